Background: an optimization exercise with open tools, aiming at small area and a short achievable clock period. Do not read the settings as production practice. Only simulation tests tie the RTL to the original design; equivalence was not proved. Runs are listed by start time; runs that overlapped did not see each other's results, and the first one shown may already differ from the original design. The series may have gaps, and a smaller design here may also do less where the tests do not look.

==> flow/design.v <==
module pe_8e #(
	parameter ELE_BITS = 8 ,	 
	parameter OUT_BITS = 32,
	parameter BIAS_BITS = 32
)(
	clk 		
	,	reset 		
	,	act_0 		
	,	act_1 		
	,	act_2 		
	,	act_3 		
	,	act_4 		
	,	act_5 		
	,	act_6 		
	,	act_7 		
	,	valid_in 		
	,	final_in 		
	,	ker_0		
	,	ker_1		
	,	ker_2		
	,	ker_3		
	,	ker_4		
	,	ker_5		
	,	ker_6		
	,	ker_7		
	,	bias_in	
	,	pass_ker				
	,	pass_bias				
	,	valid_out				
	,	outmacb_sum 			
	,	outact_sum			
);
	input clk 	;
	input reset 	;
	input [ELE_BITS-1 : 0 ] act_0 	;
	input [ELE_BITS-1 : 0 ] act_1 	;
	input [ELE_BITS-1 : 0 ] act_2 	;
	input [ELE_BITS-1 : 0 ] act_3 	;
	input [ELE_BITS-1 : 0 ] act_4 	;
	input [ELE_BITS-1 : 0 ] act_5 	;
	input [ELE_BITS-1 : 0 ] act_6 	;
	input [ELE_BITS-1 : 0 ] act_7 	;
	input valid_in 	;
	input final_in 	;
	input [ELE_BITS-1 : 0 ] ker_0 ;
	input [ELE_BITS-1 : 0 ] ker_1 ;
	input [ELE_BITS-1 : 0 ] ker_2 ;
	input [ELE_BITS-1 : 0 ] ker_3 ;
	input [ELE_BITS-1 : 0 ] ker_4 ;
	input [ELE_BITS-1 : 0 ] ker_5 ;
	input [ELE_BITS-1 : 0 ] ker_6 ;
	input [ELE_BITS-1 : 0 ] ker_7 ;
	input wire signed [BIAS_BITS-1 : 0 ] bias_in ;
	output wire			[ELE_BITS*8-1 : 0 ] 	pass_ker 	;
	output wire signed	[BIAS_BITS-1 : 0 ] 		pass_bias 	;
	output reg valid_out ;
	output reg signed  [OUT_BITS-1 : 0 ] outmacb_sum ;
	output reg signed  [OUT_BITS-1 : 0 ] outact_sum ;
reg valid_in_dly0 , valid_in_dly1 , valid_in_dly2 , valid_in_dly3 , valid_in_dly4 , valid_in_dly5 , valid_in_dly6 , valid_in_dly7 ;
reg final_in_dly0 , final_in_dly1 , final_in_dly2 , final_in_dly3 , final_in_dly4 , final_in_dly5 , final_in_dly6 , final_in_dly7	;
reg signed [BIAS_BITS-1 : 0] stage0_bias_in ;
reg signed [BIAS_BITS-1 : 0] stage1_bias_in ;
reg signed [BIAS_BITS-1 : 0] stage2_bias_in ;
reg signed [BIAS_BITS-1 : 0] stage3_bias_in ;
reg signed [BIAS_BITS-1 : 0] stage4_bias_in ;
reg signed [BIAS_BITS-1 : 0] stage5_bias_in ;
reg signed [BIAS_BITS-1 : 0] stage6_bias_in ;
reg signed [BIAS_BITS-1 : 0] stage7_bias_in ;
reg signed [BIAS_BITS-1 : 0] bias_in_dly0 , bias_in_dly1 , bias_in_dly2 , bias_in_dly3 , bias_in_dly4 , bias_in_dly5 , bias_in_dly6 , bias_in_dly7 ;
reg		[ELE_BITS-1 : 0 ] stage0_act_0 ;
reg		[ELE_BITS-1 : 0 ] stage0_act_1 ;
reg		[ELE_BITS-1 : 0 ] stage0_act_2 ;
reg		[ELE_BITS-1 : 0 ] stage0_act_3 ;
reg		[ELE_BITS-1 : 0 ] stage0_act_4 ;
reg		[ELE_BITS-1 : 0 ] stage0_act_5 ;
reg		[ELE_BITS-1 : 0 ] stage0_act_6 ;
reg		[ELE_BITS-1 : 0 ] stage0_act_7 ;
reg		[ELE_BITS-1 : 0 ] stage0_ker_0 ;
reg		[ELE_BITS-1 : 0 ] stage0_ker_1 ;
reg		[ELE_BITS-1 : 0 ] stage0_ker_2 ;
reg		[ELE_BITS-1 : 0 ] stage0_ker_3 ;
reg		[ELE_BITS-1 : 0 ] stage0_ker_4 ;
reg		[ELE_BITS-1 : 0 ] stage0_ker_5 ;
reg		[ELE_BITS-1 : 0 ] stage0_ker_6 ;
reg		[ELE_BITS-1 : 0 ] stage0_ker_7 ;
reg		stage0_final_in	;
reg		stage1_final_in	;
reg		stage2_final_in	;
reg		stage3_final_in	;
reg		stage4_final_in	;
reg		stage5_final_in	;
reg		stage6_final_in	;
reg		stage7_final_in	;
reg		stage0_align_final	;
reg		stage1_align_final	;
reg		stage2_align_final	;
reg		stage3_align_final	;
reg		stage4_align_final	;
reg		stage5_align_final	;
reg		stage6_align_final	;
reg		stage7_align_final	;
reg 	stage0_valid_in	;
reg 	stage1_valid_in	;
reg 	stage2_valid_in	;
reg 	stage3_valid_in	;
reg 	stage4_valid_in	;
reg 	stage5_valid_in	;
reg 	stage6_valid_in	;
reg 	stage7_valid_in	;
reg signed [ 2*ELE_BITS+1  : 0] stage1_multsigned_pd_0 ;
reg signed [ 2*ELE_BITS+1  : 0] stage1_multsigned_pd_1 ;
reg signed [ 2*ELE_BITS+1  : 0] stage1_multsigned_pd_2 ;
reg signed [ 2*ELE_BITS+1  : 0] stage1_multsigned_pd_3 ;
reg signed [ 2*ELE_BITS+1  : 0] stage1_multsigned_pd_4 ;
reg signed [ 2*ELE_BITS+1  : 0] stage1_multsigned_pd_5 ;
reg signed [ 2*ELE_BITS+1  : 0] stage1_multsigned_pd_6 ;
reg signed [ 2*ELE_BITS+1  : 0] stage1_multsigned_pd_7 ;
reg signed [ 2*ELE_BITS+1  : 0] stage2_addmult_0 ;
reg signed [ 2*ELE_BITS+1  : 0] stage2_addmult_1 ;
reg signed [ 2*ELE_BITS+1  : 0] stage2_addmult_2 ;
reg signed [ 2*ELE_BITS+1  : 0] stage2_addmult_3 ;
reg signed [ 2*ELE_BITS+2  : 0] stage3_add2_0 ;
reg signed [ 2*ELE_BITS+2  : 0] stage3_add2_1 ;
reg signed [ OUT_BITS-1  : 0] stage4_addend_0 ;
reg signed [ OUT_BITS-1  : 0] stage5_acc_0 ;
reg signed [ OUT_BITS-1  : 0] stage5_accout ;
reg signed [ OUT_BITS-1  : 0] stage6_ab_0 ;
reg  [ ELE_BITS : 0] stage1_addact_ru_0	;
reg  [ ELE_BITS : 0] stage1_addact_ru_1	;
reg  [ ELE_BITS : 0] stage1_addact_ru_2	;
reg  [ ELE_BITS : 0] stage1_addact_ru_3	;
reg  [ ELE_BITS+1 : 0] stage2_addact_ru_0	;
reg  [ ELE_BITS+1 : 0] stage2_addact_ru_1	;
reg  [ ELE_BITS+2 : 0] stage3_addact_ru_0	;
reg  [ 17 : 0] stage4_addact_acc_0 ;
reg  [ 17 : 0] stage4_asum_out_0 ;
reg  [ 17 : 0] stage5_asum_out_0 ;
reg  [ 17 : 0] stage6_actsum ;
assign pass_ker =	{
	stage0_ker_0 , stage0_ker_1 , stage0_ker_2 , stage0_ker_3
	,	stage0_ker_4 , stage0_ker_5 , stage0_ker_6 , stage0_ker_7	};
assign pass_bias 	=	stage0_bias_in	;
always@( posedge clk )begin
	if ( stage0_valid_in )begin
		stage0_act_0 <= act_0	;
		stage0_act_1 <= act_1	;
		stage0_act_2 <= act_2	;
		stage0_act_3 <= act_3	;
		stage0_act_4 <= act_4	;
		stage0_act_5 <= act_5	;
		stage0_act_6 <= act_6	;
		stage0_act_7 <= act_7	;
	end
	else begin
		stage0_act_0 <= 'd0	;
		stage0_act_1 <= 'd0	;
		stage0_act_2 <= 'd0	;
		stage0_act_3 <= 'd0	;
		stage0_act_4 <= 'd0	;
		stage0_act_5 <= 'd0	;
		stage0_act_6 <= 'd0	;
		stage0_act_7 <= 'd0	;
	end
end
always@( posedge clk )begin
	if ( stage0_valid_in )begin
		stage0_ker_0 <= ker_0	;
		stage0_ker_1 <= ker_1	;
		stage0_ker_2 <= ker_2	;
		stage0_ker_3 <= ker_3	;
		stage0_ker_4 <= ker_4	;
		stage0_ker_5 <= ker_5	;
		stage0_ker_6 <= ker_6	;
		stage0_ker_7 <= ker_7	;
	end
	else begin
		stage0_ker_0 <= 'd0	;
		stage0_ker_1 <= 'd0	;
		stage0_ker_2 <= 'd0	;
		stage0_ker_3 <= 'd0	;
		stage0_ker_4 <= 'd0	;
		stage0_ker_5 <= 'd0	;
		stage0_ker_6 <= 'd0	;
		stage0_ker_7 <= 'd0	;
	end
end
always@( posedge clk )begin
	if( reset )begin
		stage1_multsigned_pd_0 <= 'd0 ;
		stage1_multsigned_pd_1 <= 'd0 ;
		stage1_multsigned_pd_2 <= 'd0 ;
		stage1_multsigned_pd_3 <= 'd0 ;
		stage1_multsigned_pd_4 <= 'd0 ;
		stage1_multsigned_pd_5 <= 'd0 ;
		stage1_multsigned_pd_6 <= 'd0 ;
		stage1_multsigned_pd_7 <= 'd0 ;
	end
	else begin
		stage1_multsigned_pd_0 <= $signed( {1'd0 , stage0_act_0} ) * $signed( {1'd0 , stage0_ker_0} )	;
		stage1_multsigned_pd_1 <= $signed( {1'd0 , stage0_act_1} ) * $signed( {1'd0 , stage0_ker_1} )	;
		stage1_multsigned_pd_2 <= $signed( {1'd0 , stage0_act_2} ) * $signed( {1'd0 , stage0_ker_2} )	;
		stage1_multsigned_pd_3 <= $signed( {1'd0 , stage0_act_3} ) * $signed( {1'd0 , stage0_ker_3} )	;
		stage1_multsigned_pd_4 <= $signed( {1'd0 , stage0_act_4} ) * $signed( {1'd0 , stage0_ker_4} )	;
		stage1_multsigned_pd_5 <= $signed( {1'd0 , stage0_act_5} ) * $signed( {1'd0 , stage0_ker_5} )	;
		stage1_multsigned_pd_6 <= $signed( {1'd0 , stage0_act_6} ) * $signed( {1'd0 , stage0_ker_6} )	;
		stage1_multsigned_pd_7 <= $signed( {1'd0 , stage0_act_7} ) * $signed( {1'd0 , stage0_ker_7} )	;
	end
end
always@(posedge clk )begin
	if(reset)begin
		stage1_addact_ru_0 <= 'd0 ;
		stage1_addact_ru_1 <= 'd0 ;
		stage1_addact_ru_2 <= 'd0 ;
		stage1_addact_ru_3 <= 'd0 ;
	end
	else begin
		stage1_addact_ru_0 <= stage0_act_0 + stage0_act_1	;
		stage1_addact_ru_1 <= stage0_act_2 + stage0_act_3	;
		stage1_addact_ru_2 <= stage0_act_4 + stage0_act_5	;
		stage1_addact_ru_3 <= stage0_act_6 + stage0_act_7	;
	end
end
always@( posedge clk )begin
	if( reset )begin
		stage2_addmult_0 <= 'd0 ;
		stage2_addmult_1 <= 'd0 ;
		stage2_addmult_2 <= 'd0 ;
		stage2_addmult_3 <= 'd0 ;
	end
	else begin
		stage2_addmult_0 <= $signed( stage1_multsigned_pd_0 ) + $signed( stage1_multsigned_pd_1 )	;
		stage2_addmult_1 <= $signed( stage1_multsigned_pd_2 ) + $signed( stage1_multsigned_pd_3 )	;
		stage2_addmult_2 <= $signed( stage1_multsigned_pd_4 ) + $signed( stage1_multsigned_pd_5 )	;
		stage2_addmult_3 <= $signed( stage1_multsigned_pd_6 ) + $signed( stage1_multsigned_pd_7 )	;
	end
end
always@(posedge clk )begin
	if( reset )begin
		stage2_addact_ru_0 <= 'd0 ;
		stage2_addact_ru_1 <= 'd0 ;
	end
	else begin
		stage2_addact_ru_0 <= stage1_addact_ru_0 + stage1_addact_ru_1 ;
		stage2_addact_ru_1 <= stage1_addact_ru_2 + stage1_addact_ru_3 ;
	end
end
always@( posedge clk )begin
	if( reset )begin
		stage3_add2_0 <= 'd0 ;
		stage3_add2_1 <= 'd0 ;
	end
	else begin
		stage3_add2_0	<= $signed( stage2_addmult_0 ) + $signed( stage2_addmult_1 )	;
		stage3_add2_1	<= $signed( stage2_addmult_2 ) + $signed( stage2_addmult_3 )	;
	end
end
always@(posedge clk )begin
	if( reset )begin
		stage3_addact_ru_0 <= 'd0 ;
	end
	else begin
		stage3_addact_ru_0 <= stage2_addact_ru_0 + stage2_addact_ru_1 ;
	end
end
always@( posedge clk )begin
	if( reset )begin
		stage4_addend_0 <= 'd0 ;
	end
	else begin
		stage4_addend_0 <= $signed( stage3_add2_0 ) + $signed( stage3_add2_1 )	;
	end
end
always@(posedge clk )begin
	if( reset )begin
		stage4_addact_acc_0 <= 'd0 ;
	end
	else begin
		if( stage4_valid_in)begin
			if( !stage4_final_in )begin
				stage4_addact_acc_0 <=  stage4_addact_acc_0 +  stage3_addact_ru_0  ;
			end
			else begin
				stage4_addact_acc_0 <=  0  ;
			end
		end
		else begin
			stage4_addact_acc_0 <= stage4_addact_acc_0 ;
		end
	end
end
always @(posedge clk ) begin
	if(reset)begin
		stage4_asum_out_0 <= 0 ;
	end
	else begin
		if(stage4_final_in)begin
			stage4_asum_out_0 <=  stage4_addact_acc_0 +  stage3_addact_ru_0  ;
		end
		else begin
			stage4_asum_out_0 <=  0 ;
		end
	end
end
always @(posedge clk ) begin
	if(reset)begin
		stage5_accout <= 'd0 ;
	end
	else begin
		if(stage5_final_in)begin
			stage5_accout <= $signed( stage5_acc_0 ) + $signed( stage4_addend_0 )	;
		end
		else begin
			stage5_accout <= 'd0 ;
		end
	end
end
always@( posedge clk )begin
	if( reset )begin
		stage5_acc_0 <= 'd0 ;
	end
	else begin
		if( stage5_valid_in )begin
			if( !stage5_final_in)begin
				stage5_acc_0 <= $signed( stage5_acc_0 ) + $signed( stage4_addend_0 )	;
			end
			else begin
				stage5_acc_0 <= 'd0 	;
			end
		end
		else begin
			stage5_acc_0 <= stage5_acc_0	;
		end
	end
end
always@(posedge clk )begin
	if(reset) begin
		stage5_asum_out_0 <= 'd0 ;
	end
	else begin
		stage5_asum_out_0 <= stage4_asum_out_0 ;
	end
end
always@(posedge clk )begin
	if(reset)begin
		stage6_ab_0 <= 32'd0	;
	end
	else begin
		if( stage6_final_in )begin
			stage6_ab_0 <= stage5_accout + stage6_bias_in;
		end
		else begin
			stage6_ab_0 <= 32'd0 ;
		end
	end
end
always@(posedge clk )begin
	if(reset) begin
		stage6_actsum <= 'd0 ;
	end
	else begin
		stage6_actsum <= stage5_asum_out_0 ;
	end
end
always@( posedge clk )begin
	if(reset )begin
		outmacb_sum <= 32'd0 ;
		outact_sum <= 32'd0 ;
		valid_out <= 0 ;
	end
	else begin
		if( stage7_valid_in )begin
			if( stage7_final_in)begin
				outmacb_sum <= stage6_ab_0		 ;
				outact_sum <=  stage6_actsum	 ;
				valid_out <= 1 ;
			end
			else begin
				outmacb_sum <= outmacb_sum;
				outact_sum <= outact_sum;
				valid_out <= 0 ;
			end
		end
		else begin
			outmacb_sum <= 32'd0	;
			outact_sum <= 32'd0	;
			valid_out <= 0 ;
		end
	end
end
always@( * )begin
	stage0_align_final	= final_in_dly0;
	stage1_align_final	= final_in_dly1 ;
	stage2_align_final	= final_in_dly2 ;
	stage3_align_final	= final_in_dly3 ;
	stage4_align_final	= final_in_dly4 ;
	stage5_align_final	= final_in_dly5 ;
	stage6_align_final	= final_in_dly6 ;
	stage7_align_final	= final_in_dly7 ;
end
always@( * )begin
	stage0_final_in	= final_in_dly0;
	stage1_final_in	= final_in_dly1 ;
	stage2_final_in	= final_in_dly2 ;
	stage3_final_in	= final_in_dly3 ;
	stage4_final_in	= stage3_align_final ;
	stage5_final_in	= stage4_align_final ;
	stage6_final_in	= stage5_align_final ;
	stage7_final_in	= stage6_align_final ;
end
always@( * )begin
	stage0_valid_in	= valid_in ;
	stage1_valid_in	= valid_in_dly0 ;
	stage2_valid_in	= valid_in_dly1 ;
	stage3_valid_in	= valid_in_dly2 ;
	stage4_valid_in	= valid_in_dly3 ;
	stage5_valid_in	= valid_in_dly4 ;
	stage6_valid_in	= valid_in_dly5 ;
	stage7_valid_in	= valid_in_dly6 ;
end
always @(posedge clk ) begin
	valid_in_dly0 <= valid_in ;
	valid_in_dly1 <= valid_in_dly0 ;
	valid_in_dly2 <= valid_in_dly1 ;
	valid_in_dly3 <= valid_in_dly2 ;
	valid_in_dly4 <= valid_in_dly3 ;
	valid_in_dly5 <= valid_in_dly4 ;
	valid_in_dly6 <= valid_in_dly5 ;
	valid_in_dly7 <= valid_in_dly6 ;
end
always @(posedge clk ) begin
	final_in_dly0 <= final_in ;
	final_in_dly1 <= final_in_dly0 ;
	final_in_dly2 <= final_in_dly1 ;
	final_in_dly3 <= final_in_dly2 ;
	final_in_dly4 <= final_in_dly3 ;
	final_in_dly5 <= final_in_dly4 ;
	final_in_dly6 <= final_in_dly5 ;
	final_in_dly7 <= final_in_dly6 ;
end
always @(posedge clk ) begin
	bias_in_dly0 <= bias_in ;
	bias_in_dly1 <= bias_in_dly0 ;
	bias_in_dly2 <= bias_in_dly1 ;
	bias_in_dly3 <= bias_in_dly2 ;
	bias_in_dly4 <= bias_in_dly3 ;
	bias_in_dly5 <= bias_in_dly4 ;
	bias_in_dly6 <= bias_in_dly5 ;
	bias_in_dly7 <= bias_in_dly6 ;
end
always @(*) begin
		stage0_bias_in	= bias_in_dly0	;
		stage1_bias_in	= bias_in_dly0	;
		stage2_bias_in	= bias_in_dly0	;
		stage3_bias_in	= bias_in_dly1	;
		stage4_bias_in	= bias_in_dly2	;
		stage5_bias_in	= bias_in_dly3	;
		stage6_bias_in	= bias_in_dly4	;	 
		stage7_bias_in	= bias_in_dly5	;
end
endmodule
module getpe_result #(
	parameter INV_BITS = 1 ,		 
	parameter OUTQ_BITS = 32		 
) (
	clk			
	,	reset				
	,	pe0_result 			
	,	pe1_result 			
	,	pe2_result 			
	,	pe3_result 			
	,	pe4_result 			
	,	pe5_result 			
	,	pe6_result 			
	,	pe7_result 			
	,	pe0_actsum 			
	,	pe1_actsum 			
	,	pe2_actsum 			
	,	pe3_actsum 			
	,	pe4_actsum 			
	,	pe5_actsum 			
	,	pe6_actsum 			
	,	pe7_actsum 			
	,	valid_out 			
	,	serial_result 		
	,	serial_actresult 	
);
input wire			clk 		;
input wire			reset 		;
input wire	[ OUTQ_BITS + INV_BITS - 1 : 0 ]		pe0_result 		;
input wire	[ OUTQ_BITS + INV_BITS - 1 : 0 ]		pe1_result 		;
input wire	[ OUTQ_BITS + INV_BITS - 1 : 0 ]		pe2_result 		;
input wire	[ OUTQ_BITS + INV_BITS - 1 : 0 ]		pe3_result 		;
input wire	[ OUTQ_BITS + INV_BITS - 1 : 0 ]		pe4_result 		;
input wire	[ OUTQ_BITS + INV_BITS - 1 : 0 ]		pe5_result 		;
input wire	[ OUTQ_BITS + INV_BITS - 1 : 0 ]		pe6_result 		;
input wire	[ OUTQ_BITS + INV_BITS - 1 : 0 ]		pe7_result 		;
input wire	[ OUTQ_BITS - 1 : 0 ]		pe0_actsum 		;
input wire	[ OUTQ_BITS - 1 : 0 ]		pe1_actsum 		;
input wire	[ OUTQ_BITS - 1 : 0 ]		pe2_actsum 		;
input wire	[ OUTQ_BITS - 1 : 0 ]		pe3_actsum 		;
input wire	[ OUTQ_BITS - 1 : 0 ]		pe4_actsum 		;
input wire	[ OUTQ_BITS - 1 : 0 ]		pe5_actsum 		;
input wire	[ OUTQ_BITS - 1 : 0 ]		pe6_actsum 		;
input wire	[ OUTQ_BITS - 1 : 0 ]		pe7_actsum 		;
output reg						valid_out 		;
output reg	[ OUTQ_BITS - 1: 0 ]			serial_result		;
output reg	[ OUTQ_BITS - 1: 0 ]			serial_actresult		;
wire [ 7:0 ] valid_in ;
reg signed [ 31 : 0 ] data_choose ;
reg signed [ 31 : 0 ] actsum_choose ;
assign valid_in = { 
	pe0_result[ OUTQ_BITS + INV_BITS-1  -: 1 ],
	pe1_result[ OUTQ_BITS + INV_BITS-1  -: 1 ],
	pe2_result[ OUTQ_BITS + INV_BITS-1  -: 1 ],
	pe3_result[ OUTQ_BITS + INV_BITS-1  -: 1 ],
	pe4_result[ OUTQ_BITS + INV_BITS-1  -: 1 ],
	pe5_result[ OUTQ_BITS + INV_BITS-1  -: 1 ],
	pe6_result[ OUTQ_BITS + INV_BITS-1  -: 1 ],
	pe7_result[ OUTQ_BITS + INV_BITS-1  -: 1 ]
	}	;
always@(*)begin
	case (valid_in)
		8'b1000_0000: data_choose = { pe0_result[ OUTQ_BITS -1  -: 32 ]};
		8'b0100_0000: data_choose = { pe1_result[ OUTQ_BITS -1  -: 32 ]};
		8'b0010_0000: data_choose = { pe2_result[ OUTQ_BITS -1  -: 32 ]};
		8'b0001_0000: data_choose = { pe3_result[ OUTQ_BITS -1  -: 32 ]};
		8'b0000_1000: data_choose = { pe4_result[ OUTQ_BITS -1  -: 32 ]};
		8'b0000_0100: data_choose = { pe5_result[ OUTQ_BITS -1  -: 32 ]};
		8'b0000_0010: data_choose = { pe6_result[ OUTQ_BITS -1  -: 32 ]};
		8'b0000_0001: data_choose = { pe7_result[ OUTQ_BITS -1  -: 32 ]};
		default: data_choose = 32'd0 ;
	endcase
end
always@(*)begin
	case (valid_in)
		8'b1000_0000: actsum_choose = pe0_actsum;
		8'b0100_0000: actsum_choose = pe1_actsum;
		8'b0010_0000: actsum_choose = pe2_actsum;
		8'b0001_0000: actsum_choose = pe3_actsum;
		8'b0000_1000: actsum_choose = pe4_actsum;
		8'b0000_0100: actsum_choose = pe5_actsum;
		8'b0000_0010: actsum_choose = pe6_actsum;
		8'b0000_0001: actsum_choose = pe7_actsum;
		default: actsum_choose = 32'd0 ;
	endcase
end
always@( posedge clk )begin
	if(reset)begin
		serial_result <= 32'd0 ;
		serial_actresult <= 32'd0 ;
		valid_out <= 0;
	end
	else begin
		if(  valid_in != 8'd0 )begin
			serial_result <= data_choose ;
			serial_actresult <= actsum_choose ;
			valid_out <= 1;
		end
		else begin
			serial_result <= 32'd0;
			serial_actresult <= 32'd0;
			valid_out <= 0;
		end
	end
end
endmodule
module quan2uint8(
	clk				
	,	reset			
	,	m0_scale		
	,	index			
	,	z_of_weight		
	,	z3				
	,	valid_in		
	,	serial32_in		
	,	act_sum_in		
	,	q_out			
	,	valid_out		
);
input wire    		clk;
input wire     		reset;
input wire    		valid_in;
input wire   [31:0] serial32_in;  
input wire   [31:0] act_sum_in;   
input wire   [31:0] m0_scale;     
input wire   [7 :0] index;
input wire 	 [15:0] z_of_weight;  
input wire	 [7 :0] z3; 		  
output reg   [7 :0] q_out;
output reg  		valid_out;
wire  signed [31:0] neg_result;
wire   		 [31:0] maskiflessthan;
wire   		 [31:0] threshold;
wire   		 [31:0] remainder;
wire  signed [31:0] maskifgreaterthan;
wire  signed [31:0] m_move_rounding;
reg   signed [31:0] act_zofw_reg ;
reg   signed [31:0] serial32_reg ;
reg   signed [63:0] saturatingrounding ;
reg   signed [31:0] bfm0_reg ;
reg   signed [63:0] after_m0_reg ;
reg   signed [31:0] m0_scale_reg ;
reg   signed [31:0] mask_index ;
reg   signed [31:0] add_z3;
reg   signed [7 :0] index_reg;
reg   signed [7 :0] z3_reg;
reg                	stage0_valid_in;
reg                	stage1_valid_in;
reg                	stage2_valid_in;
reg                	stage3_valid_in;
reg                	stage4_valid_in;
assign neg_result        = (after_m0_reg >= 0) ? (1<<30) : (1-(1<<30));  
assign maskiflessthan    = (saturatingrounding<0) ? 1 : 0;               
assign remainder         = saturatingrounding&mask_index;
assign threshold         = (mask_index>>1) + (maskiflessthan & 1);       
assign maskifgreaterthan = (remainder>threshold)?1:0;
assign m_move_rounding   = (saturatingrounding>>>index_reg)+(maskifgreaterthan&1);
always@( posedge clk )begin
	if( reset )begin
  		act_zofw_reg <= 'd0;
		m0_scale_reg <= 'd0;
		serial32_reg <= 'd0;
		index_reg <= 'd0;
		z3_reg <= 'd0;
	end
	else if(valid_in) begin
		act_zofw_reg <= act_sum_in * z_of_weight;	 
		serial32_reg <= serial32_in;
		m0_scale_reg <= m0_scale;
		index_reg <= index;
		z3_reg <= z3;
	end
	else begin
		act_zofw_reg <= 'd0;
		serial32_reg <= 'd0;
		m0_scale_reg <= m0_scale_reg;
		index_reg <= index_reg;
		z3_reg <= z3_reg;
	end
end
always@( posedge clk )begin
	if( reset )begin
		bfm0_reg <= 'd0;
	end
	else begin
		bfm0_reg <= serial32_reg - act_zofw_reg;
	end
end
always@( posedge clk )begin
	if( reset )begin
		after_m0_reg <= 'd0;
	end
	else begin
		after_m0_reg <= m0_scale_reg * bfm0_reg;
	end
end
always@( posedge clk ) begin
    if(reset) saturatingrounding <= 0;
    else      saturatingrounding <= (after_m0_reg + neg_result) >>> 31;
end
always@( posedge clk )begin
	if(reset)  mask_index <= 0;
	else   	mask_index <= (1<<index_reg)-1;
end
always@(posedge clk) begin
    if(reset) add_z3 <= 0;
    else      add_z3 <= m_move_rounding+z3_reg;
end
always@(*)
begin
    if(add_z3>255)     q_out = 255;
    else if (add_z3<0) q_out = 0;
    else               q_out = add_z3[7:0];
end
always@( posedge clk )begin
	stage0_valid_in <= valid_in;
	stage1_valid_in <= stage0_valid_in;
	stage2_valid_in <= stage1_valid_in;
	stage3_valid_in <= stage2_valid_in;
	stage4_valid_in <= stage3_valid_in;
end
always @(*) begin
	valid_out = stage4_valid_in ;
end
endmodule
module pe_blk64 
#(
	parameter TBITS = 64 
	,	TBYTE = 8
	,	BIAS_BITS = 32 
)(
	clk			
	,	reset	
	,	cfg_m0_scale 	
	,	cfg_index 		
	,	cfg_z_of_weight	
	,	cfg_z3			
	,	valid_din		
	,	final_din		
	,	act_din			
	,	ker_din_0		
	,	ker_din_1		
	,	ker_din_2		
	,	ker_din_3		
	,	ker_din_4		
	,	ker_din_5		
	,	ker_din_6		
	,	ker_din_7		
	,	bias_din_0		
	,	bias_din_1		
	,	bias_din_2		
	,	bias_din_3		
	,	bias_din_4		
	,	bias_din_5		
	,	bias_din_6		
	,	bias_din_7		
	,	pass_ker_dout_0			
	,	pass_ker_dout_1			
	,	pass_ker_dout_2			
	,	pass_ker_dout_3			
	,	pass_ker_dout_4			
	,	pass_ker_dout_5			
	,	pass_ker_dout_6			
	,	pass_ker_dout_7			
	,	pass_bias_dout_0		
	,	pass_bias_dout_1		
	,	pass_bias_dout_2		
	,	pass_bias_dout_3		
	,	pass_bias_dout_4		
	,	pass_bias_dout_5		
	,	pass_bias_dout_6		
	,	pass_bias_dout_7		
	,	q_result_dout			
	,	valid_dout				
);
	input wire clk	;
	input wire reset	;
input wire	[ 32	-1 :0	]	cfg_m0_scale 		;
input wire	[ 8		-1 :0	]	cfg_index 			;
input wire	[ 16	-1 :0	]	cfg_z_of_weight		;
input wire	[ 8		-1 :0	]	cfg_z3				;
input wire									valid_din			;
input wire									final_din			;
input wire			[TBITS-1:0]				act_din 			;
input wire			[TBITS-1:0]			ker_din_0 , ker_din_1 , ker_din_2 , ker_din_3 , ker_din_4 , ker_din_5 , ker_din_6 , ker_din_7			;
input wire			[BIAS_BITS	-1:0]	bias_din_0 , bias_din_1 , bias_din_2 , bias_din_3 , bias_din_4 , bias_din_5 , bias_din_6 , bias_din_7	;	
output wire			[TBITS-1 : 0 ] 		pass_ker_dout_0 , pass_ker_dout_1 , pass_ker_dout_2 , pass_ker_dout_3 , pass_ker_dout_4 , pass_ker_dout_5 , pass_ker_dout_6 , pass_ker_dout_7		;
output wire signed	[BIAS_BITS-1 : 0 ] 	pass_bias_dout_0 , pass_bias_dout_1 , pass_bias_dout_2 , pass_bias_dout_3 , pass_bias_dout_4 , pass_bias_dout_5 , pass_bias_dout_6 , pass_bias_dout_7	;
output wire [8-1	:0	]	q_result_dout	;
output wire 				valid_dout		;
reg	[TBITS-1:0]		act_shf		[0:7] 	;
reg 				valid_pe	[0:7] 	;
reg 				final_pe	[0:7] 	;
wire q_valid[0:7]	;
wire [32-1:0]	mac_result	[0:7]	;
wire [32-1:0]	act_sum		[0:7]	;
wire 			serial_valid		;
wire [32-1:0]	serial_conv		;
wire [32-1:0]	serial_actsum	;
integer i0 ;
always @(*) begin
	act_shf[0] 		= act_din ;
	valid_pe[0] 	= valid_din ;
	final_pe[0] 	= final_din ;
end
always @(posedge clk ) begin
	if(reset)begin
		for (i0 =1 ;i0<8 ;i0=i0+1 ) begin
			act_shf[i0]		<= 0 ;
			valid_pe[i0]	<= 0 ;
			final_pe[i0]	<= 0 ;
		end
	end
	else begin
		for (i0 =1 ;i0<8 ;i0=i0+1 ) begin
			act_shf[i0]		<= act_shf[i0-1]	;
			valid_pe[i0]	<= valid_pe[i0-1]	;
			final_pe[i0]	<= final_pe[i0-1]	;
		end
	end
end
quan2uint8	q0(
	.clk ( clk )  
	,	.reset 	( reset ) 		
	,	.m0_scale		(	cfg_m0_scale 		)
	,	.index			(	cfg_index 			)
	,	.z_of_weight	(	cfg_z_of_weight		)
	,	.z3				(	cfg_z3				)
	,	.valid_in		(	serial_valid	)
	,	.serial32_in	(	serial_conv		)
	,	.act_sum_in		(	serial_actsum	)
	,	.q_out			(	q_result_dout	)
	,	.valid_out		(	valid_dout		)
);
getpe_result #(
	.INV_BITS(	1 	) 		 
	,	.OUTQ_BITS(	32 	) 	 
) gr00(
	.clk ( clk )  
	,	.reset ( reset ) 			
	,	.pe0_result 		(	{	q_valid[0]	,mac_result[0]	}	)
	,	.pe1_result 		(	{	q_valid[1]	,mac_result[1]	}	)
	,	.pe2_result 		(	{	q_valid[2]	,mac_result[2]	}	)
	,	.pe3_result 		(	{	q_valid[3]	,mac_result[3]	}	)
	,	.pe4_result 		(	{	q_valid[4]	,mac_result[4]	}	)
	,	.pe5_result 		(	{	q_valid[5]	,mac_result[5]	}	)
	,	.pe6_result 		(	{	q_valid[6]	,mac_result[6]	}	)
	,	.pe7_result 		(	{	q_valid[7]	,mac_result[7]	}	)
	,	.pe0_actsum 		(	act_sum[0]	)
	,	.pe1_actsum 		(	act_sum[1]	)
	,	.pe2_actsum 		(	act_sum[2]	)
	,	.pe3_actsum 		(	act_sum[3]	)
	,	.pe4_actsum 		(	act_sum[4]	)
	,	.pe5_actsum 		(	act_sum[5]	)
	,	.pe6_actsum 		(	act_sum[6]	)
	,	.pe7_actsum 		(	act_sum[7]	)
	,	.valid_out 			(	serial_valid			)
	,	.serial_result 		(	serial_conv			)
	,	.serial_actresult 	(	serial_actsum		)
);
pe_8e  #(    .ELE_BITS(	8 	)     ,   .OUT_BITS(	32	)     ,   .BIAS_BITS(	32	) 
    )pe_r0_col_0(.clk ( clk )  ,    .reset ( reset ) 
    , .act_0( act_shf[0][63-:8] )
    , .act_1( act_shf[0][55-:8] )
    , .act_2( act_shf[0][47-:8] )
    , .act_3( act_shf[0][39-:8] )
    , .act_4( act_shf[0][31-:8] )
    , .act_5( act_shf[0][23-:8] )
    , .act_6( act_shf[0][15-:8] )
    , .act_7( act_shf[0][ 7-:8] )
    ,  .valid_in( valid_pe[0] )
    ,  .final_in( final_pe[0] )
    ,  .ker_0( ker_din_0[63-:8] )
    ,  .ker_1( ker_din_0[55-:8] )
    ,  .ker_2( ker_din_0[47-:8] )
    ,  .ker_3( ker_din_0[39-:8] )
    ,  .ker_4( ker_din_0[31-:8] )
    ,  .ker_5( ker_din_0[23-:8] )
    ,  .ker_6( ker_din_0[15-:8] )
    ,  .ker_7( ker_din_0[ 7-:8] )
    ,  .bias_in	( bias_din_0 )	
    ,  .pass_ker ( pass_ker_dout_0 )	
    ,  .pass_bias ( pass_bias_dout_0 )	
    ,  .valid_out ( q_valid[0] )	
    ,  .outmacb_sum ( mac_result[0] )	
    ,  .outact_sum ( act_sum[0] )	
    );
pe_8e  #(    .ELE_BITS(	8 	)     ,   .OUT_BITS(	32	)     ,   .BIAS_BITS(	32	) 
    )pe_r0_col_1(.clk ( clk )  ,    .reset ( reset ) 
    , .act_0( act_shf[1][63-:8] )
    , .act_1( act_shf[1][55-:8] )
    , .act_2( act_shf[1][47-:8] )
    , .act_3( act_shf[1][39-:8] )
    , .act_4( act_shf[1][31-:8] )
    , .act_5( act_shf[1][23-:8] )
    , .act_6( act_shf[1][15-:8] )
    , .act_7( act_shf[1][ 7-:8] )
    ,  .valid_in( valid_pe[1] )
    ,  .final_in( final_pe[1] )
    ,  .ker_0( ker_din_1[63-:8] )
    ,  .ker_1( ker_din_1[55-:8] )
    ,  .ker_2( ker_din_1[47-:8] )
    ,  .ker_3( ker_din_1[39-:8] )
    ,  .ker_4( ker_din_1[31-:8] )
    ,  .ker_5( ker_din_1[23-:8] )
    ,  .ker_6( ker_din_1[15-:8] )
    ,  .ker_7( ker_din_1[ 7-:8] )
    ,  .bias_in	( bias_din_1 )	
    ,  .pass_ker ( pass_ker_dout_1 )	
    ,  .pass_bias ( pass_bias_dout_1 )	
    ,  .valid_out ( q_valid[1] )	
    ,  .outmacb_sum ( mac_result[1] )	
    ,  .outact_sum ( act_sum[1] )	
    );
pe_8e  #(    .ELE_BITS(	8 	)     ,   .OUT_BITS(	32	)     ,   .BIAS_BITS(	32	) 
    )pe_r0_col_2(.clk ( clk )  ,    .reset ( reset ) 
    , .act_0( act_shf[2][63-:8] )
    , .act_1( act_shf[2][55-:8] )
    , .act_2( act_shf[2][47-:8] )
    , .act_3( act_shf[2][39-:8] )
    , .act_4( act_shf[2][31-:8] )
    , .act_5( act_shf[2][23-:8] )
    , .act_6( act_shf[2][15-:8] )
    , .act_7( act_shf[2][ 7-:8] )
    ,  .valid_in( valid_pe[2] )
    ,  .final_in( final_pe[2] )
    ,  .ker_0( ker_din_2[63-:8] )
    ,  .ker_1( ker_din_2[55-:8] )
    ,  .ker_2( ker_din_2[47-:8] )
    ,  .ker_3( ker_din_2[39-:8] )
    ,  .ker_4( ker_din_2[31-:8] )
    ,  .ker_5( ker_din_2[23-:8] )
    ,  .ker_6( ker_din_2[15-:8] )
    ,  .ker_7( ker_din_2[ 7-:8] )
    ,  .bias_in	( bias_din_2 )	
    ,  .pass_ker ( pass_ker_dout_2 )	
    ,  .pass_bias ( pass_bias_dout_2 )	
    ,  .valid_out ( q_valid[2] )	
    ,  .outmacb_sum ( mac_result[2] )	
    ,  .outact_sum ( act_sum[2] )	
    );
pe_8e  #(    .ELE_BITS(	8 	)     ,   .OUT_BITS(	32	)     ,   .BIAS_BITS(	32	) 
    )pe_r0_col_3(.clk ( clk )  ,    .reset ( reset ) 
    , .act_0( act_shf[3][63-:8] )
    , .act_1( act_shf[3][55-:8] )
    , .act_2( act_shf[3][47-:8] )
    , .act_3( act_shf[3][39-:8] )
    , .act_4( act_shf[3][31-:8] )
    , .act_5( act_shf[3][23-:8] )
    , .act_6( act_shf[3][15-:8] )
    , .act_7( act_shf[3][ 7-:8] )
    ,  .valid_in( valid_pe[3] )
    ,  .final_in( final_pe[3] )
    ,  .ker_0( ker_din_3[63-:8] )
    ,  .ker_1( ker_din_3[55-:8] )
    ,  .ker_2( ker_din_3[47-:8] )
    ,  .ker_3( ker_din_3[39-:8] )
    ,  .ker_4( ker_din_3[31-:8] )
    ,  .ker_5( ker_din_3[23-:8] )
    ,  .ker_6( ker_din_3[15-:8] )
    ,  .ker_7( ker_din_3[ 7-:8] )
    ,  .bias_in	( bias_din_3 )	
    ,  .pass_ker ( pass_ker_dout_3 )	
    ,  .pass_bias ( pass_bias_dout_3 )	
    ,  .valid_out ( q_valid[3] )	
    ,  .outmacb_sum ( mac_result[3] )	
    ,  .outact_sum ( act_sum[3] )	
    );
pe_8e  #(    .ELE_BITS(	8 	)     ,   .OUT_BITS(	32	)     ,   .BIAS_BITS(	32	) 
    )pe_r0_col_4(.clk ( clk )  ,    .reset ( reset ) 
    , .act_0( act_shf[4][63-:8] )
    , .act_1( act_shf[4][55-:8] )
    , .act_2( act_shf[4][47-:8] )
    , .act_3( act_shf[4][39-:8] )
    , .act_4( act_shf[4][31-:8] )
    , .act_5( act_shf[4][23-:8] )
    , .act_6( act_shf[4][15-:8] )
    , .act_7( act_shf[4][ 7-:8] )
    ,  .valid_in( valid_pe[4] )
    ,  .final_in( final_pe[4] )
    ,  .ker_0( ker_din_4[63-:8] )
    ,  .ker_1( ker_din_4[55-:8] )
    ,  .ker_2( ker_din_4[47-:8] )
    ,  .ker_3( ker_din_4[39-:8] )
    ,  .ker_4( ker_din_4[31-:8] )
    ,  .ker_5( ker_din_4[23-:8] )
    ,  .ker_6( ker_din_4[15-:8] )
    ,  .ker_7( ker_din_4[ 7-:8] )
    ,  .bias_in	( bias_din_4 )	
    ,  .pass_ker ( pass_ker_dout_4 )	
    ,  .pass_bias ( pass_bias_dout_4 )	
    ,  .valid_out ( q_valid[4] )	
    ,  .outmacb_sum ( mac_result[4] )	
    ,  .outact_sum ( act_sum[4] )	
    );
pe_8e  #(    .ELE_BITS(	8 	)     ,   .OUT_BITS(	32	)     ,   .BIAS_BITS(	32	) 
    )pe_r0_col_5(.clk ( clk )  ,    .reset ( reset ) 
    , .act_0( act_shf[5][63-:8] )
    , .act_1( act_shf[5][55-:8] )
    , .act_2( act_shf[5][47-:8] )
    , .act_3( act_shf[5][39-:8] )
    , .act_4( act_shf[5][31-:8] )
    , .act_5( act_shf[5][23-:8] )
    , .act_6( act_shf[5][15-:8] )
    , .act_7( act_shf[5][ 7-:8] )
    ,  .valid_in( valid_pe[5] )
    ,  .final_in( final_pe[5] )
    ,  .ker_0( ker_din_5[63-:8] )
    ,  .ker_1( ker_din_5[55-:8] )
    ,  .ker_2( ker_din_5[47-:8] )
    ,  .ker_3( ker_din_5[39-:8] )
    ,  .ker_4( ker_din_5[31-:8] )
    ,  .ker_5( ker_din_5[23-:8] )
    ,  .ker_6( ker_din_5[15-:8] )
    ,  .ker_7( ker_din_5[ 7-:8] )
    ,  .bias_in	( bias_din_5 )	
    ,  .pass_ker ( pass_ker_dout_5 )	
    ,  .pass_bias ( pass_bias_dout_5 )	
    ,  .valid_out ( q_valid[5] )	
    ,  .outmacb_sum ( mac_result[5] )	
    ,  .outact_sum ( act_sum[5] )	
    );
pe_8e  #(    .ELE_BITS(	8 	)     ,   .OUT_BITS(	32	)     ,   .BIAS_BITS(	32	) 
    )pe_r0_col_6(.clk ( clk )  ,    .reset ( reset ) 
    , .act_0( act_shf[6][63-:8] )
    , .act_1( act_shf[6][55-:8] )
    , .act_2( act_shf[6][47-:8] )
    , .act_3( act_shf[6][39-:8] )
    , .act_4( act_shf[6][31-:8] )
    , .act_5( act_shf[6][23-:8] )
    , .act_6( act_shf[6][15-:8] )
    , .act_7( act_shf[6][ 7-:8] )
    ,  .valid_in( valid_pe[6] )
    ,  .final_in( final_pe[6] )
    ,  .ker_0( ker_din_6[63-:8] )
    ,  .ker_1( ker_din_6[55-:8] )
    ,  .ker_2( ker_din_6[47-:8] )
    ,  .ker_3( ker_din_6[39-:8] )
    ,  .ker_4( ker_din_6[31-:8] )
    ,  .ker_5( ker_din_6[23-:8] )
    ,  .ker_6( ker_din_6[15-:8] )
    ,  .ker_7( ker_din_6[ 7-:8] )
    ,  .bias_in	( bias_din_6 )	
    ,  .pass_ker ( pass_ker_dout_6 )	
    ,  .pass_bias ( pass_bias_dout_6 )	
    ,  .valid_out ( q_valid[6] )	
    ,  .outmacb_sum ( mac_result[6] )	
    ,  .outact_sum ( act_sum[6] )	
    );
pe_8e  #(    .ELE_BITS(	8 	)     ,   .OUT_BITS(	32	)     ,   .BIAS_BITS(	32	) 
    )pe_r0_col_7(.clk ( clk )  ,    .reset ( reset ) 
    , .act_0( act_shf[7][63-:8] )
    , .act_1( act_shf[7][55-:8] )
    , .act_2( act_shf[7][47-:8] )
    , .act_3( act_shf[7][39-:8] )
    , .act_4( act_shf[7][31-:8] )
    , .act_5( act_shf[7][23-:8] )
    , .act_6( act_shf[7][15-:8] )
    , .act_7( act_shf[7][ 7-:8] )
    ,  .valid_in( valid_pe[7] )
    ,  .final_in( final_pe[7] )
    ,  .ker_0( ker_din_7[63-:8] )
    ,  .ker_1( ker_din_7[55-:8] )
    ,  .ker_2( ker_din_7[47-:8] )
    ,  .ker_3( ker_din_7[39-:8] )
    ,  .ker_4( ker_din_7[31-:8] )
    ,  .ker_5( ker_din_7[23-:8] )
    ,  .ker_6( ker_din_7[15-:8] )
    ,  .ker_7( ker_din_7[ 7-:8] )
    ,  .bias_in	( bias_din_7 )	
    ,  .pass_ker ( pass_ker_dout_7 )	
    ,  .pass_bias ( pass_bias_dout_7 )	
    ,  .valid_out ( q_valid[7] )	
    ,  .outmacb_sum ( mac_result[7] )	
    ,  .outact_sum ( act_sum[7] )	
    );
endmodule
==> flow/run.sh <==
#!/bin/bash
# synth_recipe.tcl (not shown) runs the flow's synth.tcl, then flattens the netlist and writes it again
# the make line also repeats each setting of config.mk as NAME=value (left out here)
make -C /OpenROAD-flow-scripts/flow DESIGN_CONFIG=/design/flow/config.mk WORK_HOME=/design/flow/orfs CLKGATE_MAP_FILE= SYNTH_SCRIPT=/design/flow/synth_recipe.tcl finish
==> flow/config.mk <==
export PLATFORM = sky130hd
export DESIGN_NAME = pe_blk64
export DESIGN_NICKNAME = pe_blk64
export VERILOG_FILES = /design/flow/design.v
export SDC_FILE = /design/flow/constraint.sdc
export NUM_CORES = 4
export LEC_CHECK = 0
export CAP_MARGIN = 20
export CORE_MARGIN = 2
export CORE_UTILIZATION = 45
export PLACE_DENSITY = 0.6
export SLEW_MARGIN = 20
==> flow/constraint.sdc <==
create_clock -name core_clock -period 10.0 [get_ports {clk}]
set_input_delay 2.0000 -clock core_clock [delete_from_list [all_inputs] [get_ports {clk}]]
set_output_delay 2.0000 -clock core_clock [all_outputs]
set_load 0.01 [all_outputs]
==> run_results.csv, run 1 <==
group,metric,value,unit
timing,finalCritPeriodShare,89.7,%
global_route,grt_max_degree,189,
clocking,cts_tree,"yes",
synth,yosys_most_used_dff,"dfxtp_1",
global_route,grt_pass1_vias,336000,
critical_path,critical_path.slowest_cell,"dfxtp_1",
detailed_routing,vias,332000,
synth,ys_ff_latch,7535,
detailed_routing,drt_first_pass_iters,6,
critical_path,cp-start-kind,"register",
timing,tns,0,ns
placement,io_buffer_count,1676,
global_route,globalRouteOverflowTotal,0,
cells_and_area,nNetsFinal,58100,
clocking,h-tree-depth,6,
detailed_routing,wire_per_inst,22.1,µm
die,start_util,45.2,%
synth,yosys.cell_types.count,91,
critical_path,crit_start,"q0.m0_scale_reg[6]",
critical_path,cp_max_fo,18,
die,fp-row-count,367,
critical_path,cpPeakStageDelay,1.01,ns
synth,yosys-top-cells-area,"dfxtp_1 (33%), fa_1 (17%), ha_1 (13%)",
synth,yosysSeqAreaShare,33.4,%
placement,gp_congestion,0.939,
die,io_pins,1677,
synth,ys_warn_count,10,
critical_path,cp-end-kind,"register",
cells_and_area,fillCellCount,91300,
critical_path,crit_required,11.07,ns
clocking,clk_latency,1.23,ns
clocking,cts_buffer_depth,5,
synth,synthCells,47300,
global_route,antenna_found_initial,248,
timing,worst-slew-pin-transition,1.37,ns
clocking,cts_setup_buffers,0,
clocking,cts.clk_slew.worst_paths,0.07,ns
status,status,"complete, no violations",
timing,grt_setup_unrepaired,"no",
synth,yosys.area.top_type,"dfxtp_1",
cells_and_area,area_delta_synth_final,13.9,%
placement,hpwl,1120000,µm
critical_path,cp_top_family,"adder cells",
clocking,holdBufCountCts,0,
critical_path,crit_path_frequent_cell,"fa_1",
global_route,grt_pass1_wl,2080000,µm
timing,setup_violations,0,
die,die_x,1010,µm
synth,yosysMostFrequentCell,"dfxtp_1",
synth,synth.avg_cell_area,9.54,µm²
clocking,cts.sinks,7535,
detailed_routing,drcViolationCount,0,
synth,synth-edff-count,0,
clocking,numCtsBuffers,832,
synth,synth_top_area_share,33.4,%
synth,ys_async_sr_fraction,0,%
timing,fmax,112,MHz
timing,timing.final.hold_violations,0,
die,die_height,1010,µm
critical_path,arrival,10.04,ns
detailed_routing,drt-total-wl,1400000,µm
critical_path,criticalPathCategory,"reg -> reg",
cells_and_area,largest_reg_flops,448,
detailed_routing,viasPerCell,5.24,
critical_path,cp_num_buf_inv,4,
synth,synth_commonest_cells,"dfxtp_1 (7535), inv_1 (5630), ha_1 (4607), and2_1 (4049), fa_1 (3746)",
critical_path,crit-reg2reg-launch,"q0.m0_scale_reg[6]",
timing,fin_skew,0.105,ns
detailed_routing,drt_iter0_markers,22100,
cells_and_area,drive_gt1_share,4.22,%
global_route,grt.total_usage,27.1,%
worst_hold_path,min_from,"pe_r0_col_3.bias_in_dly2[7]",
clocking,cts_resized,0,
critical_path,cp_cell_sequence,"buf_4 > nand2_1 > fa_1 > fa_1 > fa_1 > inv_1 > fa_1 > ha_1 > ha_1 > inv_1 > fa_1 > inv_1 > fa_1 > ha_1 > a2111oi_0 > o21ai_0 > a21boi_0 > o32ai_1 > o2111ai_1 > a21oi_1 > o21ai_0 > o21ai_0 > o21ai_0 > mux2_2",
die,dieArea,1010000,µm²
detailed_routing,antenna_left,0,
clocking,clockRootBuffer,"clkbuf_16",
synth,mappedNetlistArea,451000,µm²
die,core_area,999000,µm²
timing,fin_crit,8.97,ns
timing,slew_headroom,8.54,%
worst_hold_path,min_path_type,"reg -> reg",
timing,maxSlewViolCount,0,
flow_run,cap_violations,0,
per-layer routing:
layer	track usage, %	part of all wire [%]	vias to the layer above
met5	0	0.024	-
met4	12.6	5.5	52
met3	3.91	5.9	2183
met2	42.2	44	9214
met1	37.2	45	163000
li1	-	-	157000
layout make-up:
type	count	area [µm²]	share of cell area [%]
clock inverter	450	6510	1.27
antenna	412	1030	0.201
sequential	7535	151000	29.4
timing repair buffer	1977	19300	3.76
inverter	5634	21200	4.12
tap	13300	16600	3.23
clock buffer	1093	23500	4.58
multi-input combinational	32900	275000	53.5
per-stage QoR:
step | hold WS, ns | area, µm² | cells | utilization [%] | setup slack (ns)
2_1_floorplan | 0.310 | 451000 | 47300 | - | 1.94
3_3_place_gp | 0.310 | 483000 | 61300 | 48.3 | 0.841
3_5_place_dp | 0.312 | 483000 | 61300 | 48.3 | 0.966
4_1_cts | 0.267 | 513000 | 62900 | 51.3 | 1.20
5_1_grt | 0.277 | 514000 | 63200 | 51.4 | 0.493
6_report | 0.272 | 514000 | 63300 | 51.4 | 1.03
layout by cell type, fill, tap and decap left out, types with 127 or more instances in the layout:
cell	netlist	layout
mux2i_1	517	517
diode_2	0	412
a21boi_0	325	325
buf_4	1	277
fa_1	3746	3746
a211oi_1	177	174
and2_1	4049	4049
nor2_1	3710	3710
and3_1	508	508
xnor2_1	1073	1071
mux2_2	127	127
nand2b_1	249	248
a21o_1	591	591
inv_1	5630	5627
nand3_1	391	391
clkdlybuf4s50_1	0	1674
o21bai_1	326	326
dfxtp_1	7535	7507
o21ai_0	1449	1449
nor3b_1	155	145
a22oi_1	209	209
clkbuf_16	0	842
ha_1	4607	4607
a21oi_1	1728	1727
or3_1	240	240
a31oi_1	265	264
nand2_1	3439	3428
xor2_1	705	704
nor2b_1	1626	1611
clkbuf_8	0	153
nor3_1	1238	1230
kinds of logic after synthesis:
| kind of cell | after synthesis | synth area share [%] |
|---|---|---|
| XOR/XNOR | 1778 | 3.45 |
| flip-flops | 7535 | 33.4 |
| AO/OA/AOI/OAI | 6178 | 8.74 |
| adder cells (fa/ha/maj) | 8353 | 29.4 |
| buffers and inverters | 6877 | 5.72 |
| multiplexers | 646 | 1.47 |
| AND/OR/NAND/NOR | 15900 | 17.8 |
path summary, 6_finish.rpt:
kind	cells past startpoint	slack (ns)	end
worst max-delay path	24	1.03	q0.after_m0_reg[61]
worst min-delay path	0	0.27	pe_r0_col_3.bias_in_dly3[7]
worst max register to register	24	1.03	q0.after_m0_reg[61]
worst min register to register	0	0.27	pe_r0_col_3.bias_in_dly3[7]
Power of run 1 is not shown: the default activity estimate is doubtful for this run.
==> run 2: too many edits to list; what changed since run 1 <==
flow/design.v: 1037 -> 4668 lines; modules unchanged: 0
  pe_mac: new, 1227 lines, not shown
  fa: new, 4 lines
  ha: new, 4 lines
  gpc: new, 3 lines
  bpc: new, 4 lines
  result_sel: new, 15 lines
  asum_zw: new, 777 lines, not shown
  quant: new, 2497 lines, shown in part
  pe_blk64: edited, 352 -> 137 lines
  removed: pe_8e, getpe_result, quan2uint8
==> module fa as of run 2 <==
module fa (input wire a, input wire b, input wire c, output wire s, output wire co);
assign s = a ^ b ^ c;
assign co = (a & b) | (a & c) | (b & c);
endmodule
==> module ha as of run 2 <==
module ha (input wire a, input wire b, output wire s, output wire co);
assign s = a ^ b;
assign co = a & b;
endmodule
==> module gpc as of run 2 <==
module gpc (input wire g1, input wire p1, input wire g0, output wire g);
assign g = g1 | (p1 & g0);
endmodule
==> module bpc as of run 2 <==
module bpc (input wire g1, input wire p1, input wire g0, input wire p0, output wire g, output wire p);
assign g = g1 | (p1 & g0);
assign p = p1 & p0;
endmodule
==> module result_sel as of run 2 <==
module result_sel (
	input  wire [7:0]  fb,
	input  wire [7:0]  fsn,
	input  wire [7:0]  fc,
	input  wire [31:0] b0, b1, b2, b3, b4, b5, b6, b7,
	input  wire [31:0] s0, s1, s2, s3, s4, s5, s6, s7,
	input  wire [31:0] c0, c1, c2, c3, c4, c5, c6, c7,
	output wire [31:0] bsel,
	output wire [31:0] ssel,
	output wire [31:0] csel
);
assign bsel = ({32{fb[0]}} & b0) | ({32{fb[1]}} & b1) | ({32{fb[2]}} & b2) | ({32{fb[3]}} & b3) | ({32{fb[4]}} & b4) | ({32{fb[5]}} & b5) | ({32{fb[6]}} & b6) | ({32{fb[7]}} & b7);
assign ssel = ({32{~fsn[0]}} & s0) | ({32{~fsn[1]}} & s1) | ({32{~fsn[2]}} & s2) | ({32{~fsn[3]}} & s3) | ({32{~fsn[4]}} & s4) | ({32{~fsn[5]}} & s5) | ({32{~fsn[6]}} & s6) | ({32{~fsn[7]}} & s7);
assign csel = ({32{fc[0]}} & c0) | ({32{fc[1]}} & c1) | ({32{fc[2]}} & c2) | ({32{fc[3]}} & c3) | ({32{fc[4]}} & c4) | ({32{fc[5]}} & c5) | ({32{fc[6]}} & c6) | ({32{fc[7]}} & c7);
endmodule
==> module quant as of run 2, first 62 of 2497 lines <==
module quant (
	input  wire        clk,
	input  wire [31:0] ss,
	input  wire [31:0] sc,
	input  wire [31:0] bsel,
	input  wire [31:0] azs,
	input  wire [31:0] azc,
	input  wire [31:0] cfg_m0,
	input  wire [4:0]  cfg_e,
	input  wire [7:0]  cfg_z3,
	output reg  [7:0]  q
);
reg [15:0] bone, btwo, bneg, bonen, btwon, bnegn;
reg m0nz;
reg m0s;
reg [4:0] e;
reg [31:0] eoh;
reg ef;
reg [7:0] z3;
genvar g;
wire [32:0] m0x = {cfg_m0, 1'b0};
reg [32:0] mz, m1;
wire [32:0] mz_n, m1_n;
generate for (g = 0; g < 33; g = g + 1) begin : mk
	assign mz_n[g] = (g >= ((e + 6'd8) > 6'd32 ? 6'd32 : e + 6'd8)) && (g <= ((e + 6'd30) > 6'd32 ? 6'd32 : e + 6'd30));
	assign m1_n[g] = (g >= ((e + 6'd9) > 6'd32 ? 6'd32 : e + 6'd9)) && (g <= ((e + 6'd30) > 6'd32 ? 6'd32 : e + 6'd30));
end endgenerate
wire [15:0] d_one, d_two, d_neg;
generate for (g = 0; g < 16; g = g + 1) begin : bd
	assign d_one[g] = m0x[2*g+1] ^ m0x[2*g];
	assign d_two[g] = (m0x[2*g+2] & ~m0x[2*g+1] & ~m0x[2*g]) | (~m0x[2*g+2] & m0x[2*g+1] & m0x[2*g]);
	assign d_neg[g] = m0x[2*g+2];
end endgenerate
always @(posedge clk) begin
	bone <= d_one;
	btwo <= d_two;
	bneg <= d_neg;
	bonen <= ~d_one;
	btwon <= ~d_two;
	bnegn <= ~d_neg;
	m0nz <= |cfg_m0;
	m0s <= cfg_m0[31];
	e <= cfg_e;
	eoh <= 32'd1 << cfg_e;
	ef <= |cfg_e;
	z3 <= cfg_z3;
	mz <= mz_n;
	m1 <= m1_n;
end
wire xx_1 = ~(bsel[0] ^ azs[0]);
wire xo_2 = bsel[0] | azs[0];
wire xs3, xc3;
ha uxs3 (.a(~ss[0]), .b(~sc[0]), .s(xs3), .co(xc3));
wire xx_4 = ~(bsel[1] ^ azs[1]);
wire xo_5 = bsel[1] | azs[1];
wire xs6, xc6;
fa uxs6 (.a(azc[1]), .b(xo_2), .c(~ss[1]), .s(xs6), .co(xc6));
wire xs7, xc7;
fa uxs7 (.a(~sc[1]), .b(xx_4), .c(xc3), .s(xs7), .co(xc7));
wire xs8, xc8;
fa uxs8 (.a(bsel[2]), .b(azs[2]), .c(azc[2]), .s(xs8), .co(xc8));
wire xs9, xc9;
==> module pe_blk64 as of run 2 <==
module pe_blk64 (
	input  wire        clk,
	input  wire        reset,
	input  wire [31:0] cfg_m0_scale,
	input  wire [7:0]  cfg_index,
	input  wire [15:0] cfg_z_of_weight,
	input  wire [7:0]  cfg_z3,
	input  wire        valid_din,
	input  wire        final_din,
	input  wire [63:0] act_din,
	input  wire [63:0] ker_din_0, ker_din_1, ker_din_2, ker_din_3,
	input  wire [63:0] ker_din_4, ker_din_5, ker_din_6, ker_din_7,
	input  wire [31:0] bias_din_0, bias_din_1, bias_din_2, bias_din_3,
	input  wire [31:0] bias_din_4, bias_din_5, bias_din_6, bias_din_7,
	output wire [63:0] pass_ker_dout_0, pass_ker_dout_1, pass_ker_dout_2, pass_ker_dout_3,
	output wire [63:0] pass_ker_dout_4, pass_ker_dout_5, pass_ker_dout_6, pass_ker_dout_7,
	output wire signed [31:0] pass_bias_dout_0, pass_bias_dout_1, pass_bias_dout_2, pass_bias_dout_3,
	output wire signed [31:0] pass_bias_dout_4, pass_bias_dout_5, pass_bias_dout_6, pass_bias_dout_7,
	output wire [7:0]  q_result_dout,
	output wire        valid_dout
);
wire [63:0] ker_din [0:7];
wire [31:0] bias_din [0:7];
assign ker_din[0] = ker_din_0; assign ker_din[1] = ker_din_1;
assign ker_din[2] = ker_din_2; assign ker_din[3] = ker_din_3;
assign ker_din[4] = ker_din_4; assign ker_din[5] = ker_din_5;
assign ker_din[6] = ker_din_6; assign ker_din[7] = ker_din_7;
assign bias_din[0] = bias_din_0; assign bias_din[1] = bias_din_1;
assign bias_din[2] = bias_din_2; assign bias_din[3] = bias_din_3;
assign bias_din[4] = bias_din_4; assign bias_din[5] = bias_din_5;
assign bias_din[6] = bias_din_6; assign bias_din[7] = bias_din_7;
reg rst_r;
always @(posedge clk) rst_r <= reset;
reg [7:1]  vch;
reg [10:1] fch;
wire [7:0]  vd = {vch, valid_din};
always @(posedge clk) begin
	vch <= {vch[6:1], valid_din};
	fch <= {fch[9:1], final_din};
end
reg [63:0] act_d [1:8];
integer i;
always @(posedge clk) begin
	act_d[1] <= valid_din ? act_din : 64'd0;
	for (i = 2; i <= 8; i = i + 1) act_d[i] <= act_d[i-1];
end
reg [63:0] ker_r [0:7];
reg [31:0] bias_r [0:7];
always @(posedge clk) begin
	for (i = 0; i < 8; i = i + 1) begin
		ker_r[i] <= vd[i] ? ker_din[i] : 64'd0;
		bias_r[i] <= bias_din[i];
	end
end
assign pass_ker_dout_0 = ker_r[0]; assign pass_ker_dout_1 = ker_r[1];
assign pass_ker_dout_2 = ker_r[2]; assign pass_ker_dout_3 = ker_r[3];
assign pass_ker_dout_4 = ker_r[4]; assign pass_ker_dout_5 = ker_r[5];
assign pass_ker_dout_6 = ker_r[6]; assign pass_ker_dout_7 = ker_r[7];
assign pass_bias_dout_0 = bias_r[0]; assign pass_bias_dout_1 = bias_r[1];
assign pass_bias_dout_2 = bias_r[2]; assign pass_bias_dout_3 = bias_r[3];
assign pass_bias_dout_4 = bias_r[4]; assign pass_bias_dout_5 = bias_r[5];
assign pass_bias_dout_6 = bias_r[6]; assign pass_bias_dout_7 = bias_r[7];
wire [31:0] accs [0:7];
wire [31:0] accc [0:7];
reg [1:0] clrp [0:7];
always @(posedge clk)
	for (i = 0; i < 8; i = i + 1) clrp[i] <= {~(fch[i+2] | reset), fch[i+2] | reset};
genvar k;
generate for (k = 0; k < 8; k = k + 1) begin : pe
	pe_mac u (
		.clk(clk),
		.clr(clrp[k]),
		.act(act_d[k+1]),
		.ker(ker_r[k]),
		.accs(accs[k]),
		.accc(accc[k])
	);
end endgenerate
wire [31:0] azs, azc;
reg [15:0] zw_r;
always @(posedge clk) zw_r <= cfg_z_of_weight;
reg clra, lda, ldan;
always @(posedge clk) begin
	clra <= fch[1] | reset;
	lda <= fch[1];
	ldan <= ~fch[1];
end
asum_zw uz (
	.clk(clk),
	.clr(clra),
	.load(lda),
	.loadn(ldan),
	.act(act_d[1]),
	.zw(zw_r),
	.azs(azs),
	.azc(azc)
);
wire [31:0] ss, sc;
wire [31:0] bs;
reg [7:0] selb, selsn, selc;
always @(posedge clk) begin
	selb <= fch[8:1];
	selsn <= ~fch[9:2];
	selc <= fch[9:2];
end
result_sel us (
	.fb(selb),
	.fsn(selsn),
	.fc(selc),
	.b0(bias_r[0]), .b1(bias_r[1]), .b2(bias_r[2]), .b3(bias_r[3]),
	.b4(bias_r[4]), .b5(bias_r[5]), .b6(bias_r[6]), .b7(bias_r[7]),
	.s0(accs[0]), .s1(accs[1]), .s2(accs[2]), .s3(accs[3]),
	.s4(accs[4]), .s5(accs[5]), .s6(accs[6]), .s7(accs[7]),
	.c0(accc[0]), .c1(accc[1]), .c2(accc[2]), .c3(accc[3]),
	.c4(accc[4]), .c5(accc[5]), .c6(accc[6]), .c7(accc[7]),
	.bsel(bs), .ssel(ss), .csel(sc)
);
reg [31:0] bsel;
always @(posedge clk) bsel <= bs;
wire [7:0] q;
quant uq (
	.clk(clk),
	.ss(ss), .sc(sc), .bsel(bsel), .azs(azs), .azc(azc),
	.cfg_m0(cfg_m0_scale), .cfg_e(cfg_index[4:0]), .cfg_z3(cfg_z3),
	.q(q)
);
reg [7:0] qd [8:14];
reg [14:4] vq;
always @(posedge clk) begin
	qd[8] <= q;
	for (i = 9; i <= 14; i = i + 1) qd[i] <= qd[i-1];
	if (rst_r) vq <= 11'd0;
	else vq <= {vq[13:4], |fch[10:3]};
end
assign q_result_dout = qd[14];
assign valid_dout = vq[14];
endmodule
--- a/flow/config.mk
+++ b/flow/config.mk
@@ -7,6 +7,9 @@
 export LEC_CHECK = 0
 export CAP_MARGIN = 20
 export CORE_MARGIN = 2
-export CORE_UTILIZATION = 45
-export PLACE_DENSITY = 0.6
+export CORE_UTILIZATION = 50
+export PLACE_DENSITY = 0.62
+export SETUP_SLACK_MARGIN = 5
 export SLEW_MARGIN = 20
+export SYNTH_HIERARCHICAL = 1
+export SYNTH_MINIMUM_KEEP_SIZE = 0
==> run_results.csv, run 2 <==
group,metric,value,unit
clocking,cts_tree,"yes",
clocking,holdBufCountCts,0,
critical_path,critical_path.slowest_cell,"dfxtp_1",
cells_and_area,multi_input_comb_area,147000,µm²
die,io_pins,1677,
detailed_routing,drt_iter0_markers,19700,
placement,dpl_cell_area,238000,µm²
worst_hold_path,min_path_type,"reg -> reg",
cells_and_area,area_delta_synth_final,13.6,%
synth,synthCells,19300,
cells_and_area,nNetsFinal,26000,
timing,slew_headroom,10.3,%
die,core_area,438000,µm²
placement,io_buffer_count,1673,
placement,hpwl,740000,µm
detailed_routing,viasPerCell,6.06,
status,status,"complete, no violations",
clocking,h-tree-depth,5,
critical_path,cp-start-kind,"register",
cells_and_area,utilization,57.0,%
critical_path,crit_required,8.00,ns
critical_path,cp_max_fo,9,
die,dieArea,444000,µm²
clocking,clockRootBuffer,"clkbuf_16",
cells_and_area,fillCellCount,37200,
die,fp-row-count,243,
timing,fin_skew,0.0648,ns
synth,ys_warn_count,20,
critical_path,cp.depth,1,
cells_and_area,ff_latch_area,62000,µm²
cells_and_area,layout_common_cells,"fa_1 (4918), nand2_1 (4470), dfxtp_1 (2979)",
detailed_routing,drt-total-wl,925000,µm
global_route,grt_pass1_vias,165000,
critical_path,criticalPathCategory,"reg -> out",
timing,tns,0,ns
timing,timing.final.hold_violations,0,
critical_path,cp_cell_sequence,"clkdlybuf4s50_1",
worst_hold_path,hold_depth,0,
global_route,globalRouteOverflowTotal,0,
timing,fmax,204,MHz
die,start_util,50.1,%
timing,finalCritPeriodShare,49.0,%
timing,worst-slew-pin-transition,1.34,ns
critical_path,arrival,2.90,ns
die,die_x,666,µm
timing,grt_setup_unrepaired,"no",
clocking,cts.sinks,3064,
synth,mappedNetlistArea,219000,µm²
global_route,antenna_found_initial,102,
die,die_height,666,µm
synth,synth.avg_cell_area,11.3,µm²
detailed_routing,antenna_left,0,
critical_path,cp_num_buf_inv,1,
clocking,cts.clk_slew.worst_paths,0.06,ns
critical_path,rrSetupSlack,5.12,ns
critical_path,cp_top_family,"flip-flops",
timing,setup_violations,0,
critical_path,cp-end-kind,"output pin",
timing,fin_crit,4.90,ns
detailed_routing,drt_first_pass_iters,9,
detailed_routing,wire_per_inst,35.7,µm
global_route,grt_max_degree,117,
critical_path,cpPeakStageDelay,1.02,ns
detailed_routing,vias,157000,
placement,gp_congestion,1.07,
clocking,cts_buffer_depth,4,
cells_and_area,layout_commonest_cell,"fa_1",
cells_and_area,final_area,249000,µm²
clocking,clk_latency,1.00,ns
clocking,numCtsBuffers,336,
timing,maxSlewViolCount,0,
global_route,grt_pass1_wl,1280000,µm
flow_run,cap_violations,0,
critical_path,reg2regPathDepth,14,
detailed_routing,drcViolationCount,0,
global_route,grt.total_usage,41.4,%
cells_and_area,drive_gt1_share,5.76,%
[run 2: per-layer routing]
metal / vias to the layer above / global-route usage [%] / routed length [µm]
met3: 2916 / 16.1 / 126000
met5: - / 0.141 / 958
met4: 78 / 24.5 / 67900
li1: 60500 / - / -
met1: 81100 / 52.0 / 334000
met2: 12300 / 60.6 / 396000
[run 2: path summary, 6_finish.rpt]
| path | startpoint | end |
|---|---|---|
| hold / removal | qd[11][0] | qd[12][0] |
| setup reg to reg | selsn[3] | uq.xbn[31] |
| setup / recovery | ker_r[1][47] | pass_ker_dout_1[47] |
| hold reg to reg | qd[11][0] | qd[12][0] |
[run 2: repair_timing]
item	4_1_cts	5_1_grt
cloned	0	0
buffers inserted	1	5
endpoints found under the setup margin	2	2
resized for setup	5	6
[run 2: layout make-up]
type | count | share of cell area, %
antenna | 41 | 0.0412
tap | 5757 | 2.89
multi-input combinational | 13700 | 59.1
timing repair buffer | 1775 | 7.07
clock inverter | 156 | 0.773
sequential | 3064 | 24.9
clock buffer | 451 | 3.79
inverter | 985 | 1.48
[run 2: metrics by stage]
stage / worst slack, ns / hold slack [ns] / instances
detailed placement: 4.82 / 0.312 / 25300
finish: 5.10 / 0.325 / 25900
floorplan: 6.17 / 0.310 / 19400
global route: 5.01 / 0.330 / 25900
CTS: 5.01 / 0.323 / 25900
global placement: 4.86 / 0.310 / 25300
Power of run 2 is not shown: the default activity estimate is doubtful for this run.
==> run 3, diff against run 2 <==
==> flow/flow/run.sh (new file) <==
#!/bin/bash
set -euo pipefail
bash standard.sh SETUP_SLACK_MARGIN=6.0 finish > orfs_make.log 2>&1
==> flow/standard.sh (new file) <==
#!/bin/bash
# synth_recipe.tcl (not shown) runs the flow's synth.tcl, then flattens the netlist and writes it again
# the make line also repeats each setting of config.mk as NAME=value (left out here)
make -C /OpenROAD-flow-scripts/flow DESIGN_CONFIG=/design/flow/config.mk WORK_HOME=/design/flow/orfs CLKGATE_MAP_FILE= SYNTH_SCRIPT=/design/flow/synth_recipe.tcl "${@:-finish}"
--- a/flow/config.mk
+++ b/flow/config.mk
@@ -9,7 +9,6 @@
 export CORE_MARGIN = 2
 export CORE_UTILIZATION = 50
 export PLACE_DENSITY = 0.62
-export SETUP_SLACK_MARGIN = 5
 export SLEW_MARGIN = 20
 export SYNTH_HIERARCHICAL = 1
 export SYNTH_MINIMUM_KEEP_SIZE = 0
removed: flow/run.sh
==> run_results.csv, run 3 <==
group,metric,value,unit
status,status,"complete, no violations",
timing,fin_skew,0.0688,ns
timing,timing.final.hold_violations,0,
clocking,clockRootBuffer,"clkbuf_16",
global_route,grt_pass1_wl,1290000,µm
die,die_x,666,µm
critical_path,cp-start-kind,"register",
clocking,cts.clk_slew.worst_paths,0.06,ns
global_route,globalRouteOverflowTotal,0,
global_route,grt_max_degree,117,
synth,synthCells,19300,
global_route,antenna_found_initial,114,
die,core_area,438000,µm²
worst_hold_path,min_path_type,"reg -> reg",
die,fp-row-count,243,
synth,mappedNetlistArea,219000,µm²
clocking,cts_buffer_depth,4,
cells_and_area,layout_commonest_cell,"fa_1",
detailed_routing,drt-total-wl,933000,µm
detailed_routing,vias,159000,
timing,setup_violations,0,
critical_path,criticalPathCategory,"reg -> reg",
detailed_routing,wire_per_inst,35.5,µm
critical_path,cp_max_fo,24,
detailed_routing,drt_first_pass_iters,9,
detailed_routing,drt_iter0_markers,20400,
cells_and_area,layout.cells.non_filler,26300,
placement,hpwl,740000,µm
die,start_util,50.1,%
detailed_routing,drcViolationCount,0,
critical_path,crit_required,10.89,ns
timing,finalCritPeriodShare,42.1,%
critical_path,cp-end-kind,"register",
timing,timing.hold.ws,0.322,ns
clocking,holdBufCountCts,0,
clocking,cts_tree,"yes",
critical_path,rrSetupSlack,5.79,ns
synth,ys_warn_count,20,
timing,grt_setup_unrepaired,"yes",
die,dieArea,444000,µm²
timing,slew_headroom,25.5,%
clocking,cts.sinks,3064,
placement,dp.cells,25300,
die,die_height,666,µm
timing,tns,0,ns
global_route,grt.total_usage,41.7,%
timing,worst-slew-pin-transition,1.12,ns
global_route,grt_pass1_vias,167000,
clocking,clk_latency,1.01,ns
placement,gp_congestion,1.07,
clocking,h-tree-depth,5,
timing,fmax,237,MHz
timing,fin_crit,4.21,ns
critical_path,arrival,5.10,ns
detailed_routing,viasPerCell,6.06,
flow_run,cap_violations,0,
die,io_pins,1677,
placement,io_buffer_count,1673,
timing,maxSlewViolCount,0,
cells_and_area,area_delta_synth_final,17.2,%
cells_and_area,layout_common_cells,"fa_1 (4908), nand2_1 (4470), dfxtp_1 (1955)",
detailed_routing,antenna_left,0,
clocking,numCtsBuffers,336,
synth,synth.avg_cell_area,11.3,µm²
cells_and_area,nNetsFinal,26400,
cells_and_area,drive_gt1_share,14.2,%
==> run 3: layout make-up <==
type	instances	area [µm²]
fillers	36600	180000
inverters	985	3800
multi-input cells	13700	149000
clock inverters	156	1930
clock buffers	451	9450
diodes	62	155
well taps	5757	7200
flip-flops and latches	3064	64900
repair buffers	2161	21000
==> run 3: repair_timing <==
| action | 4_1_cts | 5_1_grt |
|---|---|---|
| pin swaps | 78 | 102 |
| buffers inserted | 285 | 102 |
| gates cloned | 3 | 3 |
| gates resized for setup | 2423 | 349 |
| setup endpoints to repair | 932 | 150 |
==> run 3: path summary, 6_finish.rpt <==
| path | from | to | cells after the start |
|---|---|---|---|
| worst max-delay path | fch[5] | uq.xbn[31] | 14 |
| worst min-delay path | qd[13][5] | qd[14][5] | 0 |
| worst max register to register | fch[5] | uq.xbn[31] | 14 |
| worst min register to register | qd[13][5] | qd[14][5] | 0 |
==> run 3: critical path, cell delays in order, from the launching register on <==
cell and delay, ns:
dfxtp_4 0.48, a22oi_1 0.60, nand4_1 0.17, inv_1 0.23
fa_1 0.47, fa_1 0.54, ha_4 0.23, and2_1 0.17
and2_1 0.17, a21o_1 0.18, a21o_1 0.19, a21o_1 0.19
xnor2_2 0.14, xnor2_2 0.22, inv_1 0.06
==> run 3: stage by stage <==
| stage | worst slack [ns] | cell area (µm²) | utilization (%) |
|---|---|---|---|
| floorplan | 6.17 | 219000 | - |
| global placement | 4.86 | 238000 | 54.3 |
| detailed placement | 4.82 | 238000 | 54.3 |
| CTS | 5.82 | 255000 | 58.3 |
| global route | 5.76 | 257000 | 58.7 |
| finish | 5.79 | 257000 | 58.8 |
==> run 3: layer usage <==
metal | vias up | wire (µm) | track usage (%)
met2 | 12700 | 401000 | 61.3
met1 | 82300 | 336000 | 52.2
met3 | 3038 | 126000 | 16.0
met4 | 82 | 69000 | 24.8
met5 | - | 1220 | 0.890
li1 | 61300 | - | -
Power of run 3 is not shown: the default activity estimate is doubtful for this run.
==> run 4, diff against run 3 <==
==> flow/flow/run.sh (replaced) <==
#!/bin/bash
set -euo pipefail
bash standard.sh SETUP_SLACK_MARGIN=6.5 "BUFFER_PORTS_ARGS=-buffer_cell sky130_fd_sc_hd__buf_2" CTS_CLUSTER_SIZE=30 CTS_CLUSTER_DIAMETER=65 finish > orfs_make.log 2>&1
==> run_results.csv, run 4 <==
group,metric,value,unit
die,core_area,438000,µm²
critical_path,cp_cell_sequence,"buf_4 > a22oi_1 > nand4_1 > inv_1 > fa_1 > fa_1 > ha_4 > a21o_1 > a21o_1 > a21o_1 > a21o_1 > a21o_1 > xnor2_2 > xnor2_2 > inv_1",
detailed_routing,drcViolationCount,0,
critical_path,cp-end-kind,"register",
critical_path,crit_start,"fch[9]",
detailed_routing,viasPerCell,6.00,
critical_path,arrival,5.15,ns
cells_and_area,layout_commonest_cell,"nand2_1",
critical_path,cp_top_family,"compound AO/OA/AOI/OAI gates",
timing,maxSlewViolCount,0,
clocking,holdBufCountCts,0,
detailed_routing,antenna_left,0,
cells_and_area,layout.cells.non_filler,27800,
global_route,grt_pass1_vias,178000,
timing,timing.final.hold_violations,0,
timing,timing.hold.ws,0.331,ns
global_route,grt.total_usage,43.4,%
detailed_routing,drt_first_pass_iters,12,
timing,finalCritPeriodShare,42.7,%
global_route,grt_pass1_wl,1340000,µm
clocking,cts.sinks,3064,
timing,fmax,234,MHz
clocking,cts.clk_slew.worst_paths,0.09,ns
die,io_pins,1677,
cells_and_area,layout_common_cells,"nand2_1 (4385), fa_1 (3653), dfxtp_1 (1538)",
placement,gp_congestion,1.02,
clocking,clk_latency,1.01,ns
die,dieArea,444000,µm²
timing,slew_headroom,24.9,%
clocking,numCtsBuffers,273,
global_route,grt_max_degree,130,
critical_path,cpPeakStageDelay,0.56,ns
global_route,globalRouteOverflowTotal,0,
placement,io_buffer_count,1673,
cells_and_area,drive_gt1_share,36.1,%
status,status,"complete, no violations",
timing,grt_setup_unrepaired,"yes",
worst_hold_path,min_path_type,"reg -> reg",
clocking,clockRootBuffer,"clkbuf_16",
cells_and_area,final_area,278000,µm²
critical_path,cp_max_fo,11,
critical_path,cp_num_buf_inv,3,
timing,setup_violations,0,
detailed_routing,drt-total-wl,972000,µm
critical_path,crit_path_frequent_cell,"a21o_1",
cells_and_area,area_delta_synth_final,26.9,%
die,die_x,666,µm
critical_path,crit_required,10.88,ns
critical_path,crit-reg2reg-launch,"fch[9]",
detailed_routing,vias,167000,
placement,dp.cells,25300,
placement,dpl_cell_area,230000,µm²
detailed_routing,drt_iter0_markers,20500,
synth,synth.avg_cell_area,11.3,µm²
die,start_util,50.1,%
detailed_routing,wire_per_inst,34.9,µm
cells_and_area,nNetsFinal,28000,
placement,hpwl,735000,µm
synth,ys_warn_count,20,
timing,worst-slew-pin-transition,1.12,ns
synth,synthCells,19300,
clocking,cts_tree,"yes",
critical_path,cp-start-kind,"register",
synth,mappedNetlistArea,219000,µm²
clocking,cts_buffer_depth,4,
die,die_height,666,µm
timing,fin_crit,4.27,ns
critical_path,criticalPathCategory,"reg -> reg",
global_route,antenna_found_initial,121,
clocking,h-tree-depth,5,
critical_path,critical_path.slowest_cell,"fa_1",
worst_hold_path,min_from,"qd[12][7]",
critical_path,rrSetupSlack,5.73,ns
die,fp-row-count,243,
timing,fin_skew,0.0861,ns
timing,tns,0,ns
flow_run,cap_violations,0,
run 4: repair_timing:
action                                   CTS  global route
pin swaps                                416           670
resized for setup                       4553          1036
gates cloned                               5             1
endpoints found under the setup margin  1456           674
buffers inserted                        1836           192
run 4: worst paths after layout:
| kind | to | depth (start not counted) |
|---|---|---|
| worst max-delay path | uq.xbn[31] | 15 |
| worst min-delay path | qd[13][7] | 0 |
| worst max register to register | uq.xbn[31] | 15 |
| worst min register to register | qd[13][7] | 0 |
run 4: stage by stage:
stage | utilization, % | worst slack [ns]
after floorplan | - | 6.36
after global placement | 52.5 | 4.91
after detailed placement | 52.5 | 4.85
after CTS | 62.4 | 5.74
after global routing | 63.6 | 5.72
final | 63.7 | 5.73
run 4: cell type report:
| cell class | count | area (µm²) |
|---|---|---|
| Clock inverter | 195 | 3240 |
| Timing Repair Buffer | 3797 | 36700 |
| Fill cell | 33600 | 159000 |
| Timing Repair inverter | 1 | 7.51 |
| Multi-Input combinational cell | 13700 | 153000 |
| Tap cell | 5757 | 7200 |
| Clock buffer | 306 | 7250 |
| Inverter | 985 | 3850 |
| Antenna cell | 57 | 143 |
| Sequential cell | 3064 | 66900 |
run 4: routing by layer:
layer | vias to the layer above | GRT usage, % | routed length (µm)
met3 | 3799 | 13.3 | 114000
li1 | 64500 | - | -
met2 | 13200 | 65.9 | 428000
met1 | 85400 | 53.7 | 345000
met5 | - | 0.0109 | 305
met4 | 48 | 28.5 | 84700
Power of run 4 is not shown: the default activity estimate is doubtful for this run.
--- run 5: outline of the changes from run 4 ---
flow/design.v: 4668 -> 4767 lines; modules unchanged: 5
  pe_mac: edited, 1227 -> 1251 lines, not shown
  asum_zw: edited, 777 -> 780 lines, not shown
  quant: edited, 2497 -> 2568 lines, shown in part
  pe_blk64: edited, 137 -> 138 lines
==> module quant as of run 5, first 62 of 2568 lines <==
module quant (
	input  wire        clk,
	input  wire [31:0] ss,
	input  wire [31:0] sc,
	input  wire [31:0] bsel,
	input  wire [31:0] azs,
	input  wire [31:0] azc,
	input  wire [31:0] cfg_m0,
	input  wire [4:0]  cfg_e,
	input  wire [7:0]  cfg_z3,
	output reg  [7:0]  q
);
reg [15:0] bone, btwo, bneg, bonen, btwon, bnegn;
reg m0nz;
reg m0s;
reg [4:0] e;
reg [31:0] eoh;
reg ef;
reg [7:0] z3;
genvar g;
wire [32:0] m0x = {cfg_m0, 1'b0};
reg [32:0] mz, m1;
wire [32:0] mz_n, m1_n;
generate for (g = 0; g < 33; g = g + 1) begin : mk
	assign mz_n[g] = (g >= ((e + 6'd8) > 6'd32 ? 6'd32 : e + 6'd8)) && (g <= ((e + 6'd30) > 6'd32 ? 6'd32 : e + 6'd30));
	assign m1_n[g] = (g >= ((e + 6'd9) > 6'd32 ? 6'd32 : e + 6'd9)) && (g <= ((e + 6'd30) > 6'd32 ? 6'd32 : e + 6'd30));
end endgenerate
wire [15:0] d_one, d_two, d_neg;
generate for (g = 0; g < 16; g = g + 1) begin : bd
	assign d_one[g] = m0x[2*g+1] ^ m0x[2*g];
	assign d_two[g] = (m0x[2*g+2] & ~m0x[2*g+1] & ~m0x[2*g]) | (~m0x[2*g+2] & m0x[2*g+1] & m0x[2*g]);
	assign d_neg[g] = m0x[2*g+2];
end endgenerate
always @(posedge clk) begin
	bone <= d_one;
	btwo <= d_two;
	bneg <= d_neg;
	bonen <= ~d_one;
	btwon <= ~d_two;
	bnegn <= ~d_neg;
	m0nz <= |cfg_m0;
	m0s <= cfg_m0[31];
	e <= cfg_e;
	eoh <= 32'd1 << cfg_e;
	ef <= |cfg_e;
	z3 <= cfg_z3;
	mz <= mz_n;
	m1 <= m1_n;
end
wire xx_1 = ~(bsel[0] ^ azs[0]);
wire xo_2 = bsel[0] | azs[0];
wire xs3, xc3;
ha uxs3 (.a(~ss[0]), .b(~sc[0]), .s(xs3), .co(xc3));
wire xx_4 = ~(bsel[1] ^ azs[1]);
wire xo_5 = bsel[1] | azs[1];
wire xs6, xc6;
fa uxs6 (.a(azc[1]), .b(xo_2), .c(~ss[1]), .s(xs6), .co(xc6));
wire xs7, xc7;
fa uxs7 (.a(~sc[1]), .b(xx_4), .c(xc3), .s(xs7), .co(xc7));
wire xs8, xc8;
fa uxs8 (.a(bsel[2]), .b(azs[2]), .c(azc[2]), .s(xs8), .co(xc8));
wire xs9, xc9;
==> module pe_blk64, changes in run 5 <==
@@ -124,11 +124,12 @@
 	.cfg_m0(cfg_m0_scale), .cfg_e(cfg_index[4:0]), .cfg_z3(cfg_z3),
 	.q(q)
 );
-reg [7:0] qd [8:14];
+localparam QD0 = 9;
+reg [7:0] qd [QD0:14];
 reg [14:4] vq;
 always @(posedge clk) begin
-	qd[8] <= q;
-	for (i = 9; i <= 14; i = i + 1) qd[i] <= qd[i-1];
+	qd[QD0] <= q;
+	for (i = QD0 + 1; i <= 14; i = i + 1) qd[i] <= qd[i-1];
 	if (rst_r) vq <= 11'd0;
 	else vq <= {vq[13:4], |fch[10:3]};
 end
==> flow/flow/run.sh (replaced) <==
#!/bin/bash
set -euo pipefail
bash standard.sh SETUP_SLACK_MARGIN=6.0 "BUFFER_PORTS_ARGS=-buffer_cell sky130_fd_sc_hd__buf_2" CTS_CLUSTER_SIZE=25 CTS_CLUSTER_DIAMETER=60 finish > orfs_make.log 2>&1
==> run_results.csv, run 5 <==
group,metric,value,unit
cells_and_area,multi_input_comb_area,148000,µm²
die,io_pins,1677,
clocking,numCtsBuffers,303,
placement,gp_congestion,1.04,
placement,hpwl,730000,µm
cells_and_area,ff_latch_area,66600,µm²
detailed_routing,wire_per_inst,34.3,µm
die,core_area,446000,µm²
status,status,"complete, no violations",
cells_and_area,fillCellCount,38600,
worst_hold_path,hold_depth,0,
placement,pre_cts_ws,5.58,ns
critical_path,cp-start-kind,"register",
critical_path,crit-reg2reg-launch,"act_d[1][37]",
clocking,cts.clk_slew.worst_paths,0.09,ns
clocking,cts_tree,"yes",
placement,dp.cells,25700,
clocking,cts.sinks,3268,
critical_path,cp_max_fo,10,
critical_path,criticalPathCategory,"reg -> reg",
worst_hold_path,min_from,"uq.q[5]",
die,fp-row-count,245,
cells_and_area,nNetsFinal,26300,
cells_and_area,final_area,247000,µm²
flow_run,cap_violations,0,
clocking,cts_buffer_depth,4,
critical_path,cp-end-kind,"register",
timing,slew_headroom,18.7,%
detailed_routing,antenna_left,0,
global_route,grt_max_degree,130,
critical_path,crit_required,10.89,ns
detailed_routing,wl_met2,394000,µm
detailed_routing,routed.top_layer,"met5",
die,die_x,674,µm
timing,fin_crit,4.03,ns
die,dieArea,454000,µm²
detailed_routing,drt_first_pass_iters,8,
detailed_routing,viasPerCell,5.96,
worst_hold_path,min_path_type,"reg -> reg",
clocking,clk_latency,1.02,ns
global_route,grt_pass1_wl,1250000,µm
timing,finalCritPeriodShare,40.3,%
critical_path,reg2regPathDepth,12,
critical_path,rrSetupSlack,5.97,ns
detailed_routing,wl_met1,333000,µm
die,die_height,674,µm
critical_path,cp_cell_sequence,"buf_6 > fa_2 > fa_2 > fa_1 > fa_1 > ha_4 > a21o_1 > a21o_1 > a21o_1 > a21o_1 > a21o_1 > xor2_1",
cells_and_area,layout.cells.non_filler,26300,
placement,dpl_cell_area,235000,µm²
timing,fmax,248,MHz
synth,mappedNetlistArea,224000,µm²
global_route,antenna_found_initial,142,
timing,fin_skew,0.0678,ns
cells_and_area,drive_gt1_share,16.1,%
critical_path,arrival,4.93,ns
critical_path,cp_num_buf_inv,1,
detailed_routing,vias,157000,
die,start_util,50.3,%
clocking,h-tree-depth,5,
detailed_routing,wl_met3,109000,µm
cells_and_area,area_delta_synth_final,10.3,%
critical_path,critical_path.slowest_cell,"fa_1",
detailed_routing,drt_iter0_markers,18600,
timing,grt_setup_unrepaired,"yes",
timing,worst-slew-pin-transition,1.22,ns
cells_and_area,layout_commonest_cell,"fa_1",
placement,io_buffer_count,1673,
cells_and_area,layout_common_cells,"fa_1 (4898), nand2_1 (4182), dfxtp_1 (2851)",
timing,setup_ws,5.97,ns
worst_hold_path,whs_endpoint,"qd[9][5]",
synth,synth.avg_cell_area,11.5,µm²
detailed_routing,drt-total-wl,904000,µm
timing,timing.final.hold_violations,0,
critical_path,cp_top_family,"adder cells",
critical_path,crit_path_frequent_cell,"a21o_1",
synth,synthCells,19500,
critical_path,cpPeakStageDelay,0.57,ns
synth,ys_warn_count,20,
timing,maxSlewViolCount,0,
timing,tns,0,ns
detailed_routing,drcViolationCount,0,
global_route,grt.total_usage,39.6,%
clocking,clockRootBuffer,"clkbuf_16",
global_route,grt_pass1_vias,165000,
global_route,globalRouteOverflowTotal,0,
critical_path,rr_endpoint,"uz.asumn[17]",
timing,setup_violations,0,
[run 5: worst max path at each step]
stage	start	endpoint	slack, ns	cells after the start
floorplan	clra	uz.asumn[17]	6.06	14
global route	clra	uz.asumn[17]	5.88	13
finish	act_d[1][37]	uz.asumn[17]	5.97	12
global placement	zw_r[11]	uz.azc[19]	5.57	8
CTS	zw_r[5]	uz.azc[19]	5.94	7
detailed placement	zw_r[11]	uz.azc[19]	5.58	8
[run 5: stage by stage]
| stage | hold slack, ns | utilization (%) |
|---|---|---|
| 2_1_floorplan | 0.310 | - |
| 3_3_place_gp | 0.310 | 52.6 |
| 3_5_place_dp | 0.312 | 52.6 |
| 4_1_cts | 0.315 | 55.3 |
| 5_1_grt | 0.314 | 55.4 |
| 6_report | 0.311 | 55.4 |
[run 5: worst reg2reg max path, delay by kind of cell (launching register included)]
kind	cells	cell delay (ns)
buffers and inverters	1	0.22
xor gates and xnor gates	1	0.18
adders and majority gates	5	2.23
DFF	1	0.33
AOI/OAI and AO/OA	5	0.96
[run 5: per-layer routing]
layer / track usage (%) / up-vias
met4: 23.9 / 82
met5: 0.223 / -
met3: 12.7 / 2752
met2: 59.0 / 11700
li1: - / 61300
met1: 50.6 / 81100
[run 5: layout make-up]
class                   instances  area share [%]
flip-flops and latches       3268            26.9
inverters                     977            1.48
clock buffers                 329            3.21
repair buffers               1849            3.99
diodes                         59          0.0597
clock inverters               222            1.32
well taps                    5928            3.00
multi-input cells           13700            60.0
[run 5: timing repair]
| item | 4_1_cts | 5_1_grt |
|---|---|---|
| buffers inserted | 0 | 34 |
| resized for setup | 367 | 87 |
| pin swaps | 2 | 15 |
| setup endpoints to repair | 333 | 62 |
| hold buffers | 0 | 0 |
Power of run 5 is not shown: the default activity estimate is doubtful for this run.
==> run 6, diff against run 5 <==
==> flow/flow/run.sh (replaced) <==
#!/bin/bash
set -euo pipefail
bash standard.sh SETUP_SLACK_MARGIN=6.3 "BUFFER_PORTS_ARGS=-buffer_cell sky130_fd_sc_hd__buf_2" CTS_CLUSTER_SIZE=25 CTS_CLUSTER_DIAMETER=60 finish > orfs_make.log 2>&1
==> run_results.csv, run 6 <==
group,metric,value,unit
clocking,clockRootBuffer,"clkbuf_16",
detailed_routing,antenna_left,0,
cells_and_area,layout_commonest_cell,"fa_1",
detailed_routing,wire_per_inst,34.5,µm
global_route,grt-busiest-layer,"met2",
critical_path,cpPeakStageDelay,0.56,ns
global_route,grt_pass1_vias,167000,
detailed_routing,drt_iter0_markers,19600,
critical_path,crit_start,"act_d[1][5]",
clocking,cts_tree,"yes",
timing,setup_violations,0,
critical_path,crit-reg2reg-launch,"act_d[1][5]",
die,start_util,50.3,%
status,status,"complete, no violations",
die,die_x,674,µm
critical_path,cp-end-kind,"register",
synth,ys_warn_count,20,
critical_path,cp_cell_sequence,"buf_12 > fa_2 > fa_2 > fa_1 > fa_1 > ha_4 > a21o_1 > a21o_1 > buf_4 > buf_6 > a21o_1 > a21o_1 > xor2_1",
cells_and_area,nNetsFinal,26500,
global_route,grt_pass1_wl,1270000,µm
worst_hold_path,hold_depth,0,
clocking,clk_latency,1.00,ns
cells_and_area,drive_gt1_share,20.7,%
critical_path,criticalPathCategory,"reg -> reg",
die,io_pins,1677,
synth,synth.avg_cell_area,11.5,µm²
die,dieArea,454000,µm²
global_route,grt_max_degree,121,
timing,grt_setup_unrepaired,"yes",
critical_path,reg2regPathDepth,13,
placement,hpwl,731000,µm
timing,finalCritPeriodShare,39.4,%
timing,fmax,254,MHz
timing,fin_skew,0.0600,ns
critical_path,crit_required,10.85,ns
clocking,cts.clk_slew.worst_paths,0.09,ns
worst_hold_path,min_path_type,"reg -> reg",
critical_path,arrival,4.79,ns
detailed_routing,drcViolationCount,0,
timing,timing.final.hold_violations,0,
global_route,globalRouteOverflowTotal,0,
detailed_routing,viasPerCell,5.98,
cells_and_area,layout_common_cells,"fa_1 (4831), nand2_1 (4182), dfxtp_1 (2212)",
clocking,cts.sinks,3268,
detailed_routing,drt_first_pass_iters,7,
worst_hold_path,min_from,"qd[10][6]",
critical_path,rr_endpoint,"uz.asum[13]",
clocking,h-tree-depth,5,
global_route,grt_use_met1,50.4,%
cells_and_area,utilization,56.7,%
critical_path,rrSetupSlack,6.06,ns
critical_path,cp-start-kind,"register",
global_route,grt.total_usage,40.1,%
die,fp-row-count,245,
detailed_routing,drt-total-wl,916000,µm
global_route,grt_util_met2,59.7,%
critical_path,cp_top_family,"adder cells",
global_route,use_met3,13.2,%
global_route,antenna_found_initial,141,
synth,mappedNetlistArea,224000,µm²
worst_hold_path,whs_endpoint,"qd[11][6]",
critical_path,critical_path.slowest_cell,"fa_1",
detailed_routing,vias,159000,
flow_run,cap_violations,0,
cells_and_area,final_area,253000,µm²
die,core_area,446000,µm²
timing,maxSlewViolCount,0,
die,die_height,674,µm
timing,tns,0,ns
timing,timing.hold.ws,0.330,ns
placement,io_buffer_count,1673,
timing,slew_headroom,18.1,%
critical_path,crit_path_frequent_cell,"a21o_1",
cells_and_area,area_delta_synth_final,12.8,%
synth,synthCells,19500,
clocking,cts_buffer_depth,4,
critical_path,cp_max_fo,10,
clocking,numCtsBuffers,308,
timing,fin_crit,3.94,ns
critical_path,cp_num_buf_inv,3,
placement,gp_congestion,1.04,
placement,dpl_cell_area,235000,µm²
timing,worst-slew-pin-transition,1.23,ns
run 6: metal layers:
metal  part of all wire [%]  vias to the layer above
met4                    8.0                       78
met5                  0.063                        -
met1                     36                    82100
met3                     12                     3005
li1                       -                    61800
met2                     43                    11900
run 6: cell type report:
cell class | instances | area (µm²)
clock inverters | 230 | 3480
flip-flops and latches | 3268 | 68900
repair buffers | 2078 | 12400
diodes | 46 | 115
well taps | 5928 | 7420
fillers | 37900 | 193000
clock buffers | 335 | 8080
multi-input cells | 13700 | 149000
inverters | 977 | 3690
run 6: worst max path at each step:
stage	to	slack, ns	cells past startpoint
floorplan	uz.asumn[17]	6.18	14
global placement	uz.asumn[10]	5.55	11
detailed placement	uz.asumn[10]	5.57	11
CTS	uz.asum[17]	6.07	12
global route	uz.asumn[17]	6.00	12
finish	uz.asum[13]	6.06	13
run 6: repair_timing:
action / 4_1_cts / 5_1_grt
hold buffers: 0 / 0
buffers inserted: 235 / 47
gates resized for setup: 1742 / 199
pin swaps: 53 / 45
setup endpoints to repair: 877 / 136
run 6: worst reg2reg max path: stages (launching register included):
cell and delay [ns]:
dfxtp_2 0.33, buf_12 0.15, fa_2 0.57, fa_2 0.45
fa_1 0.45, fa_1 0.56, ha_4 0.23, a21o_1 0.19
a21o_1 0.18, buf_4 0.13, buf_6 0.10, a21o_1 0.14
a21o_1 0.19, xor2_1 0.14
run 6: through the flow:
step	setup slack (ns)	std cells
after floorplan	6.18	19500
after global placement	5.55	25700
after detailed placement	5.57	25700
after CTS	6.07	26500
after global routing	6.00	26500
final	6.06	26600
Power of run 6 is not shown: the default activity estimate is doubtful for this run.
==> run 7, diff against run 6 <==
==> flow/flow/run.sh (replaced) <==
#!/bin/bash
set -euo pipefail
bash standard.sh SETUP_SLACK_MARGIN=6.0 "BUFFER_PORTS_ARGS=-buffer_cell sky130_fd_sc_hd__buf_1" CTS_CLUSTER_SIZE=25 CTS_CLUSTER_DIAMETER=60 finish > orfs_make.log 2>&1
==> run_results.csv, run 7 <==
group,metric,value,unit
critical_path,cp-end-kind,"output pin",
cells_and_area,layout_common_cells,"fa_1 (4903), nand2_1 (4182), dfxtp_1 (2850)",
global_route,grt_pass1_wl,1240000,µm
detailed_routing,wire_per_inst,34.0,µm
synth,mappedNetlistArea,224000,µm²
clocking,cts_buffer_depth,4,
critical_path,cpPeakStageDelay,0.64,ns
critical_path,criticalPathCategory,"reg -> out",
critical_path,endpoint,"pass_ker_dout_2[59]",
timing,fin_skew,0.0615,ns
timing,tns,0,ns
clocking,h-tree-depth,5,
placement,pre_cts_ws,5.58,ns
detailed_routing,drt-total-wl,895000,µm
synth,synthCells,19500,
cells_and_area,final_area,245000,µm²
clocking,cts_tree,"yes",
detailed_routing,antenna_left,0,
clocking,clk_latency,1.03,ns
cells_and_area,layout.cells.non_filler,26300,
timing,finalCritPeriodShare,40.6,%
placement,dpl_cell_area,233000,µm²
timing,setup_ws,5.94,ns
clocking,numCtsBuffers,300,
cells_and_area,layout_commonest_cell,"fa_1",
critical_path,arrival,2.06,ns
detailed_routing,drt_first_pass_iters,10,
die,die_x,674,µm
die,io_pins,1677,
placement,io_buffer_count,1673,
placement,dp.cells,25700,
flow_run,cap_violations,0,
cells_and_area,drive_gt1_share,7.98,%
timing,timing.final.hold_violations,0,
critical_path,cp-start-kind,"register",
clocking,cts.sinks,3268,
synth,ys_warn_count,20,
global_route,antenna_found_initial,118,
critical_path,crit_required,8.00,ns
detailed_routing,viasPerCell,5.96,
detailed_routing,vias,157000,
cells_and_area,nNetsFinal,26200,
global_route,grt.total_usage,39.2,%
placement,gp_congestion,1.07,
timing,fmax,246,MHz
placement,hpwl,722000,µm
timing,worst-slew-pin-transition,1.26,ns
detailed_routing,drt_iter0_markers,19000,
global_route,grt_pass1_vias,165000,
timing,setup_violations,0,
critical_path,crit_start,"ker_r[2][59]",
timing,fin_crit,4.06,ns
critical_path,cp_num_buf_inv,1,
critical_path,rr_endpoint,"pe[3].u.r1_42",
die,core_area,446000,µm²
worst_hold_path,min_path_type,"reg -> reg",
timing,slew_headroom,15.7,%
critical_path,reg2regPathDepth,6,
critical_path,cp.depth,1,
die,fp-row-count,245,
critical_path,rrSetupSlack,5.95,ns
critical_path,cp_max_fo,9,
timing,grt_setup_unrepaired,"yes",
critical_path,critical_path.slowest_cell,"dfxtp_2",
critical_path,crit-reg2reg-launch,"act_d[4][20]",
global_route,globalRouteOverflowTotal,0,
die,dieArea,454000,µm²
clocking,clockRootBuffer,"clkbuf_16",
cells_and_area,area_delta_synth_final,9.30,%
detailed_routing,drcViolationCount,0,
die,start_util,50.3,%
critical_path,cp_cell_sequence,"clkbuf_2",
critical_path,cp_top_family,"flip-flops",
global_route,grt_max_degree,130,
clocking,cts.clk_slew.worst_paths,0.08,ns
timing,maxSlewViolCount,0,
status,status,"complete, no violations",
synth,synth.avg_cell_area,11.5,µm²
die,die_height,674,µm
[run 7: how the worst min path moves through the flow]
stage                          from   endpoint  slack, ns  cells after the start
final                      qd[9][2]  qd[10][2]       0.33                      0
after global routing       qd[9][0]  qd[10][0]       0.33                      0
after CTS                  qd[9][2]  qd[10][2]       0.33                      0
after detailed placement  qd[12][4]  qd[13][4]       0.31                      0
after global placement      uq.q[5]   qd[9][5]       0.31                      0
after floorplan            qd[9][0]  qd[10][0]       0.31                      0
[run 7: through the flow]
| stage | hold WS [ns] | util [%] |
|---|---|---|
| floorplan | 0.310 | - |
| global placement | 0.311 | 52.1 |
| detailed placement | 0.312 | 52.1 |
| CTS | 0.327 | 54.8 |
| global route | 0.330 | 54.9 |
| finish | 0.325 | 55.0 |
[run 7: cell type report]
cell class / instances / area, µm²
fillers: 38900 / 201000
multi-input cells: 13700 / 148000
flip-flops and latches: 3268 / 66600
clock buffers: 335 / 8020
repair buffers: 1818 / 7650
well taps: 5928 / 7420
inverters: 977 / 3670
clock inverters: 217 / 3190
diodes: 65 / 163
[run 7: per-layer routing]
| metal | wire length [µm] | global-route usage [%] |
|---|---|---|
| met3 | 106000 | 12.2 |
| met1 | 331000 | 50.1 |
| met2 | 389000 | 58.4 |
| met5 | 660 | 0.255 |
| met4 | 68700 | 24.6 |
[run 7: timing repair]
item                                    in CTS  in global routing
pin swaps                                    1                  7
endpoints found under the setup margin     316                 82
gates resized for setup                    429                102
hold buffers                                 0                  0
gates cloned                                 0                  1
setup buffers                                0                 21
Power of run 7 is not shown: the default activity estimate is doubtful for this run.
==> run 8, diff against run 7 <==
--- a/flow/config.mk
+++ b/flow/config.mk
@@ -7,8 +7,8 @@
 export LEC_CHECK = 0
 export CAP_MARGIN = 20
 export CORE_MARGIN = 2
-export CORE_UTILIZATION = 50
-export PLACE_DENSITY = 0.62
+export CORE_UTILIZATION = 56
+export PLACE_DENSITY = 0.68
 export SLEW_MARGIN = 20
 export SYNTH_HIERARCHICAL = 1
 export SYNTH_MINIMUM_KEEP_SIZE = 0
==> run_results.csv, run 8 <==
group,metric,value,unit
critical_path,cp-end-kind,"output pin",
detailed_routing,drt_iter0_markers,19700,
status,status,"complete, no violations",
cells_and_area,utilization,61.1,%
critical_path,critical_path.slowest_cell,"dfxtp_1",
timing,worst-slew-pin-transition,1.32,ns
timing,fin_skew,0.0629,ns
clocking,clockRootBuffer,"clkbuf_16",
global_route,grt_pass1_vias,166000,
global_route,grt_max_degree,130,
critical_path,crit_required,8.00,ns
timing,fin_crit,4.02,ns
clocking,cts_tree,"yes",
detailed_routing,drt_first_pass_iters,12,
timing,finalCritPeriodShare,40.2,%
critical_path,criticalPathCategory,"reg -> out",
clocking,numCtsBuffers,290,
critical_path,cp_top_family,"flip-flops",
clocking,clk_latency,1.01,ns
cells_and_area,layout_commonest_cell,"fa_1",
synth,mappedNetlistArea,224000,µm²
global_route,grt.total_usage,42.9,%
detailed_routing,antenna_left,0,
critical_path,cp_num_buf_inv,1,
global_route,grt_pass1_wl,1220000,µm
die,dieArea,406000,µm²
timing,slew_headroom,11.7,%
cells_and_area,final_area,244000,µm²
die,start_util,56.2,%
synth,synth.avg_cell_area,11.5,µm²
clocking,h-tree-depth,5,
critical_path,cp-start-kind,"register",
placement,gp_congestion,1.03,
critical_path,cp_max_fo,2,
cells_and_area,fillCellCount,32700,
timing,timing.hold.ws,0.317,ns
critical_path,crit_start,"bias_r[3][6]",
flow_run,cap_violations,0,
cells_and_area,area_delta_synth_final,8.79,%
critical_path,arrival,2.02,ns
detailed_routing,drcViolationCount,0,
clocking,cts.clk_slew.worst_paths,0.09,ns
critical_path,crit-reg2reg-launch,"act_d[4][22]",
die,die_height,637,µm
placement,hpwl,697000,µm
worst_hold_path,min_path_type,"reg -> reg",
timing,timing.final.hold_violations,0,
global_route,antenna_found_initial,116,
detailed_routing,drt-total-wl,873000,µm
synth,ys_warn_count,20,
die,fp-row-count,232,
critical_path,cp_cell_sequence,"buf_2",
worst_hold_path,min_from,"qd[10][3]",
timing,setup_violations,0,
die,core_area,399000,µm²
die,die_x,637,µm
timing,fmax,249,MHz
die,io_pins,1677,
global_route,globalRouteOverflowTotal,0,
clocking,cts_buffer_depth,4,
clocking,cts.sinks,3268,
timing,tns,0,ns
detailed_routing,viasPerCell,6.16,
timing,maxSlewViolCount,0,
detailed_routing,wire_per_inst,34.1,µm
timing,grt_setup_unrepaired,"yes",
cells_and_area,drive_gt1_share,7.47,%
cells_and_area,layout_common_cells,"fa_1 (4899), nand2_1 (4182), dfxtp_1 (2936)",
cells_and_area,nNetsFinal,26200,
critical_path,cpPeakStageDelay,0.69,ns
placement,dpl_cell_area,232000,µm²
placement,io_buffer_count,1673,
synth,synthCells,19500,
detailed_routing,vias,158000,
run 8: repair_timing:
action	in CTS	in global routing
setup buffers	1	32
endpoints found under the setup margin	215	76
resized for setup	289	113
hold buffers	0	0
pin swaps	4	23
run 8: worst paths after layout:
| path | endpoint | slack [ns] | cells past startpoint |
|---|---|---|---|
| hold reg to reg | qd[11][3] | 0.32 | 0 |
| setup reg to reg | pe[3].u.r1_42 | 6.00 | 6 |
| hold / removal | qd[11][3] | 0.32 | 0 |
| setup / recovery | pass_bias_dout_3[6] | 5.98 | 1 |
run 8: final cells by class:
class                           count  area, µm²  share of cell area (%)
Clock inverter                    226       3560                    1.46
Sequential cell                  3268      66500                    27.3
Inverter                          977       3670                    1.50
Multi-Input combinational cell  13700     148000                    60.8
Clock buffer                      307       7460                    3.06
Antenna cell                       42        105                  0.0431
Tap cell                         5265       6590                    2.70
Timing Repair Buffer             1836       7720                    3.17
run 8: metal layers:
metal | track usage (%) | routed length (µm) | part of all wire (%)
met1 | 54.5 | 316000 | 36
met3 | 16.2 | 118000 | 13
met4 | 24.2 | 61800 | 7.1
met2 | 63.2 | 377000 | 43
met5 | 0.886 | 670 | 0.077
run 8: per-stage QoR:
| step | instances | setup slack (ns) |
|---|---|---|
| 2_1_floorplan | 19500 | 6.06 |
| 3_3_place_gp | 25000 | 5.59 |
| 3_5_place_dp | 25000 | 5.56 |
| 4_1_cts | 25500 | 5.96 |
| 5_1_grt | 25600 | 5.95 |
| 6_report | 25600 | 5.98 |
Power of run 8 is not shown: the default activity estimate is doubtful for this run.
==> run 9, diff against run 8 <==
--- a/flow/config.mk
+++ b/flow/config.mk
@@ -7,8 +7,8 @@
 export LEC_CHECK = 0
 export CAP_MARGIN = 20
 export CORE_MARGIN = 2
-export CORE_UTILIZATION = 56
-export PLACE_DENSITY = 0.68
+export CORE_UTILIZATION = 62
+export PLACE_DENSITY = 0.74
 export SLEW_MARGIN = 20
 export SYNTH_HIERARCHICAL = 1
 export SYNTH_MINIMUM_KEEP_SIZE = 0
==> run_results.csv, run 9 <==
group,metric,value,unit
detailed_routing,wire_per_inst,35.0,µm
timing,timing.final.hold_violations,0,
critical_path,endpoint,"pass_bias_dout_1[7]",
detailed_routing,drt_first_pass_iters,10,
critical_path,cp-start-kind,"register",
timing,setup_violations,0,
critical_path,rrSetupSlack,5.94,ns
clocking,clockRootBuffer,"clkbuf_16",
detailed_routing,antenna_left,0,
timing,fin_skew,0.0652,ns
critical_path,reg2regPathDepth,6,
critical_path,cpPeakStageDelay,0.65,ns
critical_path,criticalPathCategory,"reg -> out",
timing,fin_crit,4.10,ns
critical_path,cp_num_buf_inv,1,
timing,worst-slew-pin-transition,1.34,ns
cells_and_area,area_delta_synth_final,8.12,%
timing,fmax,244,MHz
placement,gp_congestion,1.07,
placement,hpwl,714000,µm
critical_path,cp_top_family,"flip-flops",
critical_path,crit-reg2reg-launch,"ker_r[6][10]",
detailed_routing,viasPerCell,6.37,
critical_path,crit_start,"bias_r[1][7]",
status,status,"complete, no violations",
timing,grt_setup_unrepaired,"yes",
critical_path,critical_path.slowest_cell,"dfxtp_1",
synth,ys_warn_count,20,
global_route,grt_pass1_wl,1220000,µm
worst_hold_path,min_path_type,"reg -> reg",
timing,maxSlewViolCount,0,
die,die_x,605,µm
cells_and_area,layout_commonest_cell,"fa_1",
clocking,clk_latency,0.99,ns
clocking,numCtsBuffers,272,
critical_path,crit_required,8.00,ns
global_route,grt.total_usage,48.1,%
critical_path,rr_endpoint,"pe[6].u.r1_5",
global_route,grt_max_degree,130,
detailed_routing,drt_iter0_markers,22000,
critical_path,cp_cell_sequence,"buf_1",
global_route,antenna_found_initial,106,
cells_and_area,nNetsFinal,26300,
die,fp-row-count,220,
cells_and_area,drive_gt1_share,7.02,%
clocking,cts.clk_slew.worst_paths,0.09,ns
synth,synthCells,19500,
timing,slew_headroom,10.6,%
die,start_util,62.4,%
critical_path,cp-end-kind,"output pin",
detailed_routing,drcViolationCount,0,
clocking,cts_buffer_depth,4,
global_route,grt_pass1_vias,165000,
die,die_height,605,µm
clocking,holdBufCountCts,0,
global_route,globalRouteOverflowTotal,0,
clocking,h-tree-depth,5,
detailed_routing,drt-total-wl,879000,µm
clocking,cts_tree,"yes",
die,dieArea,367000,µm²
detailed_routing,vias,160000,
critical_path,cp.depth,1,
flow_run,cap_violations,0,
critical_path,arrival,2.10,ns
timing,finalCritPeriodShare,41.0,%
critical_path,cp_max_fo,2,
timing,tns,0,ns
clocking,cts.sinks,3268,
placement,io_buffer_count,1673,
die,io_pins,1677,
cells_and_area,utilization,67.4,%
synth,mappedNetlistArea,224000,µm²
die,core_area,359000,µm²
synth,synth.avg_cell_area,11.5,µm²
cells_and_area,layout_common_cells,"fa_1 (4896), nand2_1 (4182), dfxtp_1 (3039)",
run 9: layer usage:
| metal | track usage (%) | part of all wire [%] | vias to the layer above |
|---|---|---|---|
| met4 | 28.0 | 7.3 | 82 |
| li1 | - | - | 61200 |
| met3 | 22.7 | 16 | 3076 |
| met5 | 0 | 0.078 | - |
| met2 | 67.2 | 41 | 14000 |
| met1 | 61.3 | 35 | 81700 |
run 9: worst min-delay path by stage:
stage,from,to,slack [ns],cells past startpoint
finish,qd[13][3],qd[14][3],0.32,0
global route,uq.q[3],qd[9][3],0.33,0
floorplan,qd[9][0],qd[10][0],0.31,0
global placement,qd[9][7],qd[10][7],0.31,0
CTS,qd[10][3],qd[11][3],0.32,0
detailed placement,qd[13][6],qd[14][6],0.31,0
run 9: timing repair:
action,4_1_cts,5_1_grt
endpoints found under the hold margin,0,0
setup buffers,3,29
endpoints found under the setup margin,169,76
gates cloned,0,0
pin swaps,10,10
gates resized for setup,206,92
run 9: stage by stage:
stage               area, µm²  hold slack, ns  setup slack (ns)  cells
floorplan              224000           0.310              6.06  19500
global placement       231000           0.310              5.63  24600
detailed placement     231000           0.312              5.62  24600
CTS                    242000           0.321              5.95  25000
global route           242000           0.329              5.93  25100
finish                 242000           0.317              5.90  25100
run 9: layout make-up:
class                      instances  area (µm²)
inverter                         977        3670
sequential                      3268       66300
timing repair buffer            1870        8020
antenna                           40         100
multi-input combinational      13700      148000
clock inverter                   201        2870
clock buffer                     294        7110
fill                           27100      117000
tap                             4773        5970
Power of run 9 is not shown: the default activity estimate is doubtful for this run.
==> run 10, diff against run 9 <==
==> flow/flow/run.sh (replaced) <==
#!/bin/bash
set -euo pipefail
bash standard.sh SETUP_SLACK_MARGIN=6.15 "BUFFER_PORTS_ARGS=-buffer_cell sky130_fd_sc_hd__buf_1" CTS_CLUSTER_SIZE=25 CTS_CLUSTER_DIAMETER=60 finish > orfs_make.log 2>&1
--- a/flow/config.mk
+++ b/flow/config.mk
@@ -7,8 +7,8 @@
 export LEC_CHECK = 0
 export CAP_MARGIN = 20
 export CORE_MARGIN = 2
-export CORE_UTILIZATION = 62
-export PLACE_DENSITY = 0.74
+export CORE_UTILIZATION = 58
+export PLACE_DENSITY = 0.7
 export SLEW_MARGIN = 20
 export SYNTH_HIERARCHICAL = 1
 export SYNTH_MINIMUM_KEEP_SIZE = 0
==> run_results.csv, run 10 <==
group,metric,value,unit
die,dieArea,392000,µm²
placement,hpwl,708000,µm
global_route,grt_max_degree,130,
synth,synthCells,19500,
cells_and_area,drive_gt1_share,10.1,%
timing,setup_ws,6.07,ns
detailed_routing,vias,160000,
synth,ys_warn_count,20,
placement,dp.cells,25000,
critical_path,cp_max_fo,9,
timing,fin_crit,3.93,ns
clocking,cts.sinks,3268,
clocking,cts_buffer_depth,4,
die,io_pins,1677,
critical_path,crit-reg2reg-launch,"act_d[7][33]",
clocking,h-tree-depth,5,
cells_and_area,nNetsFinal,26300,
die,core_area,385000,µm²
timing,fin_skew,0.0547,ns
flow_run,cap_violations,0,
detailed_routing,drcViolationCount,0,
global_route,globalRouteOverflowTotal,0,
placement,gp_congestion,1.04,
detailed_routing,drt_iter0_markers,20700,
detailed_routing,wire_per_inst,34.6,µm
critical_path,cp-end-kind,"register",
timing,timing.final.hold_violations,0,
critical_path,criticalPathCategory,"reg -> reg",
timing,finalCritPeriodShare,39.3,%
clocking,holdBufCountCts,0,
global_route,grt_pass1_vias,167000,
die,die_x,626,µm
critical_path,rr_endpoint,"pe[6].u.r1_5",
cells_and_area,layout.cells.non_filler,25600,
critical_path,cp_cell_sequence,"nand2_1 > fa_1 > fa_1 > fa_1 > fa_1 > fa_2",
die,start_util,58.2,%
critical_path,cp-start-kind,"register",
status,status,"complete, no violations",
timing,worst-slew-pin-transition,1.40,ns
detailed_routing,antenna_left,0,
detailed_routing,viasPerCell,6.24,
cells_and_area,area_delta_synth_final,9.36,%
global_route,antenna_found_initial,139,
timing,tns,0,ns
timing,slew_headroom,6.85,%
critical_path,arrival,4.82,ns
placement,pre_cts_ws,5.65,ns
die,die_height,626,µm
clocking,cts.clk_slew.worst_paths,0.09,ns
clocking,clockRootBuffer,"clkbuf_16",
detailed_routing,drt_first_pass_iters,10,
cells_and_area,layout_common_cells,"fa_1 (4870), nand2_1 (4182), dfxtp_1 (2520)",
critical_path,reg2regPathDepth,6,
detailed_routing,drt-total-wl,887000,µm
die,fp-row-count,228,
clocking,numCtsBuffers,287,
worst_hold_path,whs_endpoint,"qd[12][1]",
critical_path,crit_required,10.89,ns
timing,setup_violations,0,
clocking,cts_tree,"yes",
timing,maxSlewViolCount,0,
global_route,grt_pass1_wl,1230000,µm
worst_hold_path,hold_depth,0,
worst_hold_path,min_from,"qd[11][1]",
placement,io_buffer_count,1673,
cells_and_area,layout_commonest_cell,"fa_1",
synth,synth.avg_cell_area,11.5,µm²
timing,grt_setup_unrepaired,"yes",
critical_path,critical_path.slowest_cell,"fa_2",
global_route,grt.total_usage,45.2,%
worst_hold_path,min_path_type,"reg -> reg",
timing,fmax,255,MHz
synth,mappedNetlistArea,224000,µm²
critical_path,crit_path_frequent_cell,"fa_1",
critical_path,cpPeakStageDelay,0.80,ns
critical_path,rrSetupSlack,6.07,ns
clocking,clk_latency,1.01,ns
==> run 10: per-stage QoR <==
step	hold WS (ns)	utilization (%)	area [µm²]
6_report	0.329	63.6	245000
5_1_grt	0.336	63.6	245000
4_1_cts	0.331	63.4	244000
3_5_place_dp	0.312	60.2	232000
3_3_place_gp	0.313	60.2	232000
2_1_floorplan	0.310	-	224000
==> run 10: final cells by class <==
| class | instances | area [µm²] |
|---|---|---|
| diodes | 72 | 180 |
| clock buffers | 311 | 7520 |
| clock inverters | 220 | 3240 |
| fillers | 30400 | 140000 |
| inverters | 977 | 3700 |
| multi-input cells | 13700 | 149000 |
| flip-flops and latches | 3268 | 67100 |
| well taps | 5175 | 6470 |
| repair buffers | 1922 | 8490 |
==> run 10: routing by layer <==
metal | GRT usage [%] | wire, µm | vias up
li1 | - | - | 61400
met1 | 59.6 | 328000 | 82000
met2 | 64.8 | 375000 | 13300
met3 | 16.0 | 119000 | 3196
met4 | 26.2 | 64500 | 78
met5 | 0.235 | 617 | -
==> run 10: worst max path at each step <==
| stage | startpoint | to | slack (ns) | cells after the start |
|---|---|---|---|---|
| 6_report | act_d[7][33] | pe[6].u.r1_5 | 6.07 | 6 |
| 5_1_grt | act_d[1][4] | uz.asumn[17] | 6.03 | 12 |
| 4_1_cts | ker_r[2][30] | pass_ker_dout_2[30] | 6.02 | 1 |
| 3_5_place_dp | zw_r[9] | uz.azc[18] | 5.65 | 10 |
| 3_3_place_gp | zw_r[9] | uz.azc[19] | 5.67 | 8 |
| 2_1_floorplan | zw_r[14] | uz.azc[19] | 6.15 | 9 |
==> run 10: timing repair <==
item,in CTS,in global routing
resized for setup,711,215
setup endpoints to repair,590,133
setup buffers,33,44
pin swaps,25,44
==> run 10: critical path, delay by kind of cell, from the launching register on <==
kind | cells | cell delay, ns
adder cells (fa/ha/maj) | 5 | 2.81
AND/OR/NAND/NOR | 1 | 0.17
flip-flops | 1 | 0.79
Power of run 10 is not shown: the default activity estimate is doubtful for this run.

[afterwards: timing with drivers on the ports]
How much do the figures lean on ideal ports? The routed layouts below were timed once more, with nothing changed but the port constraints. Step 1 (the two cells are an assumption about what drives the block):
set clk [get_ports {clk}]
set_driving_cell -lib_cell sky130_fd_sc_hd__clkbuf_16 $clk
set_driving_cell -lib_cell sky130_fd_sc_hd__buf_2 [delete_from_list [all_inputs] $clk]
Step 2 also shifts input and output timing later by t, the mid clock arrival at the registers, as if the neighbouring blocks saw the same clock. Slacks: ideal ports / drivers / drivers and shift; pairs: ideal ports / drivers.
| run | t (ns) | slack for setup (ns) | worst register clock-pin slew, ns | pins driven straight from the clock port |
|---|---|---|---|---|
| run 1 | 1.342 | 1.035 / 1.035 / 0.894 | 0.08 / 0.08 | 1 |
| run 2 | 1.106 | 5.103 / 4.970 / 5.122 | 0.08 / 0.08 | 1 |
| run 3 | 1.112 | 5.786 / 5.786 / 5.786 | 0.08 / 0.08 | 1 |
| run 4 | 1.116 | 5.732 / 5.732 / 5.732 | 0.11 / 0.11 | 1 |
| run 5 | 1.110 | 5.966 / 5.840 / 5.966 | 0.10 / 0.10 | 1 |
| run 6 | 1.110 | 6.059 / 6.059 / 6.059 | 0.10 / 0.10 | 1 |
| run 7 | 1.120 | 5.936 / 5.801 / 5.953 | 0.10 / 0.10 | 1 |
| run 8 | 1.105 | 5.984 / 5.852 / 5.996 | 0.10 / 0.10 | 1 |
| run 9 | 1.079 | 5.896 / 5.768 / 5.942 | 0.10 / 0.10 | 1 |
| run 10 | 1.129 | 6.074 / 5.988 / 6.074 | 0.10 / 0.10 | 1 |
After both steps setup and hold are still met in every run listed. The setup slack of run 1, which loses most, moves by 0.000 ns with the drivers and by -0.141 ns with both steps.
